What follows belongs to an exercise in optimizing a design on an open flow for small area and a short achievable clock period; a production flow would make more cautious choices. RTL that was checked went through simulation tests only; none was proved equivalent to the original. Order is by start time. A run may have started before the one above it ended, and the first run may already hold edits. Not every run is shown, and edits may drop behaviour that the tests do not exercise. Only the layout flow was run in run 1; the RTL was not checked for function there. Power and IR drop assume default switching activity.

--- flow/config.mk ---
export PLATFORM = sky130hd
export DESIGN_NAME = ixu_sc_pipe
export DESIGN_NICKNAME = ixu_sc_pipe
export VERILOG_FILES = /design/flow/design.v
export SDC_FILE = /design/flow/constraint.sdc
export NUM_CORES = 4
export LEC_CHECK = 0
export CAP_MARGIN = 20
export CORE_MARGIN = 2
export CORE_UTILIZATION = 40
export SETUP_SLACK_MARGIN = 1.0
export SLEW_MARGIN = 20
--- flow/constraint.sdc ---
create_clock -name core_clock -period 8.5 [get_ports {core_clock_i}]
set_input_delay 1.7000 -clock core_clock [delete_from_list [all_inputs] [get_ports {core_clock_i}]]
set_output_delay 1.7000 -clock core_clock [all_outputs]
set_load 0.01 [all_outputs]
--- flow/design.v ---
module biriq_alu #(
    parameter C_HAS_ZBA_EXTENSION   = 1,
    parameter C_HAS_ZBB_EXTENSION   = 1,
    parameter C_HAS_ZBS_EXTENSION   = 1,
    parameter C_HAS_CZERO_EXTENSION = 1
) (
    input  wire logic [31:0] a_i,
    input  wire logic [31:0] b_i,
    input  wire logic [ 6:0] op_i,
    output wire logic [31:0] result_o,
    output wire logic [31:0] adder_result_o,
    output wire logic        mts_o,
    output wire logic        mtu_o,
    output wire logic        eq_o
);
  wire [31:0] adder_result;
  wire [31:0] shifter_result;
  wire [31:0] gates_result;
  wire [31:0] branch_result;
  biriq_adder #(
      .C_HAS_ZBA_EXTENSION(C_HAS_ZBA_EXTENSION),
      .C_HAS_ZBB_EXTENSION(C_HAS_ZBB_EXTENSION)
  ) adder_inst (
      .a_i (a_i),
      .b_i (b_i),
      .op_i(op_i[3:0]),
      .c_o (adder_result)
  );
  biriq_shifter #(
      .C_HAS_ZBB_EXTENSION(C_HAS_ZBB_EXTENSION),
      .C_HAS_ZBS_EXTENSION(C_HAS_ZBS_EXTENSION)
  ) shifter_inst (
      .a_i (a_i),
      .b_i (b_i),
      .op_i(op_i[4:0]),
      .c_o (shifter_result)
  );
  biriq_branch #(
      .C_HAS_ZBB_EXTENSION  (C_HAS_ZBB_EXTENSION),
      .C_HAS_CZERO_EXTENSION(C_HAS_CZERO_EXTENSION)
  ) branch_inst (
      .a_i  (a_i),
      .b_i  (b_i),
      .op_i (op_i[2:0]),
      .mts_o(mts_o),
      .mtu_o(mtu_o),
      .eq_o (eq_o),
      .c_o  (branch_result)
  );
  biriq_gates #(
      .C_HAS_ZBB_EXTENSION(C_HAS_ZBB_EXTENSION)
  ) gates_inst (
      .a_i (a_i),
      .b_i (b_i),
      .op_i(op_i[3:0]),
      .c_o (gates_result)
  );
  assign result_o = op_i[6:5] == 2'b00 ? adder_result :
                  op_i[6:5] == 2'b01 ? shifter_result :
                  op_i[6:5] == 2'b10 ? branch_result : 
                  gates_result;
  assign adder_result_o = adder_result;
endmodule
module biriq_adder #(
    parameter C_HAS_ZBA_EXTENSION = 0,
    parameter C_HAS_ZBB_EXTENSION = 0
) (
    input  wire logic [31:0] a_i,    
    input  wire logic [31:0] b_i,    
    /*verilator lint_off UNUSED*/
    input  wire logic [ 3:0] op_i,   
    /*verilator lint_on UNUSED*/
    output wire logic [31:0] c_o     
);
  wire [31:0] add_res;   
  /*verilator lint_off UNUSED*/
  wire [31:0] ext_res;   
  /*verilator lint_on UNUSED*/
  wire [31:0] sh_res;   
  generate
    if (C_HAS_ZBB_EXTENSION) begin : g_zbb
      assign ext_res = op_i[1:0] == 2'b00 ? {{24{a_i[7]}}, a_i[7:0]} : op_i[1:0] == 2'b01 ? {{16{a_i[15]}}, a_i[15:0]} : op_i[1:0] == 2'b10 ? {16'h0000, a_i[15:0]} : 32'h00000000;
    end else begin : g_nzbb
      assign ext_res = 32'd0;
    end
  endgenerate
  generate
    if (C_HAS_ZBA_EXTENSION) begin : g_zba
      assign sh_res = a_i << op_i[1:0];
    end else begin : g_nzba
      assign sh_res = a_i;
    end
  endgenerate
  assign add_res = op_i[2] ? sh_res - b_i : sh_res + b_i;
  generate
    if (C_HAS_ZBB_EXTENSION) begin : g_zbb_res
      assign c_o = op_i[3] == 1'b0 ? add_res : ext_res;
    end else begin : g_nzbb_res
      assign c_o = add_res;
    end
  endgenerate
endmodule
module biriq_branch #(
    parameter C_HAS_ZBB_EXTENSION   = 1,
    parameter C_HAS_CZERO_EXTENSION = 1
) (
    input  wire [31:0] a_i,     
    input  wire [31:0] b_i,     
    input  wire [ 2:0] op_i,    
    output wire        mts_o,
    output wire        mtu_o,
    output wire        eq_o,
    output wire [31:0] c_o      
);
  wire [31:0] operand_2;
  wire eq;
  wire gt_30;
  logic mts;
  logic mtu;
  wire mt;
  wire slt;
  generate
    if (C_HAS_CZERO_EXTENSION) begin : g_czero
      assign operand_2 = &op_i[2:1] ? 32'd0 : b_i;
    end else begin : g_nczero
      assign operand_2 = b_i;
    end
  endgenerate
  always_comb begin
    case ({
      a_i[31], b_i[31], gt_30
    })
      3'b000: begin
        mts = 0;
        mtu = 0;
      end
      3'b001: begin
        mts = 1;
        mtu = 1;
      end
      3'b010: begin
        mts = 1;
        mtu = 0;
      end
      3'b011: begin
        mts = 1;
        mtu = 0;
      end
      3'b100: begin
        mts = 0;
        mtu = 1;
      end
      3'b101: begin
        mts = 0;
        mtu = 1;
      end
      3'b110: begin
        mts = 0;
        mtu = 0;
      end
      3'b111: begin
        mts = 1;
        mtu = 1;
      end
    endcase
  end
  assign mt = op_i[2] ? mts : mtu;
  assign eq = a_i == operand_2;
  assign gt_30 = a_i[30:0] > b_i[30:0];
  assign slt = {op_i[1:0]} == 2'b10 ? {!(mts | eq)} : {!(mtu | eq)};
  generate
    if (C_HAS_ZBB_EXTENSION && C_HAS_CZERO_EXTENSION) begin : g_zbb_and_czero
      assign c_o = {op_i[2:1]}==2'b11 ? op_i[0]^eq ? a_i : 0 : {op_i[1:0]} == 2'b00 ? mt ? a_i : operand_2 : {op_i[1:0]} == 2'b01 ? !mt ? a_i : operand_2 : {31'd0, slt};
    end else if (C_HAS_ZBB_EXTENSION && !C_HAS_CZERO_EXTENSION) begin : g_zbb_and_nczero
      assign c_o = {op_i[1:0]} == 2'b00 ? mt ? a_i : operand_2 : {op_i[1:0]} == 2'b01 ? !mt ? a_i : operand_2 : {31'd0, slt};
    end else if (!C_HAS_ZBB_EXTENSION && C_HAS_CZERO_EXTENSION) begin : g_nzbb_and_czero
      assign c_o = {op_i[2:1]} == 2'b11 ? op_i[0] ^ eq ? a_i : 0 : {31'd0, slt};
    end else begin : g_nzbb_and_nczero
      assign c_o = {31'd0, slt};
    end
  endgenerate
  assign mts_o = mts;
  assign mtu_o = mtu;
  assign eq_o  = eq;
endmodule
module biriq_gates #(
    parameter C_HAS_ZBB_EXTENSION = 0
) (
    input  wire logic [31:0] a_i,    
    /*verilator lint_off UNUSEDSIGNAL*/
    input  wire logic [31:0] b_i,    
    input  wire logic [ 3:0] op_i,   
    output wire logic [31:0] c_o     
);
  logic [31:0] logic_gate_res;   
  wire  [31:0] operand_2;   
  wire  [31:0] ct_operand;   
  logic [ 5:0] res;   
  wire  [31:0] byte_rev_res;   
  logic [31:0] bitmanip_res;   
  wire [3:0] res_0, res_1, res_2, res_3;
  wire [4:0] res_0_1, res_1_1;
  logic [5:0] cpop_result;
  /*verilator lint_on UNUSEDSIGNAL*/
  assign operand_2 = op_i[2] ? ~b_i : b_i;
  generate
    if (C_HAS_ZBB_EXTENSION) begin : g_zbb
      always_comb begin
        case (op_i[1:0])
          2'b00: logic_gate_res = a_i & operand_2;
          2'b01: logic_gate_res = a_i | operand_2;
          2'b10: logic_gate_res = a_i ^ operand_2;
          2'b11:
          logic_gate_res = {
            {8{|a_i[31:24]}}, {8{|a_i[23:16]}}, {8{|a_i[15:8]}}, {8{|a_i[7:0]}}
          };   
        endcase
      end
    end else begin : g_nzbb
      always_comb begin
        case (op_i[1:0])
          2'b00: logic_gate_res = a_i & operand_2;
          2'b01: logic_gate_res = a_i | operand_2;
          2'b10: logic_gate_res = a_i ^ operand_2;
          2'b11: logic_gate_res = 'x;
        endcase
      end
    end
  endgenerate
  generate
    if (C_HAS_ZBB_EXTENSION) begin : g_zbb_logic
      for (genvar i = 0; i < 32; i++) begin : _clz
        assign ct_operand[i] = !op_i[2] ? a_i[i] : a_i[31-i];
      end
      always_comb begin
        casez (ct_operand)
          32'bzzzzzzzzzzzzzzzzzzzzzzzzzzzzzzz1: res = 0;
          32'bzzzzzzzzzzzzzzzzzzzzzzzzzzzzzz10: res = 1;
          32'bzzzzzzzzzzzzzzzzzzzzzzzzzzzzz100: res = 2;
          32'bzzzzzzzzzzzzzzzzzzzzzzzzzzzz1000: res = 3;
          32'bzzzzzzzzzzzzzzzzzzzzzzzzzzz10000: res = 4;
          32'bzzzzzzzzzzzzzzzzzzzzzzzzzz100000: res = 5;
          32'bzzzzzzzzzzzzzzzzzzzzzzzzz1000000: res = 6;
          32'bzzzzzzzzzzzzzzzzzzzzzzzz10000000: res = 7;
          32'bzzzzzzzzzzzzzzzzzzzzzzz100000000: res = 8;
          32'bzzzzzzzzzzzzzzzzzzzzzz1000000000: res = 9;
          32'bzzzzzzzzzzzzzzzzzzzzz10000000000: res = 10;
          32'bzzzzzzzzzzzzzzzzzzzz100000000000: res = 11;
          32'bzzzzzzzzzzzzzzzzzzz1000000000000: res = 12;
          32'bzzzzzzzzzzzzzzzzzz10000000000000: res = 13;
          32'bzzzzzzzzzzzzzzzzz100000000000000: res = 14;
          32'bzzzzzzzzzzzzzzzz1000000000000000: res = 15;
          32'bzzzzzzzzzzzzzzz10000000000000000: res = 16;
          32'bzzzzzzzzzzzzzz100000000000000000: res = 17;
          32'bzzzzzzzzzzzzz1000000000000000000: res = 18;
          32'bzzzzzzzzzzzz10000000000000000000: res = 19;
          32'bzzzzzzzzzzz100000000000000000000: res = 20;
          32'bzzzzzzzzzz1000000000000000000000: res = 21;
          32'bzzzzzzzzz10000000000000000000000: res = 22;
          32'bzzzzzzzz100000000000000000000000: res = 23;
          32'bzzzzzzz1000000000000000000000000: res = 24;
          32'bzzzzzz10000000000000000000000000: res = 25;
          32'bzzzzz100000000000000000000000000: res = 26;
          32'bzzzz1000000000000000000000000000: res = 27;
          32'bzzz10000000000000000000000000000: res = 28;
          32'bzz100000000000000000000000000000: res = 29;
          32'bz1000000000000000000000000000000: res = 30;
          32'b10000000000000000000000000000000: res = 31;
          default: res = 32;
        endcase
      end
      assign byte_rev_res = {a_i[7:0], a_i[15:8], a_i[23:16], a_i[31:24]};
      always_comb begin
        cpop_result = 0;
        for (integer i = 0; i < 32; i++) begin
          /*verilator lint_off WIDTHEXPAND*/
          cpop_result += a_i[i];
          /*verilator lint_on WIDTHEXPAND*/
        end
      end
      always_comb begin
        case (op_i[1:0])
          2'b00: bitmanip_res = {26'h0, res};
          2'b01: bitmanip_res = {26'h0, res};
          2'b10: bitmanip_res = byte_rev_res;
          2'b11: bitmanip_res = {26'h0, cpop_result};
        endcase
      end
      assign c_o = op_i[3] ? bitmanip_res : logic_gate_res;
    end else begin : g_nzbb_res
      assign c_o = logic_gate_res;
    end
  endgenerate
endmodule
/*verilator lint_on SELRANGE*/
module biriq_shifter #(
    parameter C_HAS_ZBB_EXTENSION = 0,
    parameter C_HAS_ZBS_EXTENSION = 0
) (
    input  wire [31:0] a_i,    
    /*verilator lint_off UNUSED*/
    input  wire [31:0] b_i,    
    input  wire [ 4:0] op_i,   
    /*verilator lint_on UNUSED*/
    output wire [31:0] c_o     
);
  wire [31:0] shift_res;
  wire [31:0] operand_1;
  wire [ 4:0] shamt;
  wire [31:0] shift_operand1, shift_stage1, shift_res_stage1, shift_stage2, shift_res_stage2, shift_stage3, shift_res_stage3, shift_stage4, shift_res_stage4, shift_stage5, shift_res_stage5;
  generate
    if (C_HAS_ZBS_EXTENSION) begin : g_one
      assign operand_1 = op_i[3] & !op_i[0] ? 32'b1 : a_i;
    end else begin : g_none
      assign operand_1 = a_i;
    end
  endgenerate
  assign shamt = b_i[4:0];
  for (genvar i = 0; i < 32; i++) begin : g_rev
    assign shift_operand1[i] = !op_i[0] ? operand_1[31-i] : operand_1[i];
  end
  generate
    if (C_HAS_ZBB_EXTENSION) begin : g_gen_shift_w_zbb
      assign shift_stage1[31] = op_i[1] & !op_i[3] ? shift_operand1[0] : (!op_i[3] & op_i[2]) ? a_i[31] : 1'b0;
      assign shift_stage1[30:0] = shift_operand1[31:1];
      assign shift_res_stage1 = shamt[0] ? shift_stage1 : shift_operand1;
      assign shift_stage2[31:30] = op_i[1] & !op_i[3] ? shift_res_stage1[1:0] :  (!op_i[3] & op_i[2]) ? {{2{a_i[31]}}} : 2'b00;
      assign shift_stage2[29:0] = shift_res_stage1[31:2];
      assign shift_res_stage2 = shamt[1] ? shift_stage2 : shift_res_stage1;
      assign shift_stage3[31:28] = op_i[1] & !op_i[3] ? shift_res_stage2[3:0] : (!op_i[3] & op_i[2]) ? {{4{a_i[31]}}} : 4'b00;
      assign shift_stage3[27:0] = shift_res_stage2[31:4];
      assign shift_res_stage3 = shamt[2] ? shift_stage3 : shift_res_stage2;
      assign shift_stage4[31:24] = op_i[1] & !op_i[3] ? shift_res_stage3[7:0] : (!op_i[3] & op_i[2]) ? {{8{a_i[31]}}} : 8'b00;
      assign shift_stage4[23:0] = shift_res_stage3[31:8];
      assign shift_res_stage4 = shamt[3] ? shift_stage4 : shift_res_stage3;
      assign shift_stage5[31:16] = op_i[1] & !op_i[3] ? shift_res_stage4[15:0] : (!op_i[3] & op_i[2]) ? {{16{a_i[31]}}} : 16'b00;
      assign shift_stage5[15:0] = shift_res_stage4[31:16];
      assign shift_res_stage5 = shamt[4] ? shift_stage5 : shift_res_stage4;
    end else begin : g_gen_shift_wo_zbb
      assign shift_stage1[31] = (!op_i[3] & op_i[2]) ? a_i[31] : 1'b0;
      assign shift_stage1[30:0] = shift_operand1[31:1];
      assign shift_res_stage1 = shamt[0] ? shift_stage1 : shift_operand1;
      assign shift_stage2[31:30] = (!op_i[3] & op_i[2]) ? {{2{a_i[31]}}} : 2'b00;
      assign shift_stage2[29:0] = shift_res_stage1[31:2];
      assign shift_res_stage2 = shamt[1] ? shift_stage2 : shift_res_stage1;
      assign shift_stage3[31:28] = (!op_i[3] & op_i[2]) ? {{4{a_i[31]}}} : 4'b00;
      assign shift_stage3[27:0] = shift_res_stage2[31:4];
      assign shift_res_stage3 = shamt[2] ? shift_stage3 : shift_res_stage2;
      assign shift_stage4[31:24] = (!op_i[3] & op_i[2]) ? {{8{a_i[31]}}} : 8'b00;
      assign shift_stage4[23:0] = shift_res_stage3[31:8];
      assign shift_res_stage4 = shamt[3] ? shift_stage4 : shift_res_stage3;
      assign shift_stage5[31:16] = (!op_i[3] & op_i[2]) ? {{16{a_i[31]}}} : 16'b00;
      assign shift_stage5[15:0] = shift_res_stage4[31:16];
      assign shift_res_stage5 = shamt[4] ? shift_stage5 : shift_res_stage4;
    end
  endgenerate
  for (genvar i = 0; i < 32; i++) begin : g_rev_b
    assign shift_res[i] = !op_i[0] ? shift_res_stage5[31-i] : shift_res_stage5[i];
  end
  generate
    if (C_HAS_ZBS_EXTENSION) begin : g_pg
      logic [31:0] postgate_res;
      always_comb begin
        case ({
          op_i[4], op_i[1]
        })
          2'b00: postgate_res = a_i & ~shift_res;
          2'b01: postgate_res = shift_res & 1;
          2'b10: postgate_res = a_i ^ shift_res;
          2'b11: postgate_res = a_i | shift_res;
        endcase
      end
      assign c_o = op_i[3] ? postgate_res : shift_res;
    end else begin : g_npg
      assign c_o = shift_res;
    end
  endgenerate
endmodule
module ixu_branchunit (
    input  wire        mts,
    input  wire        mtu,
    input  wire [31:0] operand_1,
    input  wire [31:0] operand_2,
    input  wire [31:0] offset,
    input  wire [29:0] pc,
    input  wire        auipc,
    input  wire        call,
    input  wire        ret,
    input  wire        jal,
    input  wire        jalr,
    input  wire [ 2:0] bnch_cond,
    output wire        brnch_res,
    output wire [ 1:0] branch_type,
    output wire [31:0] excp_addr,
    output wire [31:0] result_o
);
  wire mt;
  wire lt;
  wire eq;
  wire [31:0] first_operand;
  wire [31:0] second_operand;
  assign eq = operand_1 == operand_2;
  assign mt = !bnch_cond[1] ? mts : mtu;
  assign lt = !(mt | eq);
  assign brnch_res  = {bnch_cond[2], bnch_cond[0]} == 2'b00 ? eq :   {bnch_cond[2], bnch_cond[0]} == 2'b01 ? !eq :    {bnch_cond[2], bnch_cond[0]} == 2'b10 ? lt :   mt|eq;
  assign first_operand = jalr ? operand_1 : {pc, 2'b00};
  assign second_operand = (jal | jalr | brnch_res) && !(auipc) ? offset : 32'd4;
  assign excp_addr = first_operand + second_operand;
  assign branch_type = call ? 2'b01 : ret ? 2'b11 : jal | jalr ? 2'b10 : 2'b00;
  assign result_o = auipc ? offset + {pc, 2'b00} : {pc + 30'h1, 2'b00};
endmodule
module ixu_sc_pipe (
    input  wire         core_clock_i,
    input  wire         core_flush_i,
    input  wire  [17:0] data_i,
    input  wire         valid_i,
    output wire  [ 5:0] rs1_o,
    output wire  [ 5:0] rs2_o,
    input  wire  [31:0] rs1_data_i,
    input  wire  [31:0] rs2_data_i,
    output wire  [ 4:0] rob_o,
    input  wire  [ 6:0] opcode_i,
    input  wire  [ 6:0] ins_type,
    input  wire         imm_i,
    input  wire  [31:0] immediate_i,
    input  wire  [ 5:0] dest_i,
    input  wire  [ 1:0] hint_i,
    input  wire  [29:0] pc_i,
    input  wire  [ 1:0] bm_pred_i,
    input  wire  [ 1:0] btype_i,
    input  wire         btb_vld_i,
    input  wire  [29:0] btb_target_i,
    input  wire         btb_way_i,
    input  wire         btb_idx_i,
    output logic [ 5:0] wakeup_dest,
    output logic        wakeup_valid,
    output logic [ 5:0] ixu_sc_ex_dest,
    output logic [31:0] ixu_sc_ex_data,
    output logic        ixu_sc_ex_valid,
    output logic [ 5:0] ixu_sc_wb_dest,
    output logic [31:0] ixu_sc_wb_data,
    output logic        ixu_sc_wb_valid,
    output wire  [ 5:0] pmu_excp_rob_o,
    output wire  [ 4:0] pmu_excp_code_o,
    output wire         pmu_excp_valid_o,
    output wire  [29:0] pmu_btb_vpc_o,
    output wire  [29:0] pmu_btb_target_o,
    output wire  [ 1:0] pmu_cntr_pred_o,
    output wire         pmu_bnch_tkn_o,
    output wire  [ 1:0] pmu_bnch_type_o,
    output wire         pmu_call_affirm_o,
    output wire         pmu_ret_affirm_o,
    output wire         pmu_btb_way_o,
    output wire         pmu_btb_bm_mod_o,
    output wire  [ 4:0] pmu_ins_id_o,
    output wire         pmu_ins_valid_o
);
  assign rob_o = data_i[4:0];
  assign rs1_o = data_i[11:6];
  assign rs2_o = data_i[17:12];
  reg  [31:0] a;
  reg  [31:0] b;
  reg  [ 6:0] opc;
  reg  [ 5:0] ex_dest;
  reg  [ 5:0] ex_rob;
  reg         ex_valid;
  reg         ex_alu;
  reg         ex_fwd;
  wire [31:0] ex_alu_result;
  wire [31:0] ex_br_result;
  wire [31:0] ex_adder_result;
  wire        mts;
  wire        mtu;
  wire        eq;
  reg  [31:0] bnch_offset;
  reg  [29:0] bnch_pc;
  reg         bnch_auipc;
  reg         bnch_call;
  reg         bnch_ret;
  reg         bnch_jal;
  reg         bnch_jalr;
  reg  [ 1:0] bnch_bm_pred;
  reg  [ 1:0] bnch_btype;
  reg         bnch_btb_vld;
  reg  [29:0] bnch_btb_target;
  reg         bnch_btb_way;
  wire        brnch_res;
  wire [ 1:0] branch_type;
  wire [31:0] excp_addr;
  reg         wb_auipc;
  reg         wb_brnch_res;
  reg  [ 1:0] wb_branch_type;
  reg  [31:0] wb_excp_addr;
  reg  [29:0] wb_pc;
  reg         wb_call;
  reg         wb_ret;
  reg  [ 1:0] wb_bm_pred;
  reg  [ 1:0] wb_btype;
  reg         wb_btb_vld;
  reg  [29:0] wb_btb_target;
  reg         wb_btb_way;
  reg  [31:0] wb_data;
  reg  [ 5:0] wb_dest;
  reg  [ 5:0] wb_rob;
  reg         wb_fwd;
  reg         wb_valid;
  reg         wb_alu;
  wire        wrongful_nbranch;
  wire        wrongful_target;
  wire        wrongful_type;
  wire        wrongful_bm;
  always_ff @(posedge core_clock_i) begin
    a <= ins_type[3] ? 32'd0 : rs1_data_i;
    b <= imm_i | ins_type[3] ? immediate_i : rs2_data_i;
    opc <= ins_type[3] ? 7'd0 : opcode_i;
    bnch_offset <= immediate_i;
    {wb_pc, bnch_pc} <= {bnch_pc, {pc_i[29:1], pc_i[0] ? 1'b1 : data_i[0]}};
    {wb_auipc, bnch_auipc} <= {bnch_auipc, ins_type[4]};
    bnch_jal <= ins_type[1];
    bnch_jalr <= ins_type[2];
    {wb_bm_pred, bnch_bm_pred} <= {bnch_bm_pred, bm_pred_i};
    {wb_btype, bnch_btype} <= {bnch_btype, btype_i};
    {wb_btb_vld, bnch_btb_vld} <= {
      bnch_btb_vld, btb_vld_i & (btb_idx_i == (pc_i[0] ? 1'b1 : data_i[0]))
    };
    {wb_btb_target, bnch_btb_target} <= {bnch_btb_target, btb_target_i};
    {wb_btb_way, bnch_btb_way} <= {bnch_btb_way, btb_way_i};   
    {wb_call, bnch_call} <= {bnch_call, hint_i[1]};
    {wb_ret, bnch_ret} <= {bnch_ret, hint_i[0]};
    wb_brnch_res <= brnch_res;
    wb_excp_addr <= excp_addr;
    wb_branch_type <= branch_type;
  end
  always_ff @(posedge core_clock_i) {wb_dest, ex_dest} <= {ex_dest, dest_i};
  always_ff @(posedge core_clock_i) {wb_rob, ex_rob} <= {ex_rob, data_i[5:0]};
  always_ff @(posedge core_clock_i)
    if (core_flush_i) {wb_valid, ex_valid} <= '0;
    else {wb_valid, ex_valid} <= {ex_valid, valid_i};
  always_ff @(posedge core_clock_i) {wb_alu, ex_alu} <= {ex_alu, ins_type[0] | ins_type[3]};
  always_ff @(posedge core_clock_i)
    if (core_flush_i) {wb_fwd, ex_fwd} <= '0;
    else {wb_fwd, ex_fwd} <= {ex_fwd, (|ins_type) & valid_i & (dest_i != '0)};
  always_ff @(posedge core_clock_i) wb_data <= ixu_sc_ex_data;
  assign ixu_sc_ex_dest = ex_dest;
  assign ixu_sc_ex_data = ex_alu ? ex_alu_result : ex_br_result;
  assign ixu_sc_ex_valid = ex_fwd;
  assign ixu_sc_wb_dest = wb_dest;
  assign ixu_sc_wb_data = wb_data;
  assign ixu_sc_wb_valid = wb_fwd;
  assign wakeup_dest = dest_i;
  assign wakeup_valid = valid_i & (|ins_type);
  assign pmu_ins_id_o = wb_rob[4:0];
  assign pmu_ins_valid_o = wb_valid;
  assign pmu_excp_rob_o = wb_rob;
  assign pmu_excp_code_o = wb_excp_addr[1] ? 5'b00000 : 5'b10000;
  assign pmu_excp_valid_o = ((wrongful_nbranch&(wb_brnch_res|(wb_branch_type[1:0]!=2'b00)))|wrongful_target|wrongful_type|wrongful_bm)&&!wb_alu&&wb_valid;
  assign pmu_btb_vpc_o = wb_pc;
  assign pmu_btb_target_o = wb_excp_addr[31:2];
  assign pmu_cntr_pred_o = wb_bm_pred;
  assign pmu_bnch_tkn_o = wb_brnch_res || (wb_branch_type != 2'b00);
  assign pmu_bnch_type_o = wb_branch_type;
  assign pmu_btb_way_o = wb_btb_way;
  assign pmu_btb_bm_mod_o = !(wrongful_nbranch|wrongful_target|wrongful_type|wrongful_bm) && wb_btb_vld && !(wb_call || wb_ret) && !wb_alu && wb_valid;
  assign pmu_call_affirm_o = wb_call & !wb_alu;
  assign pmu_ret_affirm_o = wb_ret & !wb_alu;
  assign wrongful_nbranch = !wb_btb_vld && !wb_auipc;
  assign wrongful_target = {wb_btb_target, 2'b00} != wb_excp_addr && wb_btb_vld;
  assign wrongful_type = wb_branch_type != wb_btype && wb_btb_vld;
  assign wrongful_bm = (wb_brnch_res ^ wb_bm_pred[1]) && wb_btb_vld && wb_branch_type == 2'b00;
  biriq_alu #(
      .C_HAS_ZBA_EXTENSION  (1'b1),
      .C_HAS_ZBB_EXTENSION  (1'b1),
      .C_HAS_ZBS_EXTENSION  (1'b1),
      .C_HAS_CZERO_EXTENSION(1'b1)
  ) biriq_alu_inst (
      .a_i(a),
      .b_i(b),
      .op_i(opc),
      .result_o(ex_alu_result),
      .adder_result_o(ex_adder_result),
      .mts_o(mts),
      .mtu_o(mtu),
      .eq_o(eq)
  );
  ixu_branchunit branchUnit_inst (
      .mts(mts),
      .mtu(mtu),
      .operand_1(a),
      .operand_2(b),
      .offset(bnch_offset),
      .pc(bnch_pc),
      .auipc(bnch_auipc),
      .call(bnch_call),
      .ret(bnch_ret),
      .jal(bnch_jal),
      .jalr(bnch_jalr),
      .bnch_cond(opc[2:0]),
      .result_o(ex_br_result),
      .*
  );
  /*verilator lint_off UNUSED*/
  wire unused;
  assign unused = |ex_adder_result | eq;
  /*verilator lint_on UNUSED*/
endmodule
--- flow/run.sh ---
#!/bin/bash
# synth_recipe.tcl (not shown) runs the flow's synth.tcl, then flattens the netlist and writes it again
# the make line also repeats each setting of config.mk as NAME=value (left out here)
make -C /OpenROAD-flow-scripts/flow DESIGN_CONFIG=/design/flow/config.mk WORK_HOME=/design/flow/orfs CLKGATE_MAP_FILE= SYNTH_SCRIPT=/design/flow/synth_recipe.tcl finish
==> qor.yml, run 1 <==
first_pass_iters: 9
p_leak_uw: 0.0137
tritoncts.num_buffers: 40
drc: 0
slew_viol_final: 0
die-area_um2: 70900
routed.top_layer: "met4"
layout_common_cells: "359 x clkdlybuf4s50_1, 331 x dfxtp_1, 256 x ha_1, 216 x a21oi_1, 198 x nor2_1"
drt_wl_total_mm: 121
synthXorXnorAreaFrac: 0.0591
die_w_um: 266
die_y_um: 266
cts_tree: "yes"
synth_top_family_by_area: "compound AO/OA/AOI/OAI gates"
antenna_found_initial: 3
vias: 27200
min_path_type: "reg2reg"
insertion_delay_ns: 0.60
maxCapViolCount: 0
layout_commonest_cell: "clkdlybuf4s50_1"
dpl.hpwl_mm: 89.4
cts.clk_slew.worst_paths_ns: 0.06
h-tree-depth: 2
ys.warnings.count: 4
startpoint_type: "flop"
synth_compound_area_frac: 0.225
drive_gt1_frac: 0.128
grt_max_degree: 96
synth.cell_area_um2: 27500
synthAdderAreaFrac: 0.137
critPathMaxFanout: 2
grt_pass1_wl_mm: 173
cts_buffer_depth: 3
fin_nets: 3947
status: "finished clean"
ys_async_sr_fraction: 0
synth.distinct_cells: 103
grt_usage: 0.331
hold_violations: 0
drtAntennaViolNets: 0
gr-total-overflow: 0
rsz0062_at_grt: "yes"
fin_crit_ns: 7.87
worst_pin_slew_ns: 1.07
worstPathRequired_ns: 6.80
flow.area_growth_from_synthesis_pct: 21.7
detailedRoute.firstIterationViolations: 3266
synth-simple-area-share: 0.153
setup_viol: 0
wl_met2_mm: 50.9
clock_sinks: 340
fin_skew_ns: 0.0462
synth.avg_cell_area_um2: 8.52
io_buffer_count: 367
worstPathArrival_ns: 6.17
p_per_area_nw_per_um2: 187
ios: 396
peakVddDrop_v: 0.000159
wl_met1_mm: 49.8
synthCells: 3228
synthMuxAreaShare: 0.102
critPathKind: "reg2out"
tns_ns: 0
final_util: 0.490
gp_congestion: 1.01
viasPerCell: 6.23
grt_pass1_vias: 25400
synth_seq_area_share: 0.247
synth_flop_cell: "dfxtp_1"
period_share: 0.926
slew_headroom: 0.284
cp-end-kind: "primary output"
num_rows: 96
coreArea_um2: 68300
fmax_mhz: 127
start_util: 0.403
avgRoutedWirePerCell_um: 27.8
synth-edff-count: 0
dr_wl_met3_mm: 13.6
root_buffer: "clkbuf_16"
synth_seq_cells: 340
through the flow:
stage                     total power [uW]  instance area [um2]  setup WS, ns  std cells  hold WS (ns)
after CTS                             6200                33200         0.594       4360         0.308
after global routing                  6560                33500         0.443       4367         0.329
after global placement                4330                31600         0.637       4278         0.310
after floorplan                       3420                27500          1.08       3231         0.310
after detailed placement              4340                31600         0.621       4278         0.312
final                                 6260                33500         0.631       4367         0.320
per-layer routing:
metal,track usage,up-vias
met5,0,-
met4,0.166,0
li1,-,12200
met2,0.484,1711
met3,0.0802,400
met1,0.451,12900
worst paths after layout:
kind              slack, ns  cells after the start                 to           startpoint
hold / removal         0.32                      0  wb_btb_target[22]  bnch_btb_target[22]
setup reg to reg       1.34                     25   wb_excp_addr[31]                 b[4]
setup / recovery       0.63                     21  ixu_sc_ex_data[4]                a[17]
hold reg to reg        0.32                      0  wb_btb_target[22]  bnch_btb_target[22]
area by class of cell:
type	count	area (um2)
clock buffers	53	1100
flip-flops and latches	340	6830
well taps	882	1100
clock inverters	18	226
inverters	164	618
repair buffers	483	4620
multi-input cells	2425	19000
fillers	6568	34800
diodes	2	5.00
flip-flops by register name (all words and copies together) (netlist names), 2 cells and up:
| register | cells |
|---|---|
| wb_dest | 6 |
| wb_data | 32 |
| bnch_offset | 32 |
| ex_dest | 6 |
| wb_bm_pred | 2 |
| bnch_pc | 30 |
| wb_btype | 2 |
| wb_branch_type | 2 |
| bnch_btb_target | 30 |
| a | 32 |
| wb_excp_addr | 32 |
| wb_pc | 30 |
| b | 32 |
| opc | 7 |
| wb_rob | 6 |
| bnch_bm_pred | 2 |
| wb_btb_target | 30 |
| bnch_btype | 2 |
| ex_rob | 6 |
Yosys cell counts (all sizes together), types with 21 or more instances:
library cell / number / area (um2)
xnor2: 100 / 895
fa: 27 / 541
dfxtp: 340 / 6810
o31ai: 22 / 165
o211ai: 23 / 173
a221oi: 23 / 208
o21a: 25 / 188
clkbuf: 159 / 597
nor3: 64 / 325
a31oi: 48 / 300
a32oi: 33 / 312
nand3: 50 / 250
nand2: 185 / 694
a21o: 40 / 300
nand4: 23 / 144
and2: 80 / 500
a21oi: 222 / 1110
nor2: 200 / 751
nor2b: 67 / 419
nor4: 21 / 153
o22ai: 49 / 307
mux4: 44 / 991
or3b: 28 / 245
mux2i: 76 / 764
inv: 162 / 608
ha: 259 / 3240
mux2: 93 / 1050
buf: 144 / 898
nand2b: 21 / 131
o21ai: 188 / 945
xor2: 81 / 709
a211oi: 51 / 383
worst max-delay path, stage by stage (launching register included):
cell	delay (ns)
dfxtp_2	0.32
fa_1	0.54
inv_2	0.04
fa_1	0.49
inv_1	0.05
fa_1	0.47
inv_1	0.05
fa_1	0.50
fa_1	0.43
fa_1	0.50
inv_2	0.05
ha_4	0.16
fa_2	0.35
a21o_1	0.17
a21oi_2	0.15
xnor2_1	0.09
mux2i_2	0.27
o21ai_1	0.10
a21oi_1	0.15
o221ai_1	0.13
o32a_1	0.40
buf_2	0.17
cell families (layout without fill, tap and decap cells):
| kind of cell | count (synthesis) | in the layout |
|---|---|---|
| AO/OA/AOI/OAI | 924 | 925 |
| AND/OR/NAND/NOR | 815 | 815 |
| buffers and inverters | 467 | 718 |
| flip-flops | 340 | 340 |
| adder cells (fa/ha/maj) | 286 | 286 |
| multiplexers | 213 | 213 |
| XOR/XNOR | 182 | 182 |
| other | 1 | 6 |
report_power, final:
part / switching, uW / internal, uW / total [uW]
combinational: 1490 / 1140 / 2630
sequential: 129 / 1740 / 1870
clock: 747 / 1020 / 1760
total: 2370 / 3900 / 6260
repair_timing:
action                     4_1_cts  5_1_grt
cloned                           1        0
buffers inserted                10        4
resized for setup               61       39
pin swaps                       19       15
setup endpoints to repair       18       26
hold buffers                     0        0
==> run 2, diff against run 1 <==
==> flow/design.v (replaced) <==
module biriq_alu (
    input  wire [31:0] a_i,
    input  wire [31:0] b_i,
    input  wire [ 6:0] op_i,
    input  wire        en_i,      
    input  wire        mts_i,
    input  wire        mtu_i,
    input  wire        eq_i,
    output wire [31:0] result_o,
    output wire [ 9:0] cpop_o
);
  wire [1:0] cls = op_i[6:5];
  wire [3:0] op = op_i[3:0];
  wire       op4 = op_i[4];
  wire c_add = en_i & (cls == 2'b00), c_sh = en_i & (cls == 2'b01);
  wire c_br = en_i & (cls == 2'b10), c_gt = en_i & (cls == 2'b11);
  wire [31:0] sh_a = a_i << op_i[1:0];
  wire [31:0] add_res;
  biriq_addsub add_inst (
      .a_i  (sh_a),
      .b_i  (b_i),
      .sub_i(op_i[2]),
      .sum_o(add_res)
  );
  wire [31:0] ext_res = op_i[1:0] == 2'b00 ? {{24{a_i[7]}}, a_i[7:0]} :
                        op_i[1:0] == 2'b01 ? {{16{a_i[15]}}, a_i[15:0]} :
                        op_i[1:0] == 2'b10 ? {16'h0000, a_i[15:0]} : 32'h00000000;
  wire [31:0] shift_res;
  biriq_shifter shifter_inst (
      .a_i (a_i),
      .b_i (b_i),
      .op_i(op_i[4:0]),
      .c_o (shift_res)
  );
  wire mt = op[2] ? mts_i : mtu_i;
  logic k00, k01, k10, k11, hi_off;
  always_comb begin
    {k00, k01, k10, k11} = 4'b0000;
    hi_off = 1'b0;
    if (c_sh) begin
      if (!op[3]) {k01, k11} = 2'b11;
      else
        case ({op4, op[1]})
          2'b00: k10 = 1'b1;
          2'b01: begin
            {k01, k11} = 2'b11;
            hi_off = 1'b1;
          end
          2'b10: {k01, k10} = 2'b11;
          default: {k01, k10, k11} = 3'b111;
        endcase
    end else if (c_br) begin
      if (op[2:1] == 2'b11) {k10, k11} = {2{op[0]}};
      else if (op[1:0] == 2'b00) {k01, k10, k11} = {!mt, mt, 1'b1};
      else if (op[1:0] == 2'b01) {k01, k10, k11} = {mt, !mt, 1'b1};
    end else if (c_gt && !op[3])
      case (op[1:0])
        2'b00: {k10, k11} = {op[2], !op[2]};
        2'b01: {k00, k01, k10, k11} = {op[2], !op[2], 2'b11};
        2'b10: {k00, k01, k10, k11} = {op[2], !op[2], !op[2], op[2]};
        default: ;
      endcase
  end
  wire [31:0] x = op_i[6:5] == 2'b01 ? shift_res : b_i;
  wire [31:0] lut_res;
  for (genvar i = 0; i < 32; i++) begin : g_lut
    if (i == 0) begin : g0
      assign lut_res[i] = x[i] ? (a_i[i] ? k11 : k01) : (a_i[i] ? k10 : k00);
    end else begin : gn
      assign lut_res[i] = x[i] ? (a_i[i] ? k11 & !hi_off : k01 & !hi_off) : (a_i[i] ? k10 : k00);
    end
  end
  wire slt = op[0] ? !(mtu_i | eq_i) : !(mts_i | eq_i);
  wire [31:0] orc_res = {{8{|a_i[31:24]}}, {8{|a_i[23:16]}}, {8{|a_i[15:8]}}, {8{|a_i[7:0]}}};
  wire [31:0] ct_operand;
  for (genvar i = 0; i < 32; i++) begin : g_ct
    assign ct_operand[i] = op[2] ? a_i[31-i] : a_i[i];
  end
  logic [5:0] tz;
  always_comb begin
    tz = 6'd32;
    for (integer i = 31; i >= 0; i--) if (ct_operand[i]) tz = i[5:0];
  end
  wire [31:0] rev8_res = {a_i[7:0], a_i[15:8], a_i[23:16], a_i[31:24]};
  wire [4:0] cpop_lo, cpop_hi;
  biriq_cpop16 cpop_lo_inst (
      .a_i(a_i[15:0]),
      .c_o(cpop_lo)
  );
  biriq_cpop16 cpop_hi_inst (
      .a_i(a_i[31:16]),
      .c_o(cpop_hi)
  );
  assign cpop_o = {cpop_hi, cpop_lo};
  wire s_add = c_add & !op[3];
  wire s_ext = c_add & op[3];
  wire s_slt = c_br & op[1] & !op[2];
  wire s_orc = c_gt & !op[3] & (op[1:0] == 2'b11);
  wire s_tz = c_gt & op[3] & !op[1];
  wire s_rev = c_gt & op[3] & (op[1:0] == 2'b10);
  assign result_o = lut_res | ({32{s_add}} & add_res) | ({32{s_ext}} & ext_res) |
                    {31'd0, s_slt & slt} | ({32{s_orc}} & orc_res) |
                    {26'd0, {6{s_tz}} & tz} | ({32{s_rev}} & rev8_res);
endmodule
module biriq_shifter (
    input  wire [31:0] a_i,
    input  wire [31:0] b_i,
    input  wire [ 4:0] op_i,
    output wire [31:0] c_o
);
  wire [ 4:0] shamt = b_i[4:0];
  wire [31:0] operand_1 = op_i[3] & !op_i[0] ? 32'b1 : a_i;
  wire        rot = op_i[1] & !op_i[3];
  wire        fill = !op_i[3] & op_i[2] & a_i[31];
  wire [31:0] s0;
  for (genvar i = 0; i < 32; i++) begin : g_rev
    assign s0[i] = !op_i[0] ? operand_1[31-i] : operand_1[i];
  end
  wire [31:0] s1 = shamt[0] ? {rot ? s0[0] : fill, s0[31:1]} : s0;
  wire [31:0] s2 = shamt[1] ? {rot ? s1[1:0] : {2{fill}}, s1[31:2]} : s1;
  wire [31:0] s3 = shamt[2] ? {rot ? s2[3:0] : {4{fill}}, s2[31:4]} : s2;
  wire [31:0] s4 = shamt[3] ? {rot ? s3[7:0] : {8{fill}}, s3[31:8]} : s3;
  wire [31:0] s5 = shamt[4] ? {rot ? s4[15:0] : {16{fill}}, s4[31:16]} : s4;
  for (genvar i = 0; i < 32; i++) begin : g_rev_b
    assign c_o[i] = !op_i[0] ? s5[31-i] : s5[i];
  end
endmodule
module biriq_prefix_add #(
    parameter W = 32
) (
    input  wire [W-1:0] a_i,
    input  wire [W-1:0] b_i,
    input  wire         cin_i,
    output wire [W-1:0] sum_o
);
  wire [W-1:0] p0 = a_i ^ b_i;
  logic [W-1:0] g, p;
  always_comb begin
    g = a_i & b_i;
    p = p0;
    g[0] = g[0] | (p[0] & cin_i);
    for (int l = 0; (1 << l) < W; l++)
      for (int i = 0; i < W; i++)
        if ((i >> l) & 1) begin
          g[i] = g[i] | (p[i] & g[((i>>l)<<l)-1]);
          p[i] = p[i] & p[((i>>l)<<l)-1];
        end
  end
  assign sum_o = p0 ^ {g[W-2:0], cin_i};
endmodule
module biriq_addsub (
    input  wire [31:0] a_i,
    input  wire [31:0] b_i,
    input  wire        sub_i,
    output wire [31:0] sum_o
);
  wire [31:0] bx = b_i ^ {32{sub_i}};
  wire [31:0] p0 = a_i ^ bx;
  logic [31:0] g, p;
  always_comb begin
    g = a_i & bx;
    p = p0;
    g[0] = sub_i ? a_i[0] | !b_i[0] : a_i[0] & b_i[0];
    for (int l = 0; l < 5; l++)
      for (int i = 0; i < 32; i++)
        if ((i >> l) & 1) begin
          g[i] = g[i] | (p[i] & g[((i>>l)<<l)-1]);
          p[i] = p[i] & p[((i>>l)<<l)-1];
        end
  end
  assign sum_o = p0 ^ {g[30:0], sub_i};
endmodule
module biriq_compare (
    input  wire [31:0] a_i,
    input  wire [31:0] b_i,
    output wire        gt_o,
    output wire        eq_o
);
  logic [31:0] g, e;
  always_comb begin
    g = a_i & ~b_i;
    e = ~(a_i ^ b_i);
    for (int l = 0; l < 5; l++)
      for (int i = 0; i < 32; i += (2 << l)) begin
        g[i] = g[i+(1<<l)] | (e[i+(1<<l)] & g[i]);
        e[i] = e[i+(1<<l)] & e[i];
      end
  end
  assign gt_o = g[0];
  assign eq_o = e[0];
endmodule
module biriq_cpop16 (
    input  wire [15:0] a_i,
    output wire [ 4:0] c_o
);
  function automatic [2:0] cnt4(input [3:0] v);
    case (v)
      4'h0: cnt4 = 3'd0;
      4'h1, 4'h2, 4'h4, 4'h8: cnt4 = 3'd1;
      4'h3, 4'h5, 4'h6, 4'h9, 4'hA, 4'hC: cnt4 = 3'd2;
      4'hF: cnt4 = 3'd4;
      default: cnt4 = 3'd3;
    endcase
  endfunction
  function automatic [3:0] add3(input [2:0] x, input [2:0] y);
    logic [2:0] g, p;
    g = x & y;
    p = x ^ y;
    add3 = {g[2] | p[2] & g[1] | p[2] & p[1] & g[0],
            p[2] ^ (g[1] | p[1] & g[0]), p[1] ^ g[0], p[0]};
  endfunction
  function automatic [4:0] add4(input [3:0] x, input [3:0] y);
    logic [3:0] g, p;
    g = x & y;
    p = x ^ y;
    add4 = {g[3] | p[3] & g[2] | p[3] & p[2] & g[1] | p[3] & p[2] & p[1] & g[0],
            p[3] ^ (g[2] | p[2] & g[1] | p[2] & p[1] & g[0]),
            p[2] ^ (g[1] | p[1] & g[0]), p[1] ^ g[0], p[0]};
  endfunction
  wire [3:0] lo = add3(cnt4(a_i[3:0]), cnt4(a_i[7:4]));
  wire [3:0] hi = add3(cnt4(a_i[11:8]), cnt4(a_i[15:12]));
  assign c_o = add4(lo, hi);
endmodule
module ixu_branchunit (
    input  wire        mts,
    input  wire        mtu,
    input  wire        eq,           
    input  wire        lui,          
    input  wire        offset_zero,
    input  wire [31:0] operand_1,
    input  wire [31:0] offset,
    input  wire [29:0] pc,
    input  wire        auipc,
    input  wire        call,
    input  wire        ret,
    input  wire        jal,
    input  wire        jalr,
    input  wire [ 2:0] bnch_cond,
    output wire        brnch_res,
    output wire [ 1:0] branch_type,
    input  wire [29:0] btb_target,
    output wire        use_offset,
    output wire        target_ne_offset,   
    output wire        target_ne_four,     
    output wire [31:0] excp_addr,
    output wire [31:0] result_o
);
  wire mt = !bnch_cond[1] ? mts : mtu;
  wire lt = !(mt | eq);
  wire cond_res = {bnch_cond[2], bnch_cond[0]} == 2'b00 ? eq :
                  {bnch_cond[2], bnch_cond[0]} == 2'b01 ? !eq :
                  {bnch_cond[2], bnch_cond[0]} == 2'b10 ? lt : mt | eq;
  assign brnch_res = lui ? offset_zero : cond_res;
  wire [31:0] rs1 = lui ? 32'd0 : operand_1;
  wire [31:0] add_a = jalr & !auipc ? rs1 : {pc, 2'b00};
  wire [31:0] inc_a = jalr & auipc ? rs1 : {pc, 2'b00};
  wire [31:0] sum_offset;
  biriq_prefix_add #(32) add_inst (
      .a_i  (add_a),
      .b_i  (offset),
      .cin_i(1'b0),
      .sum_o(sum_offset)
  );
  wire [29:0] sum_four;
  biriq_prefix_add #(30) inc_inst (
      .a_i  (inc_a[31:2]),
      .b_i  (30'd0),
      .cin_i(1'b1),
      .sum_o(sum_four)
  );
  assign use_offset = (jal | jalr | brnch_res) && !auipc;
  assign target_ne_offset = sum_offset != {btb_target, 2'b00};
  assign target_ne_four = {sum_four, inc_a[1:0]} != {btb_target, 2'b00};
  assign excp_addr = use_offset ? sum_offset : {sum_four, inc_a[1:0]};
  assign branch_type = call ? 2'b01 : ret ? 2'b11 : jal | jalr ? 2'b10 : 2'b00;
  assign result_o = auipc ? sum_offset : {sum_four, 2'b00};
endmodule
module ixu_sc_pipe (
    input  wire         core_clock_i,
    input  wire         core_flush_i,
    input  wire  [17:0] data_i,
    input  wire         valid_i,
    output wire  [ 5:0] rs1_o,
    output wire  [ 5:0] rs2_o,
    input  wire  [31:0] rs1_data_i,
    input  wire  [31:0] rs2_data_i,
    output wire  [ 4:0] rob_o,
    input  wire  [ 6:0] opcode_i,
    input  wire  [ 6:0] ins_type,
    input  wire         imm_i,
    input  wire  [31:0] immediate_i,
    input  wire  [ 5:0] dest_i,
    input  wire  [ 1:0] hint_i,
    input  wire  [29:0] pc_i,
    input  wire  [ 1:0] bm_pred_i,
    input  wire  [ 1:0] btype_i,
    input  wire         btb_vld_i,
    input  wire  [29:0] btb_target_i,
    input  wire         btb_way_i,
    input  wire         btb_idx_i,
    output logic [ 5:0] wakeup_dest,
    output logic        wakeup_valid,
    output logic [ 5:0] ixu_sc_ex_dest,
    output logic [31:0] ixu_sc_ex_data,
    output logic        ixu_sc_ex_valid,
    output logic [ 5:0] ixu_sc_wb_dest,
    output logic [31:0] ixu_sc_wb_data,
    output logic        ixu_sc_wb_valid,
    output wire  [ 5:0] pmu_excp_rob_o,
    output wire  [ 4:0] pmu_excp_code_o,
    output wire         pmu_excp_valid_o,
    output wire  [29:0] pmu_btb_vpc_o,
    output wire  [29:0] pmu_btb_target_o,
    output wire  [ 1:0] pmu_cntr_pred_o,
    output wire         pmu_bnch_tkn_o,
    output wire  [ 1:0] pmu_bnch_type_o,
    output wire         pmu_call_affirm_o,
    output wire         pmu_ret_affirm_o,
    output wire         pmu_btb_way_o,
    output wire         pmu_btb_bm_mod_o,
    output wire  [ 4:0] pmu_ins_id_o,
    output wire         pmu_ins_valid_o
);
  assign rob_o = data_i[4:0];
  assign rs1_o = data_i[11:6];
  assign rs2_o = data_i[17:12];
  assign wakeup_dest = dest_i;
  assign wakeup_valid = valid_i & (|ins_type);
  wire        lui = ins_type[3];
  wire        alu = ins_type[0] | lui;
  wire        jal = ins_type[1];
  wire        jalr = ins_type[2];
  wire        auipc = ins_type[4];
  wire        call = hint_i[1];
  wire        ret = hint_i[0];
  wire [31:0] b = imm_i ? immediate_i : rs2_data_i;   
  wire [29:0] pc = {pc_i[29:1], pc_i[0] | data_i[0]};
  wire        btb_vld = btb_vld_i & (btb_idx_i == pc[0]);
  wire        mtu, eq;
  biriq_compare compare_inst (
      .a_i (rs1_data_i),
      .b_i (b),
      .gt_o(mtu),
      .eq_o(eq)
  );
  wire        mts = (rs1_data_i[31] ^ b[31]) ? b[31] : mtu;
  wire [31:0] alu_result;
  wire [ 9:0] cpop_halves;
  biriq_alu alu_inst (
      .a_i(rs1_data_i),
      .b_i(b),
      .op_i(opcode_i),
      .en_i(alu & !lui),
      .mts_i(mts),
      .mtu_i(mtu),
      .eq_i(eq),
      .result_o(alu_result),
      .cpop_o(cpop_halves)
  );
  wire [31:0] br_result;
  wire [31:0] excp_addr;
  wire        brnch_res;
  wire [ 1:0] branch_type;
  wire        use_offset, target_ne_offset, target_ne_four;
  ixu_branchunit branchUnit_inst (
      .mts(mts),
      .mtu(mtu),
      .eq(eq),
      .lui(lui),
      .offset_zero(immediate_i == 32'd0),
      .operand_1(rs1_data_i),
      .offset(immediate_i),
      .pc(pc),
      .auipc(auipc),
      .call(call),
      .ret(ret),
      .jal(jal),
      .jalr(jalr),
      .bnch_cond(opcode_i[2:0]),
      .brnch_res(brnch_res),
      .branch_type(branch_type),
      .btb_target(btb_target_i),
      .use_offset(use_offset),
      .target_ne_offset(target_ne_offset),
      .target_ne_four(target_ne_four),
      .excp_addr(excp_addr),
      .result_o(br_result)
  );
  wire        cpop_d = alu & !lui & (opcode_i[6:5] == 2'b11) & opcode_i[3] & (opcode_i[1:0] == 2'b11);
  wire [31:0] ex_data_d = alu_result | ({32{lui}} & immediate_i) | ({32{!alu}} & br_result) |
                          {22'd0, {10{cpop_d}} & cpop_halves};
  wire wrongful_nbranch = !btb_vld && !auipc;
  wire wrongful_target = (use_offset ? target_ne_offset : target_ne_four) && btb_vld;
  wire wrongful_type = branch_type != btype_i && btb_vld;
  wire wrongful_bm = (brnch_res ^ bm_pred_i[1]) && btb_vld && branch_type == 2'b00;
  wire tkn = brnch_res || (branch_type != 2'b00);
  wire excp_d = ((wrongful_nbranch & tkn) | wrongful_target | wrongful_type | wrongful_bm) & !alu;
  wire bm_mod_d = !(wrongful_nbranch | wrongful_target | wrongful_type | wrongful_bm) & btb_vld &
      !(call | ret) & !alu;
  reg  [31:0] ex_data, wb_data;
  reg         ex_cpop;
  reg  [ 5:0] ex_dest, wb_dest;
  reg  [ 5:0] ex_rob, wb_rob;
  reg         ex_valid, wb_valid;
  reg         ex_fwd, wb_fwd;
  reg  [29:0] ex_pc, wb_pc;
  reg  [31:1] ex_excp_addr, wb_excp_addr;
  reg  [ 1:0] ex_bm_pred, wb_bm_pred;
  reg         ex_btb_way, wb_btb_way;
  reg         ex_tkn, wb_tkn;
  reg  [ 1:0] ex_branch_type, wb_branch_type;
  reg         ex_call, wb_call;
  reg         ex_ret, wb_ret;
  reg         ex_excp, wb_excp;
  reg         ex_bm_mod, wb_bm_mod;
  always_ff @(posedge core_clock_i) begin
    ex_data <= ex_data_d;
    ex_cpop <= cpop_d;
    wb_data <= ixu_sc_ex_data;
    {wb_dest, ex_dest} <= {ex_dest, dest_i};
    {wb_rob, ex_rob} <= {ex_rob, data_i[5:0]};
    {wb_pc, ex_pc} <= {ex_pc, pc};
    {wb_excp_addr, ex_excp_addr} <= {ex_excp_addr, excp_addr[31:1]};
    {wb_bm_pred, ex_bm_pred} <= {ex_bm_pred, bm_pred_i};
    {wb_btb_way, ex_btb_way} <= {ex_btb_way, btb_way_i};
    {wb_tkn, ex_tkn} <= {ex_tkn, tkn};
    {wb_branch_type, ex_branch_type} <= {ex_branch_type, branch_type};
    {wb_call, ex_call} <= {ex_call, call & !alu};
    {wb_ret, ex_ret} <= {ex_ret, ret & !alu};
    {wb_excp, ex_excp} <= {ex_excp, excp_d};
    {wb_bm_mod, ex_bm_mod} <= {ex_bm_mod, bm_mod_d};
  end
  always_ff @(posedge core_clock_i)
    if (core_flush_i) {wb_valid, ex_valid} <= '0;
    else {wb_valid, ex_valid} <= {ex_valid, valid_i};
  always_ff @(posedge core_clock_i)
    if (core_flush_i) {wb_fwd, ex_fwd} <= '0;
    else {wb_fwd, ex_fwd} <= {ex_fwd, (|ins_type) & valid_i & (dest_i != '0)};
  assign ixu_sc_ex_dest = ex_dest;
  assign ixu_sc_ex_data = ex_cpop ? {26'd0, {1'b0, ex_data[4:0]} + {1'b0, ex_data[9:5]}} : ex_data;
  assign ixu_sc_ex_valid = ex_fwd;
  assign ixu_sc_wb_dest = wb_dest;
  assign ixu_sc_wb_data = wb_data;
  assign ixu_sc_wb_valid = wb_fwd;
  assign pmu_ins_id_o = wb_rob[4:0];
  assign pmu_ins_valid_o = wb_valid;
  assign pmu_excp_rob_o = wb_rob;
  assign pmu_excp_code_o = {!wb_excp_addr[1], 4'b0000};
  assign pmu_excp_valid_o = wb_excp & wb_valid;
  assign pmu_btb_vpc_o = wb_pc;
  assign pmu_btb_target_o = wb_excp_addr[31:2];
  assign pmu_cntr_pred_o = wb_bm_pred;
  assign pmu_bnch_tkn_o = wb_tkn;
  assign pmu_bnch_type_o = wb_branch_type;
  assign pmu_btb_way_o = wb_btb_way;
  assign pmu_btb_bm_mod_o = wb_bm_mod & wb_valid;
  assign pmu_call_affirm_o = wb_call;
  assign pmu_ret_affirm_o = wb_ret;
endmodule
--- a/flow/config.mk
+++ b/flow/config.mk
@@ -6,7 +6,8 @@
 export NUM_CORES = 4
 export LEC_CHECK = 0
+export ABC_AREA = 1
 export CAP_MARGIN = 20
 export CORE_MARGIN = 2
 export CORE_UTILIZATION = 40
-export SETUP_SLACK_MARGIN = 1.0
+export SETUP_SLACK_MARGIN = 4.0
 export SLEW_MARGIN = 20
==> run 2 against run 1 <==
Net effect: power fell by 25%; combinational power shrank 11%; global-route usage grew 8.7 points; area after synthesis decreased by 24%; sequential cell count shrank 105; design area decreased by 8.2%; register-to-register slack gained 5.3 ns; cell count increased by 3.7%.
==> qor.yml, run 2 <==
status: "finished clean"
crit_path_frequent_cell: "buf_6"
synth_area_leader_cell: "dfxtp_1"
fmax_mhz: 204
path_buf_inv: 15
root_buffer: "clkbuf_16"
coreArea_um2: 51500
num_rows: 83
hold_violations: 0
antenna_found_initial: 8
grt.busiest_layer: "met2"
grt_max_degree: 64
drive_gt1_frac: 0.221
first_pass_iters: 9
flow.area_growth_from_synthesis_pct: 46.7
fin_crit_ns: 4.91
io_buffer_count: 367
synth_seq_cells: 235
peakVddDrop_v: 0.000177
maxCapViolCount: 0
ios: 396
period_share: 0.578
cts_tree: "yes"
die_w_um: 233
cts_buffer_depth: 3
slew_viol_final: 0
h-tree-depth: 1
avgRoutedWirePerCell_um: 26.2
start_util: 0.407
worst_pin_slew_ns: 0.978
drc: 0
cpMaxStageDelayCell: "o21ai_4"
netlist_top_cells_area: "dfxtp_1 22%, nand2_1 15%, o21ai_0 9.2%"
worstPathArrival_ns: 5.34
grt_util_met2: 0.635
tns_ns: 0
ys_async_sr_fraction: 0
grt_use_met3: 0.0966
synth_seq_area_share: 0.224
synth.distinct_cells: 65
synth_common_cells: "849 x nand2_1, 411 x inv_1, 384 x o21ai_0"
clock_sinks: 235
critPathMaxFanout: 6
tritoncts.num_buffers: 25
fin_skew_ns: 0.0172
min_path_type: "reg2reg"
die_y_um: 233
fin_nets: 4202
grt_usage: 0.417
die-area_um2: 54200
synth_top_area_share: 0.224
drtAntennaViolNets: 0
cts.clk_slew.worst_paths_ns: 0.06
largestRegisters: "ex_data x32, wb_data x32"
slowest_delay_ns: 0.32
fillCellCount: 4876
critPathKind: "in2reg"
p_per_area_nw_per_um2: 152
worstPathRequired_ns: 8.93
detailedRoute.firstIterationViolations: 3030
synth.avg_cell_area_um2: 6.27
drt_wl_total_mm: 119
synthCells: 3344
grt_use_met1: 0.516
synth-edff-count: 0
grt_pass1_wl_mm: 165
synth_flop_cell: "dfxtp_1"
regToRegSetupSlack_ns: 6.66
ys.warnings.count: 7
gr-total-overflow: 0
grt_pass1_vias: 24600
setup_viol: 0
synth.most_common_cell: "nand2_1"
layout_commonest_cell: "nand2_1"
crit_family: "buffers and inverters"
startpoint_type: "input pin"
synth.cell_area_um2: 21000
gp_congestion: 1.07
viasPerCell: 5.89
p_leak_uw: 0.0143
insertion_delay_ns: 0.56
whs_ns: 0.321
dpl.hpwl_mm: 83.9
vias: 26700
cp-end-kind: "flop"
slew_headroom: 0.344
layout_common_cells: "792 x nand2_1, 350 x inv_1, 290 x o21ai_0, 258 x clkdlybuf4s50_1, 235 x dfxtp_1"
rsz0062_at_grt: "yes"
run 2: cell types whose count changed in the layout (fill, tap and decap cells not counted), moves of 66 or more:
cell,delta
nor2b_1,-66
o21ai_0,+114
a21oi_1,-69
nand2_1,+609
mux2_2,-92
nand3_1,+96
ha_1,-130
xnor2_1,-89
dfxtp_1,-96
buf_4,+102
inv_1,+195
and2_1,-78
clkdlybuf4s50_1,-101
run 2: cell type report:
type | instances | area [um2] | share of cell area
repair buffers | 672 | 6970 | 0.227
well taps | 680 | 851 | 0.0277
flip-flops and latches | 235 | 4700 | 0.153
clock inverters | 11 | 106 | 0.00346
inverters | 435 | 1820 | 0.0594
clock buffers | 32 | 682 | 0.0222
multi-input cells | 2452 | 15500 | 0.505
repair inverters | 8 | 65.1 | 0.00212
diodes | 3 | 7.51 | 0.000244
run 2: metal layers:
metal	share of wire	vias to the layer above
met4	0.091	6
li1	-	11900
met2	0.42	1945
met5	0.00028	-
met3	0.12	569
met1	0.37	12200
run 2: power by group:
group / total, uW / switching, uW / leakage, uW / internal, uW
sequential: 1270 / 38.5 / 0.00198 / 1230
combinational: 2350 / 1390 / 0.0120 / 962
clock: 1070 / 467 / 0.000377 / 600
total: 4690 / 1900 / 0.0143 / 2790
run 2: cells by family (layout without fill, tap and decap cells):
logic type	count (synthesis)	in the layout	share of synthesized area
simple gates	1376	1376	0.274
compound gates	790	791	0.213
buf+inv	661	1158	0.134
flops	235	235	0.224
fa+ha+maj	166	166	0.105
xor+xnor	87	87	0.0364
mux	28	28	0.0134
other cells	1	7	0.000179
run 2: worst reg2reg max path, cell delays in order, from the launching register on:
cell     delay (ns)
dfxtp_1        0.43
ha_1           0.21
inv_1          0.05
fa_1           0.40
inv_1          0.09
a21oi_1        0.07
nor2_1         0.10
nor2_1         0.06
xor2_1         0.13
o21ai_1        0.21
run 2: worst paths after layout:
kind                            startpoint    endpoint  cells after the start
worst max register to register  ex_data[5]  wb_data[4]                      9
worst min register to register    ex_pc[8]    wb_pc[8]                      0
worst min-delay path              ex_pc[8]    wb_pc[8]                      0
worst max-delay path                 imm_i  ex_data[7]                     27
run 2: through the flow:
| stage | util | total power, uW | cells | setup slack [ns] | area [um2] |
|---|---|---|---|---|---|
| after CTS | 0.574 | 4490 | 4471 | 3.78 | 29600 |
| after detailed placement | 0.483 | 3050 | 4227 | 1.79 | 24900 |
| after global placement | 0.483 | 3030 | 4227 | 1.77 | 24900 |
| final | 0.597 | 4690 | 4528 | 3.59 | 30700 |
| after global routing | 0.597 | 4890 | 4527 | 3.48 | 30700 |
| after floorplan | - | 2340 | 3347 | 2.97 | 21300 |
run 2: what timing repair did:
action                     in CTS  in global routing
setup buffers                 173                 49
setup endpoints to repair      67                 36
cloned                         28                  5
gates resized for setup       842                201
hold endpoints to repair        0                  0
hold buffers                    0                  0
pin swaps                     147                117
==> run 3, diff against run 2 <==
--- a/flow/config.mk
+++ b/flow/config.mk
@@ -10,4 +10,4 @@
 export CORE_MARGIN = 2
 export CORE_UTILIZATION = 40
-export SETUP_SLACK_MARGIN = 4.0
+export SETUP_SLACK_MARGIN = 3.5
 export SLEW_MARGIN = 20
==> run 3 against run 2 <==
Net effect: first-iteration DRC count grew 5.4%; global-route usage shrank 2.1 points; utilization shrank 4.3 points; clock power grew 13%; clock skew shrank 0.0033 ns; routed wire length shrank 4.8%; power shrank 2.9%; critical path type unchanged; largest cell class unchanged.
==> qor.yml, run 3 <==
status: "finished clean"
worstPathArrival_ns: 5.50
largestRegisters: "ex_data x32, wb_data x32"
detailedRoute.firstIterationViolations: 3195
num_rows: 83
antenna_found_initial: 4
maxCapViolCount: 0
worstPathRequired_ns: 8.96
slew_headroom: 0.219
cp-end-kind: "flop"
fin_skew_ns: 0.0138
grt_max_degree: 73
rsz0062_at_grt: "yes"
critPathMaxFanout: 22
synth_flop_cell: "dfxtp_1"
synth.most_common_cell: "nand2_1"
tns_ns: 0
synth_area_leader_cell: "dfxtp_1"
postCtsHoldBufs: 0
startpoint_type: "input pin"
critPathKind: "in2reg"
viasPerCell: 5.84
place_ws_ns: 1.67
drc: 0
slew_viol_final: 0
first_pass_iters: 8
path_buf_inv: 8
layout_commonest_cell: "nand2_1"
peakVddDrop_v: 0.0000885
reg2regPathDepth: 9
timing.final.ws_setup_ns: 3.46
reg2reg_from: "ex_data[5]"
synthXorXnorAreaFrac: 0.0364
slowest_delay_ns: 0.56
crit_family: "buffers and inverters"
synth.cell_area_um2: 21000
start_util: 0.407
root_buffer: "clkbuf_16"
synth_seq_cells: 235
crit_end: "ex_data[26]"
gr-total-overflow: 0
synth_top_family_by_area: "simple AND/OR/NAND/NOR gates"
crit_chain: "clkdlybuf4s50_1 > buf_12 > clkinv_1 > buf_6 > nor2_1 > inv_1 > a21oi_1 > inv_1 > nor2_1 > inv_1 > nand2_1 > inv_1 > o221ai_1 > nor2_1 > nand4_1"
setup_viol: 0
synthMuxAreaShare: 0.0134
crit_path_frequent_cell: "inv_1"
path_depth: 15
synth_common_cells: "849 x nand2_1, 411 x inv_1, 384 x o21ai_0"
gp_congestion: 1.11
fin_nets: 4075
layout_common_cells: "820 x nand2_1, 370 x inv_1, 313 x o21ai_0, 279 x clkdlybuf4s50_1, 235 x dfxtp_1"
cts_buffer_depth: 3
fmax_mhz: 198
hold_violations: 0
cp-startpoint: "opcode_i[3]"
synth.distinct_cells: 65
die_y_um: 233
ios: 396
whs_ns: 0.324
tritoncts.num_buffers: 25
insertion_delay_ns: 0.55
drive_gt1_frac: 0.152
ys_async_sr_fraction: 0
synthAdderAreaFrac: 0.105
netlist_top_cells_area: "dfxtp_1 22%, nand2_1 15%, o21ai_0 9.2%"
worst_pin_slew_ns: 1.16
synth_top_area_share: 0.224
synth-edff-count: 0
finalPower_uw: 4550
die-area_um2: 54200
grt_usage: 0.396
avgRoutedWirePerCell_um: 25.7
h-tree-depth: 1
cts_tree: "yes"
period_share: 0.593
min_path_type: "reg2reg"
synth.avg_cell_area_um2: 6.27
cpMaxStageDelayCell: "nor2_1"
regToRegEndpoint: "wb_data[4]"
die_w_um: 233
synth_seq_area_share: 0.224
coreArea_um2: 51500
dpl.hpwl_mm: 84.9
fin_crit_ns: 5.04
regToRegSetupSlack_ns: 6.57
clock_sinks: 235
p_leak_uw: 0.0136
vias: 25700
final_util: 0.554
synth-simple-area-share: 0.274
grt_pass1_wl_mm: 157
ys.warnings.count: 7
io_buffer_count: 367
synth_compound_area_frac: 0.213
grt_pass1_vias: 23500
drtAntennaViolNets: 0
flow.area_growth_from_synthesis_pct: 36.1
drt_wl_total_mm: 113
p_per_area_nw_per_um2: 159
synthCells: 3344
cts.clk_slew.worst_paths_ns: 0.06
[run 3: layer usage]
layer  up-vias  wire length [um]  track usage
met2      1784             46700        0.593
met4         4              9040        0.251
met1     11800             43200        0.506
met5         -                27            0
met3       423             14100       0.0993
li1      11700                 -            -
[run 3: kinds of logic (layout without fill, tap and decap cells)]
logic type,count (synthesis),in the layout
simple gates,1376,1378
mux,28,28
xor+xnor,87,87
fa+ha+maj,166,166
flops,235,235
buf+inv,661,1033
other cells,1,6
compound gates,790,790
[run 3: worst min path at each step]
stage / start / depth (start not counted) / to
finish: ex_pc[13] / 0 / wb_pc[13]
floorplan: ex_bm_mod / 0 / wb_bm_mod
CTS: ex_pc[10] / 0 / wb_pc[10]
global placement: ex_pc[1] / 0 / wb_pc[1]
detailed placement: ex_call / 0 / wb_call
global route: ex_excp_addr[18] / 0 / wb_excp_addr[18]
[run 3: cell type report]
class	instances	area (um2)
multi-input combinational	2453	14700
antenna	2	5.00
tap	680	851
sequential	235	4700
clock inverter	11	173
timing repair buffer	550	5610
timing repair inverter	2	13.8
fill	5154	23000
inverter	435	1750
clock buffer	35	753
[run 3: worst reg2reg max path: cells and delay by family, from the launching register on]
| family | cells | cell delay (ns) |
|---|---|---|
| simple gates | 2 | 0.16 |
| fa+ha+maj | 2 | 0.58 |
| buf+inv | 2 | 0.14 |
| compound gates | 2 | 0.40 |
| flops | 1 | 0.38 |
| xor+xnor | 1 | 0.13 |
[run 3: repair_timing]
item,4_1_cts,5_1_grt
resized for setup,347,308
endpoints found under the hold margin,0,0
buffers inserted,65,51
pin swaps,35,90
endpoints found under the setup margin,66,35
cloned,15,4
[run 3: metrics by stage]
stage               cell area, um2  cells
CTS                          27300   4346
finish                       28500   4403
global route                 28500   4401
global placement             24800   4220
floorplan                    21300   3347
detailed placement           24800   4220
[run 3: power by group]
group	leakage (uW)	switching (uW)	internal, uW	total [uW]
registers	0.00198	38.6	1230	1270
clock network	0.000458	465	740	1210
logic	0.0111	1260	815	2080
total	0.0136	1770	2780	4550
==> run 4, diff against run 3 <==
--- a/flow/design.v
+++ b/flow/design.v
@@ -26,7 +26,13 @@
                         op_i[1:0] == 2'b01 ? {{16{a_i[15]}}, a_i[15:0]} :
                         op_i[1:0] == 2'b10 ? {16'h0000, a_i[15:0]} : 32'h00000000;
+  wire        rev = op_i[6:5] == 2'b01 ? !op_i[0] : op_i[2];
+  wire [31:0] a_rev;
+  for (genvar i = 0; i < 32; i++) begin : g_rev
+    assign a_rev[i] = rev ? a_i[31-i] : a_i[i];
+  end
   wire [31:0] shift_res;
   biriq_shifter shifter_inst (
       .a_i (a_i),
+      .a_rev_i(a_rev),
       .b_i (b_i),
       .op_i(op_i[4:0]),
@@ -73,8 +79,5 @@
   wire slt = op[0] ? !(mtu_i | eq_i) : !(mts_i | eq_i);
   wire [31:0] orc_res = {{8{|a_i[31:24]}}, {8{|a_i[23:16]}}, {8{|a_i[15:8]}}, {8{|a_i[7:0]}}};
-  wire [31:0] ct_operand;
-  for (genvar i = 0; i < 32; i++) begin : g_ct
-    assign ct_operand[i] = op[2] ? a_i[31-i] : a_i[i];
-  end
+  wire [31:0] ct_operand = a_rev;
   logic [5:0] tz;
   always_comb begin
@@ -105,4 +108,5 @@
 module biriq_shifter (
     input  wire [31:0] a_i,
+    input  wire [31:0] a_rev_i,   
     input  wire [31:0] b_i,
     input  wire [ 4:0] op_i,
@@ -110,11 +114,7 @@
 );
   wire [ 4:0] shamt = b_i[4:0];
-  wire [31:0] operand_1 = op_i[3] & !op_i[0] ? 32'b1 : a_i;
   wire        rot = op_i[1] & !op_i[3];
   wire        fill = !op_i[3] & op_i[2] & a_i[31];
-  wire [31:0] s0;
-  for (genvar i = 0; i < 32; i++) begin : g_rev
-    assign s0[i] = !op_i[0] ? operand_1[31-i] : operand_1[i];
-  end
+  wire [31:0] s0 = op_i[3] & !op_i[0] ? 32'h80000000 : a_rev_i;
   wire [31:0] s1 = shamt[0] ? {rot ? s0[0] : fill, s0[31:1]} : s0;
   wire [31:0] s2 = shamt[1] ? {rot ? s1[1:0] : {2{fill}}, s1[31:2]} : s1;
==> run 4 against run 3 <==
Net effect: design area increased by 1.7%; largest cell class unchanged; first-iteration DRC count decreased by 7.6%; sequential power about the same; global-route usage decreased by 1.5 points; largest power group unchanged.
==> qor.yml, run 4 <==
synth_seq_area_share: 0.232
grt_pass1_wl_mm: 150
path_buf_inv: 3
crit_family: "compound AO/OA/AOI/OAI gates"
avgRoutedWirePerCell_um: 24.5
h-tree-depth: 1
insertion_delay_ns: 0.53
num_rows: 82
grt_max_degree: 42
setup_viol: 0
gr-total-overflow: 0
layout_common_cells: "780 x nand2_1, 351 x inv_1, 279 x o21ai_0, 271 x clkdlybuf4s50_1, 235 x dfxtp_1"
slowest_delay_ns: 0.50
cts_tree: "yes"
placed_area_um2: 24300
regToRegEndpoint: "wb_data[4]"
period_share: 0.603
cts.clk_slew.worst_paths_ns: 0.06
layout_commonest_cell: "nand2_1"
register_area_um2: 4700
fillCellCount: 4807
synth_common_cells: "829 x nand2_1, 399 x o21ai_0, 398 x inv_1"
die_y_um: 229
io_buffer_count: 367
coreArea_um2: 50200
critPathMaxFanout: 22
drc: 0
crit_path_frequent_cell: "nand2_1"
regToRegSetupSlack_ns: 6.70
path_depth: 25
holdPathStages: 0
clock_sinks: 235
vias: 25000
fmax_mhz: 195
critPathKind: "in2reg"
root_buffer: "clkbuf_16"
fin_crit_ns: 5.13
postCtsHoldBufs: 0
synth.most_common_cell: "nand2_1"
worst_pin_slew_ns: 1.01
worstPathArrival_ns: 5.52
synth_top_area_share: 0.232
fin_skew_ns: 0.00504
whs_ns: 0.325
netlist_top_cells_area: "dfxtp_1 23%, nand2_1 15%, o21ai_0 9.8%"
synth_area_leader_cell: "dfxtp_1"
maxCapViolCount: 0
flow.area_growth_from_synthesis_pct: 42.9
viasPerCell: 5.75
synth_seq_cells: 235
multiInputGateArea_um2: 14500
synth.avg_cell_area_um2: 6.36
p_per_area_nw_per_um2: 156
p_leak_uw: 0.0138
min_path_type: "reg2reg"
drt_wl_total_mm: 107
tritoncts.num_buffers: 24
drive_gt1_frac: 0.188
synth_flop_cell: "dfxtp_1"
die_w_um: 229
rsz0062_at_grt: "yes"
cp-end-kind: "flop"
die-area_um2: 52600
fin_nets: 4033
hold_violations: 0
ys_async_sr_fraction: 0
dpl.hpwl_mm: 78.7
grt_usage: 0.381
reg2reg_from: "ex_data[5]"
cpMaxStageDelayCell: "fa_1"
worstPathRequired_ns: 8.89
tns_ns: 0
drtAntennaViolNets: 0
cp-startpoint: "opcode_i[0]"
status: "finished clean"
slew_viol_final: 0
ios: 396
cts_buffer_depth: 3
gp_congestion: 1.02
ys.warnings.count: 7
finalPower_uw: 4520
final_util: 0.578
start_util: 0.405
slew_headroom: 0.327
synthCells: 3195
peakVddDrop_v: 0.000153
grt_pass1_vias: 23400
reg2regPathDepth: 9
detailedRoute.firstIterationViolations: 2952
largestRegisters: "ex_data x32, wb_data x32"
hp-start: "ex_pc[13]"
antenna_found_initial: 4
startpoint_type: "input pin"
first_pass_iters: 6
synth-edff-count: 0
min_to: "wb_pc[13]"
synth.distinct_cells: 61
synth.cell_area_um2: 20300
design_area_um2: 29000
run 4: what timing repair did:
| item | 4_1_cts | 5_1_grt |
|---|---|---|
| endpoints found under the setup margin | 66 | 35 |
| pin swaps | 77 | 153 |
| gates resized for setup | 486 | 324 |
| cloned | 16 | 6 |
| buffers inserted | 90 | 98 |
run 4: logic make-up after synthesis:
logic type,share of synthesized area
compound gates,0.214
fa+ha+maj,0.109
other cells,0.000185
buf+inv,0.129
xor+xnor,0.0393
simple gates,0.261
mux,0.0158
flops,0.232
run 4: report_power, final:
group          total, uW  internal [uW]  switching [uW]
sequential          1260           1230            35.1
clock               1060            631             432
combinational       2200            895            1300
run 4: layout make-up:
type / instances / share of cell area
Antenna cell: 3 / 0.000259
Clock buffer: 35 / 0.0242
Clock inverter: 6 / 0.00293
Inverter: 408 / 0.0574
Multi-Input combinational cell: 2344 / 0.501
Sequential cell: 235 / 0.162
Tap cell: 672 / 0.0290
Timing Repair Buffer: 645 / 0.222
Timing Repair inverter: 2 / 0.000604
run 4: how the worst max path moves through the flow:
stage,end,slack (ns)
global placement,ex_excp,1.60
floorplan,ex_data[16],3.01
CTS,ex_excp,3.41
global route,ex_excp,3.25
detailed placement,ex_excp,1.38
finish,ex_data[16],3.37
run 4: stage by stage:
stage	worst slack [ns]	instances
final	3.37	4350
after global routing	3.25	4349
after CTS	3.41	4243
after detailed placement	1.38	4096
after global placement	1.60	4096
after floorplan	3.01	3198
run 4: per-layer routing:
metal / up-vias / global-route usage / routed length [um]
met5: - / 0 / 0
met4: 0 / 0.277 / 9630
met3: 457 / 0.0698 / 10800
met2: 1639 / 0.615 / 46900
met1: 11500 / 0.456 / 39300
li1: 11400 / - / -
run 4: worst register-to-register path, cell delays in order, from the launching register on:
cell,delay (ns)
dfxtp_1,0.38
ha_1,0.19
inv_1,0.06
fa_1,0.41
inv_1,0.10
a21oi_1,0.06
nor2_1,0.09
nor2_1,0.06
xor2_1,0.13
o21ai_0,0.23
==> run 5, diff against run 4 <==
--- a/flow/design.v
+++ b/flow/design.v
@@ -26,13 +26,7 @@
                         op_i[1:0] == 2'b01 ? {{16{a_i[15]}}, a_i[15:0]} :
                         op_i[1:0] == 2'b10 ? {16'h0000, a_i[15:0]} : 32'h00000000;
-  wire        rev = op_i[6:5] == 2'b01 ? !op_i[0] : op_i[2];
-  wire [31:0] a_rev;
-  for (genvar i = 0; i < 32; i++) begin : g_rev
-    assign a_rev[i] = rev ? a_i[31-i] : a_i[i];
-  end
   wire [31:0] shift_res;
   biriq_shifter shifter_inst (
       .a_i (a_i),
-      .a_rev_i(a_rev),
       .b_i (b_i),
       .op_i(op_i[4:0]),
@@ -79,5 +73,8 @@
   wire slt = op[0] ? !(mtu_i | eq_i) : !(mts_i | eq_i);
   wire [31:0] orc_res = {{8{|a_i[31:24]}}, {8{|a_i[23:16]}}, {8{|a_i[15:8]}}, {8{|a_i[7:0]}}};
-  wire [31:0] ct_operand = a_rev;
+  wire [31:0] ct_operand;
+  for (genvar i = 0; i < 32; i++) begin : g_ct
+    assign ct_operand[i] = op[2] ? a_i[31-i] : a_i[i];
+  end
   logic [5:0] tz;
   always_comb begin
@@ -108,5 +105,4 @@
 module biriq_shifter (
     input  wire [31:0] a_i,
-    input  wire [31:0] a_rev_i,   
     input  wire [31:0] b_i,
     input  wire [ 4:0] op_i,
@@ -114,7 +110,11 @@
 );
   wire [ 4:0] shamt = b_i[4:0];
+  wire [31:0] operand_1 = op_i[3] & !op_i[0] ? 32'b1 : a_i;
   wire        rot = op_i[1] & !op_i[3];
   wire        fill = !op_i[3] & op_i[2] & a_i[31];
-  wire [31:0] s0 = op_i[3] & !op_i[0] ? 32'h80000000 : a_rev_i;
+  wire [31:0] s0;
+  for (genvar i = 0; i < 32; i++) begin : g_rev
+    assign s0[i] = !op_i[0] ? operand_1[31-i] : operand_1[i];
+  end
   wire [31:0] s1 = shamt[0] ? {rot ? s0[0] : fill, s0[31:1]} : s0;
   wire [31:0] s2 = shamt[1] ? {rot ? s1[1:0] : {2{fill}}, s1[31:2]} : s1;
--- a/flow/config.mk
+++ b/flow/config.mk
@@ -10,4 +10,4 @@
 export CORE_MARGIN = 2
 export CORE_UTILIZATION = 40
-export SETUP_SLACK_MARGIN = 3.5
+export SETUP_SLACK_MARGIN = 3.0
 export SLEW_MARGIN = 20
==> run 5 against run 4 <==
Net effect: still clean; clock skew up 0.0052 ns; worst setup slack got worse by 0.36 ns; first-iteration DRC count decreased by 3.7%; power shrank 3.9%; critical endpoint is now ex_data[8]; highest routed layer is now met5.
==> qor.yml, run 5 <==
h-tree-depth: 1
gr-total-overflow: 0
viasPerCell: 5.73
setup_viol: 0
reg2reg_from: "ex_data[5]"
slew_headroom: 0.303
synth.avg_cell_area_um2: 6.27
grt_usage: 0.381
cts.clk_slew.worst_paths_ns: 0.06
finalPower_uw: 4350
slowest_delay_ns: 0.47
coreArea_um2: 51500
maxCapViolCount: 0
antenna_found_initial: 6
grt_max_degree: 75
clock_sinks: 235
whs_ns: 0.323
synth_area_leader_cell: "dfxtp_1"
rsz0062_at_grt: "yes"
avgRoutedWirePerCell_um: 24.9
tns_ns: 0
cts_buffer_depth: 3
period_share: 0.645
die-area_um2: 54200
critPathMaxFanout: 8
fmax_mhz: 182
grt.busiest_layer: "met2"
slew_viol_final: 0
status: "finished clean"
grt_pass1_wl_mm: 152
die_y_um: 233
synth_common_cells: "849 x nand2_1, 411 x inv_1, 384 x o21ai_0"
grt_util_met2: 0.586
stdcell_count: 4323
synth.cell_area_um2: 21000
switching_share: 0.394
first_pass_iters: 8
crit_family: "adder cells"
hold_violations: 0
p_leak_uw: 0.0127
peakVddDrop_v: 0.000140
detailedRoute.firstIterationViolations: 2843
dpl.hpwl_mm: 86.1
ios: 396
vias: 24800
cp-end-kind: "flop"
largestRegisters: "ex_data x32, wb_data x32"
p_per_area_nw_per_um2: 163
die_w_um: 233
fin_nets: 3993
worstPathRequired_ns: 8.92
synthCells: 3344
min_path_type: "reg2reg"
drc: 0
path_buf_inv: 4
drt_wl_total_mm: 108
fin_crit_ns: 5.48
ys.warnings.count: 7
critPathKind: "in2reg"
ys_async_sr_fraction: 0
fin_skew_ns: 0.0102
netlist_top_cells_area: "dfxtp_1 22%, nand2_1 15%, o21ai_0 9.2%"
worstPathArrival_ns: 5.91
cts_tree: "yes"
synth.most_common_cell: "nand2_1"
crit_chain: "clkdlybuf4s50_1 > buf_6 > clkinv_4 > ha_1 > xnor2_1 > xor2_1 > inv_1 > ha_1 > fa_2 > xor2_4 > ha_1 > a21o_1 > a31oi_1 > xor2_1 > nor2_1 > a2111oi_1 > o2111ai_1"
p_clk_frac: 0.273
startpoint_type: "input pin"
dp.cells: 4232
power_frac_comb: 0.435
synth_seq_area_share: 0.224
design_area_um2: 26600
root_buffer: "clkbuf_16"
synth-edff-count: 0
intPower_uw: 2630
gp_congestion: 1.09
tritoncts.num_buffers: 25
drtAntennaViolNets: 0
grt_pass1_vias: 22900
worst_pin_slew_ns: 1.03
crit_path_frequent_cell: "ha_1"
switchingPower_uw: 1710
drive_gt1_frac: 0.0792
cpMaxStageDelayCell: "clkdlybuf4s50_1"
synth.distinct_cells: 65
insertion_delay_ns: 0.57
pwr-share-seq: 0.292
grt_use_met1: 0.496
layout_common_cells: "845 x nand2_1, 393 x inv_1, 358 x o21ai_0, 327 x clkdlybuf4s50_1, 235 x dfxtp_1"
synth_flop_cell: "dfxtp_1"
placed_area_um2: 24900
layout_commonest_cell: "nand2_1"
hp-start: "ex_excp_addr[19]"
synth_top_area_share: 0.224
cp-startpoint: "rs1_data_i[24]"
num_rows: 83
start_util: 0.407
grt_use_met3: 0.0766
flow.area_growth_from_synthesis_pct: 27.0
synth_seq_cells: 235
io_buffer_count: 367
run 5: cell count changes in the layout (fill, tap and decap cells not counted), moves of 39 or more:
cell / previous run / this run
buf_4: 212 / 80
clkdlybuf4s50_1: 271 / 327
inv_1: 351 / 393
o21ai_2: 61 / 20
o21ai_0: 279 / 358
o21ai_1: 72 / 33
nand3_1: 118 / 162
nand2_1: 780 / 845
run 5: cells by family (layout without fill, tap and decap cells):
family | after synthesis | count (layout) | synth area share
AO/OA/AOI/OAI | 790 | 790 | 0.213
XOR/XNOR | 87 | 87 | 0.0364
adder cells (fa/ha/maj) | 166 | 166 | 0.105
buffers and inverters | 661 | 951 | 0.134
flip-flops | 235 | 235 | 0.224
multiplexers | 28 | 28 | 0.0134
other | 1 | 9 | 0.000179
AND/OR/NAND/NOR | 1376 | 1377 | 0.274
run 5: cell type report:
| cell class | instances | area, um2 |
|---|---|---|
| clock inverters | 15 | 214 |
| multi-input cells | 2452 | 13800 |
| repair inverters | 3 | 18.8 |
| flip-flops and latches | 235 | 4700 |
| clock buffers | 30 | 674 |
| diodes | 5 | 12.5 |
| fillers | 5247 | 24900 |
| well taps | 680 | 851 |
| repair buffers | 468 | 4580 |
| inverters | 435 | 1710 |
run 5: path summary, 6_finish.rpt:
path	depth (start not counted)	slack, ns	end
worst min-delay path	0	0.32	wb_excp_addr[19]
worst min register to register	0	0.32	wb_excp_addr[19]
worst max register to register	9	6.65	wb_data[4]
worst max-delay path	17	3.02	ex_data[8]
run 5: metrics by stage:
stage,setup slack (ns),utilization
floorplan,2.97,-
global placement,1.70,0.483
detailed placement,1.63,0.483
CTS,2.96,0.506
global route,2.91,0.516
finish,3.02,0.517
run 5: per-layer routing:
layer	part of all wire	routed length, um
met5	0.00024	26
met4	0.067	7230
met3	0.11	11400
met2	0.42	45400
met1	0.40	43400
run 5: what timing repair did:
action / in CTS / in global routing
hold buffers: 0 / 0
gates cloned: 2 / 4
buffers inserted: 12 / 23
resized for setup: 91 / 123
pin swaps: 5 / 18
hold endpoints to repair: 0 / 0
endpoints found under the setup margin: 35 / 33
run 5: power by group through the flow:
stage          Combinational (uW)  Clock (uW)  Sequential [uW]
6_report                     1890        1180             1270
5_1_grt                      2030        1250             1280
4_1_cts                      1800        1200             1270
3_5_place_dp                 1760           0             1290
3_3_place_gp                 1750           0             1290
2_1_floorplan                1030           0             1300
==> run 6, diff against run 5 <==
--- a/flow/config.mk
+++ b/flow/config.mk
@@ -10,4 +10,5 @@
 export CORE_MARGIN = 2
 export CORE_UTILIZATION = 40
-export SETUP_SLACK_MARGIN = 3.0
+export PLACE_DENSITY = 0.75
+export SETUP_SLACK_MARGIN = 3.5
 export SLEW_MARGIN = 20
==> run 6 against run 5 <==
Net effect: cell count increased by 1.7%; sequential cell count unchanged; via count up 1.5%; synthesized cell count unchanged; global-route usage fell by 3.5 points; critical path type unchanged.
==> qor.yml, run 6 <==
status: "finished clean"
synth_seq_cells: 235
viasPerCell: 5.72
worstPathArrival_ns: 5.38
switching_share: 0.390
min_path_type: "reg2reg"
fin_nets: 4067
tns_ns: 0
worstPathRequired_ns: 8.95
slew_viol_final: 0
fmax_mhz: 203
stdcell_count: 4396
intPower_uw: 2710
p_leak_uw: 0.0136
start_util: 0.407
layout_common_cells: "810 x nand2_1, 375 x inv_1, 334 x o21ai_0, 276 x clkdlybuf4s50_1, 235 x dfxtp_1"
die_y_um: 233
postCtsHoldBufs: 0
synth-edff-count: 0
synth_seq_area_share: 0.224
fillCellCount: 4957
grt_usage: 0.347
startpoint_type: "input pin"
antenna_found_initial: 7
io_buffer_count: 367
switchingPower_uw: 1730
critPathKind: "in2reg"
ys_async_sr_fraction: 0
setup_viol: 0
cts_tree: "yes"
slowest_delay_ns: 0.45
avgRoutedWirePerCell_um: 23.1
die-area_um2: 54200
power_frac_comb: 0.452
drc: 0
crit_path_frequent_cell: "nand2_1"
synth_flop_cell: "dfxtp_1"
drtAntennaViolNets: 0
h-tree-depth: 1
largestRegisters: "ex_data x32, wb_data x32"
flow.area_growth_from_synthesis_pct: 34.9
dp.cells: 4215
drive_gt1_frac: 0.138
slew_headroom: 0.284
p_clk_frac: 0.263
insertion_delay_ns: 0.55
coreArea_um2: 51500
cpMaxStageDelayCell: "clkdlybuf4s50_1"
grt_max_degree: 87
maxCapViolCount: 0
die_w_um: 233
grt_pass1_vias: 22300
synth_common_cells: "849 x nand2_1, 411 x inv_1, 384 x o21ai_0"
root_buffer: "clkbuf_16"
timing.final.ws_setup_ns: 3.57
hold_violations: 0
detailedRoute.firstIterationViolations: 3218
worst_pin_slew_ns: 1.06
layout_commonest_cell: "nand2_1"
rsz0062_at_grt: "yes"
netlist_top_cells_area: "dfxtp_1 22%, nand2_1 15%, o21ai_0 9.2%"
critPathMaxFanout: 8
place_ws_ns: 1.60
gp_congestion: 1.06
cts_buffer_depth: 3
ys.warnings.count: 7
period_share: 0.579
ios: 396
fin_skew_ns: 0.0109
p_per_area_nw_per_um2: 157
tritoncts.num_buffers: 23
synth_top_area_share: 0.224
peakVddDrop_v: 0.000116
synth_area_leader_cell: "dfxtp_1"
drt_wl_total_mm: 101
synthCells: 3344
synth.most_common_cell: "nand2_1"
synth.distinct_cells: 65
grt_pass1_wl_mm: 141
clock_sinks: 235
vias: 25200
num_rows: 83
fin_crit_ns: 4.93
synth.avg_cell_area_um2: 6.27
synth.cell_area_um2: 21000
pwr-share-seq: 0.286
first_pass_iters: 6
cp-end-kind: "flop"
dpl.hpwl_mm: 74.9
cts.clk_slew.worst_paths_ns: 0.07
gr-total-overflow: 0
run 6: cell counts after synthesis:
No cell type changed its count.
run 6: metrics by stage:
stage          power [uW]  hold WS, ns  utilization  cell area [um2]
6_report             4440        0.324        0.549            28300
3_5_place_dp         3000        0.312        0.481            24800
2_1_floorplan        2330        0.310            -            21300
3_3_place_gp         2990        0.310        0.481            24800
4_1_cts              4260        0.326        0.519            26700
5_1_grt              4640        0.327        0.549            28300
run 6: cell type report:
| class | count | area, um2 | share of cell area |
|---|---|---|---|
| timing repair buffer | 544 | 5640 | 0.199 |
| clock buffer | 26 | 617 | 0.0218 |
| clock inverter | 16 | 251 | 0.00889 |
| tap | 680 | 851 | 0.0301 |
| multi-input combinational | 2452 | 14400 | 0.510 |
| timing repair inverter | 3 | 21.3 | 0.000752 |
| sequential | 235 | 4700 | 0.166 |
| antenna | 5 | 12.5 | 0.000442 |
| inverter | 435 | 1760 | 0.0622 |
run 6: logic make-up after synthesis:
logic type               synth area share
XOR/XNOR                           0.0364
flip-flops                          0.224
AO/OA/AOI/OAI                       0.213
adder cells (fa/ha/maj)             0.105
buffers and inverters               0.134
other                            0.000179
multiplexers                       0.0134
AND/OR/NAND/NOR                     0.274
run 6: final timing paths:
kind	startpoint	cells past startpoint	end	slack, ns
min reg2reg	ex_excp_addr[19]	0	wb_excp_addr[19]	0.32
max reg2reg	ex_data[0]	9	wb_data[4]	6.78
min	ex_excp_addr[19]	0	wb_excp_addr[19]	0.32
max	rs2_data_i[6]	32	ex_excp	3.57
run 6: power by group through the flow:
| stage | clock network [uW] | registers, uW | logic [uW] |
|---|---|---|---|
| 2_1_floorplan | 0 | 1300 | 1030 |
| 3_3_place_gp | 0 | 1290 | 1700 |
| 3_5_place_dp | 0 | 1290 | 1700 |
| 4_1_cts | 1180 | 1270 | 1810 |
| 5_1_grt | 1220 | 1280 | 2140 |
| 6_report | 1170 | 1270 | 2000 |
run 6: worst max-delay path, delay by kind of cell:
kind,cells,cell delay [ns]
simple gates,24,2.43
buf+inv,5,0.89
compound gates,2,0.08
fa+ha+maj,1,0.27
run 6: timing repair:
action	in CTS	in global routing
pin swaps	28	73
cloned	10	14
setup endpoints to repair	66	34
resized for setup	234	358
setup buffers	40	70
run 6: routing by layer:
layer | global-route usage | routed length, um
met4 | 0.226 | 8390
met1 | 0.439 | 38400
met2 | 0.530 | 42300
met5 | 0 | 40
met3 | 0.0752 | 12300
==> run 7, diff against run 6 <==
==> flow/flow/run.sh (new file) <==
#!/bin/bash
# The standard layout (standard.sh, all steps), with every input and output
# port buffered by a plain buf_2 instead of the delay-cell buffer that
# buffer_ports picks by default. Each tool's output goes to ORFS's own logs
# under orfs/logs/; the make output goes to standard.log here.
set -euo pipefail
echo "export BUFFER_PORTS_ARGS = -buffer_cell sky130_fd_sc_hd__buf_2" >> config.mk
bash standard.sh > standard.log 2>&1
==> flow/standard.sh (new file) <==
#!/bin/bash
# synth_recipe.tcl (not shown) runs the flow's synth.tcl, then flattens the netlist and writes it again
# the make line also repeats each setting of config.mk as NAME=value (left out here)
make -C /OpenROAD-flow-scripts/flow DESIGN_CONFIG=/design/flow/config.mk WORK_HOME=/design/flow/orfs CLKGATE_MAP_FILE= SYNTH_SCRIPT=/design/flow/synth_recipe.tcl "${@:-finish}"
--- a/flow/config.mk
+++ b/flow/config.mk
@@ -13,2 +13,3 @@
 export SETUP_SLACK_MARGIN = 3.5
 export SLEW_MARGIN = 20
+export BUFFER_PORTS_ARGS = -buffer_cell sky130_fd_sc_hd__buf_2
removed: flow/run.sh
==> run 7 against run 6 <==
Net effect: synthesized cell count did not move; sequential cell count did not move; clock power fell by 13%; worst hold slack got worse by 0.0076 ns; via count fell by 2.2%; clock skew rose by 0.0036 ns; count of clock-buffer cells in the layout rose by 3; cell count fell by 2.0%; register-to-register slack barely moved; sequential share of layout area rose by 1.9 points; critical endpoint is now ex_data[16].
==> qor.yml, run 7 <==
worstPathArrival_ns: 5.49
synthAdderAreaFrac: 0.105
cts_buffer_depth: 3
slowest_delay_ns: 0.52
grt_max_degree: 69
num_rows: 83
tritoncts.num_buffers: 22
hold_violations: 0
die-area_um2: 54200
fillCellCount: 5298
synth_compound_area_frac: 0.213
coreArea_um2: 51500
synth_flop_cell: "dfxtp_1"
place_ws_ns: 1.80
wl_met2_mm: 40.3
viasPerCell: 5.71
design_area_um2: 25400
largestRegisters: "ex_data x32, wb_data x32"
peakVddDrop_v: 0.000115
startpoint_type: "input pin"
synth_top_area_share: 0.224
postCtsHoldBufs: 0
tns_ns: 0
ios: 396
fmax_mhz: 197
synth.most_common_cell: "nand2_1"
synthXorXnorAreaFrac: 0.0364
first_pass_iters: 6
maxCapViolCount: 0
layout_common_cells: "828 x nand2_1, 385 x inv_1, 344 x buf_2, 340 x o21ai_0, 235 x dfxtp_1"
synth-simple-area-share: 0.274
insertion_delay_ns: 0.53
root_buffer: "clkbuf_16"
synth_common_cells: "849 x nand2_1, 411 x inv_1, 384 x o21ai_0"
die_w_um: 233
worst_pin_slew_ns: 0.964
min_path_type: "reg2reg"
regToRegEndpoint: "wb_data[4]"
synth_seq_area_share: 0.224
synthMuxAreaShare: 0.0134
worstPathRequired_ns: 8.92
grt_pass1_vias: 21700
critPathKind: "in2reg"
vias: 24600
drc: 0
cp-startpoint: "immediate_i[1]"
slew_viol_final: 0
synthCells: 3344
final_util: 0.492
synth_area_leader_cell: "dfxtp_1"
synth-edff-count: 0
crit_path_frequent_cell: "nand2_2"
netlist_top_cells_area: "dfxtp_1 22%, nand2_1 15%, o21ai_0 9.2%"
placed_area_um2: 22900
synth.avg_cell_area_um2: 6.27
hp-start: "ex_pc[22]"
p_leak_uw: 0.0127
detailedRoute.firstIterationViolations: 3391
gr-total-overflow: 0
die_y_um: 233
drt_wl_total_mm: 97.3
regToRegSetupSlack_ns: 6.78
synth_seq_cells: 235
period_share: 0.596
cp-end-kind: "flop"
flow.area_growth_from_synthesis_pct: 21.0
reg2regPathDepth: 9
timing.final.ws_setup_ns: 3.43
cts_tree: "yes"
h-tree-depth: 1
status: "finished clean"
layout_commonest_cell: "nand2_1"
io_buffer_count: 367
start_util: 0.407
avgRoutedWirePerCell_um: 22.6
grt_pass1_wl_mm: 137
p_per_area_nw_per_um2: 161
cts.clk_slew.worst_paths_ns: 0.07
crit_end: "ex_data[16]"
synth.cell_area_um2: 21000
fin_crit_ns: 5.07
antenna_found_initial: 7
dr_wl_met3_mm: 12.7
fin_nets: 3983
drive_gt1_frac: 0.191
drtAntennaViolNets: 0
dpl.hpwl_mm: 75.0
gp_congestion: 1.06
synth_top_family_by_area: "simple AND/OR/NAND/NOR gates"
rsz0062_at_grt: "yes"
clock_sinks: 235
routed.top_layer: "met5"
holdPathStages: 0
whs_ns: 0.316
cpMaxStageDelayCell: "fa_2"
setup_viol: 0
ys.warnings.count: 7
ys_async_sr_fraction: 0
grt_usage: 0.336
fin_skew_ns: 0.0145
synth.distinct_cells: 65
critPathMaxFanout: 20
reg2reg_from: "ex_data[0]"
slew_headroom: 0.351
wl_met1_mm: 36.6
## run 7: cell count changes in the layout (fill, tap and decap cells not counted), sizes merged
cell	previous run	this run
clkdlybuf4s50	276	0
dlymetal6s2s	38	0
clkinvlp	25	22
dlygate4sd2	4	0
diode	5	4
clkinv	15	11
clkbuf	74	47
clkdlybuf4s15	1	0
buf	171	443
bufbuf	6	1
bufinv	5	3
## run 7: through the flow
step                instances  total power, uW
floorplan                3347             2330
global placement         4200             2850
detailed placement       4200             2850
CTS                      4259             3940
global route             4305             4300
finish                   4307             4090
## run 7: how the worst min path moves through the flow
stage                        end  slack, ns
2_1_floorplan          wb_bm_mod       0.31
3_3_place_gp           wb_rob[1]       0.31
3_5_place_dp           wb_bm_mod       0.31
4_1_cts                wb_pc[22]       0.31
5_1_grt        wb_branch_type[0]       0.33
6_report               wb_pc[22]       0.32
## run 7: final cells by class
class | count | area (um2) | area share
diodes | 4 | 10.0 | 0.000395
clock buffers | 29 | 617 | 0.0243
clock inverters | 8 | 133 | 0.00523
inverters | 435 | 1750 | 0.0690
multi-input cells | 2452 | 14200 | 0.560
flip-flops and latches | 235 | 4700 | 0.186
well taps | 680 | 851 | 0.0336
repair buffers | 462 | 3090 | 0.122
repair inverters | 2 | 13.8 | 0.000543
## run 7: logic make-up (layout without fill, tap and decap cells)
group,after synthesis,after routing
AOI/OAI and AO/OA,790,790
xor gates and xnor gates,87,87
adders and majority gates,166,166
buffers and inverters,661,936
DFF,235,235
muxes,28,28
other,1,8
and+or+nand+nor,1376,1377
## run 7: timing repair
item / in CTS / in global routing
gates cloned: 4 / 11
endpoints found under the setup margin: 57 / 28
pin swaps: 11 / 39
hold endpoints to repair: 0 / 0
setup buffers: 18 / 33
resized for setup: 122 / 170
## run 7: power by group
part,leakage (uW),internal (uW),switching [uW]
combinational,0.0103,621,1180
clock,0.000365,603,418
sequential,0.00198,1230,35.6
## run 7: metal layers
metal  vias up  global-route usage
met5         -                   0
met4         6               0.211
met3       366              0.0752
met2      1681               0.508
met1     11100               0.432
li1      11500                   -
## run 7: critical path, delay by kind of cell
| family | cells | cell delay (ns) |
|---|---|---|
| and+or+nand+nor | 14 | 1.21 |
| AOI/OAI and AO/OA | 8 | 0.89 |
| adders and majority gates | 2 | 0.93 |
| buffers and inverters | 6 | 0.62 |
| xor gates and xnor gates | 1 | 0.16 |
==> run 8, diff against run 7 <==
--- a/flow/design.v
+++ b/flow/design.v
@@ -26,7 +26,13 @@
                         op_i[1:0] == 2'b01 ? {{16{a_i[15]}}, a_i[15:0]} :
                         op_i[1:0] == 2'b10 ? {16'h0000, a_i[15:0]} : 32'h00000000;
+  wire        rev = op_i[6:5] == 2'b01 ? !op_i[0] : op_i[2];
+  wire [31:0] a_rev;
+  for (genvar i = 0; i < 32; i++) begin : g_rev
+    assign a_rev[i] = rev ? a_i[31-i] : a_i[i];
+  end
   wire [31:0] shift_res;
   biriq_shifter shifter_inst (
       .a_i (a_i),
+      .a_rev_i(a_rev),
       .b_i (b_i),
       .op_i(op_i[4:0]),
@@ -73,8 +79,5 @@
   wire slt = op[0] ? !(mtu_i | eq_i) : !(mts_i | eq_i);
   wire [31:0] orc_res = {{8{|a_i[31:24]}}, {8{|a_i[23:16]}}, {8{|a_i[15:8]}}, {8{|a_i[7:0]}}};
-  wire [31:0] ct_operand;
-  for (genvar i = 0; i < 32; i++) begin : g_ct
-    assign ct_operand[i] = op[2] ? a_i[31-i] : a_i[i];
-  end
+  wire [31:0] ct_operand = a_rev;
   logic [5:0] tz;
   always_comb begin
@@ -105,4 +108,5 @@
 module biriq_shifter (
     input  wire [31:0] a_i,
+    input  wire [31:0] a_rev_i,   
     input  wire [31:0] b_i,
     input  wire [ 4:0] op_i,
@@ -110,11 +114,7 @@
 );
   wire [ 4:0] shamt = b_i[4:0];
-  wire [31:0] operand_1 = op_i[3] & !op_i[0] ? 32'b1 : a_i;
   wire        rot = op_i[1] & !op_i[3];
   wire        fill = !op_i[3] & op_i[2] & a_i[31];
-  wire [31:0] s0;
-  for (genvar i = 0; i < 32; i++) begin : g_rev
-    assign s0[i] = !op_i[0] ? operand_1[31-i] : operand_1[i];
-  end
+  wire [31:0] s0 = op_i[3] & !op_i[0] ? 32'h80000000 : a_rev_i;
   wire [31:0] s1 = shamt[0] ? {rot ? s0[0] : fill, s0[31:1]} : s0;
   wire [31:0] s2 = shamt[1] ? {rot ? s1[1:0] : {2{fill}}, s1[31:2]} : s1;
==> run 8 against run 7 <==
Net effect: utilization grew 2.0 points; worst setup slack improved by 0.0053 ns; non-clock buffer count up 68; maximum frequency grew 0.10%; critical path type unchanged; combinational power is 2% higher; cell count fell by 1.6%; first-iteration DRC count down 5.8%.
==> qor.yml, run 8 <==
period_share: 0.595
grt_util_met2: 0.517
ys_async_sr_fraction: 0
startpoint_type: "input pin"
synth_common_cells: "829 x nand2_1, 399 x o21ai_0, 398 x inv_1"
num_rows: 82
synth_seq_cells: 235
cts_buffer_depth: 3
crit_family: "adder cells"
synth_flop_cell: "dfxtp_1"
cts.clk_slew.worst_paths_ns: 0.06
vias: 24100
timing.final.ws_setup_ns: 3.44
setup_viol: 0
grt_use_met3: 0.0854
p_leak_uw: 0.0128
grt_pass1_vias: 21100
stdcell_count: 4240
avgRoutedWirePerCell_um: 22.8
flow.area_growth_from_synthesis_pct: 26.6
dp.cells: 4068
drtAntennaViolNets: 0
synth_seq_area_share: 0.232
synthCells: 3195
worstPathArrival_ns: 5.44
crit_chain: "buf_2 > clkinvlp_4 > ha_1 > xnor2_1 > xor2_1 > inv_1 > ha_1 > fa_1 > inv_1 > fa_1 > o22ai_1 > a311oi_1 > o21ai_0 > nor2_1 > nand3_1"
worstPathRequired_ns: 8.88
cpMaxStageDelayCell: "fa_1"
maxCapViolCount: 0
start_util: 0.405
synth-edff-count: 0
cts_tree: "yes"
worst_pin_slew_ns: 1.22
layout_common_cells: "804 x nand2_1, 366 x inv_1, 339 x buf_2, 304 x o21ai_0, 235 x dfxtp_1"
grt.busiest_layer: "met2"
synth.distinct_cells: 61
insertion_delay_ns: 0.55
slowest_delay_ns: 0.56
antenna_found_initial: 13
gp_congestion: 1.08
place_ws_ns: 1.70
cp-end-kind: "flop"
slew_viol_final: 0
die-area_um2: 52600
root_buffer: "clkbuf_16"
min_path_type: "reg2reg"
first_pass_iters: 7
tritoncts.num_buffers: 25
grt_max_degree: 61
io_buffer_count: 367
fin_crit_ns: 5.06
die_w_um: 229
largestRegisters: "ex_data x32, wb_data x32"
postCtsHoldBufs: 0
synth_area_leader_cell: "dfxtp_1"
path_buf_inv: 4
dpl.hpwl_mm: 71.8
drt_wl_total_mm: 96.8
viasPerCell: 5.69
grt_use_met1: 0.418
synth_top_area_share: 0.232
tns_ns: 0
p_per_area_nw_per_um2: 167
clock_sinks: 235
critPathKind: "in2reg"
synth.avg_cell_area_um2: 6.36
ios: 396
rsz0062_at_grt: "yes"
synth.cell_area_um2: 20300
die_y_um: 229
fin_nets: 3923
coreArea_um2: 50200
h-tree-depth: 1
fin_skew_ns: 0.0150
detailedRoute.firstIterationViolations: 3196
peakVddDrop_v: 0.000130
slew_headroom: 0.183
critPathMaxFanout: 7
synth.most_common_cell: "nand2_1"
netlist_top_cells_area: "dfxtp_1 23%, nand2_1 15%, o21ai_0 9.8%"
gr-total-overflow: 0
status: "finished clean"
grt_usage: 0.336
fmax_mhz: 198
fillCellCount: 5000
drive_gt1_frac: 0.220
grt_pass1_wl_mm: 133
layout_commonest_cell: "nand2_1"
hold_violations: 0
drc: 0
ys.warnings.count: 7
[run 8: cell count changes after synthesis, moves of 13 or more]
cell	change
o21ai_0	+15
nand2_1	-20
a31oi_1	-16
o221ai_1	+22
inv_1	-13
nand3_1	-33
nor2_1	-24
a21oi_1	-15
[run 8: per-stage QoR]
step	cell area, um2	utilization	hold WS [ns]	total power, uW
CTS	23900	0.476	0.323	4080
detailed placement	22300	0.444	0.312	2840
global route	25700	0.512	0.328	4510
global placement	22300	0.444	0.310	2830
floorplan	20400	-	0.310	2320
finish	25700	0.512	0.325	4290
[run 8: path summary, 6_finish.rpt]
| check | from | endpoint | slack [ns] | cells after the start |
|---|---|---|---|---|
| worst max register to register | ex_cpop | wb_data[1] | 6.61 | 3 |
| worst min register to register | ex_excp_addr[18] | wb_excp_addr[18] | 0.32 | 0 |
| worst min-delay path | ex_excp_addr[18] | wb_excp_addr[18] | 0.32 | 0 |
| worst max-delay path | rs1_data_i[25] | ex_data[6] | 3.44 | 15 |
[run 8: cell type report]
cell class	count	area, um2	share of cell area
antenna	2	5.00	0.000195
clock buffer	30	664	0.0258
clock inverter	13	234	0.00910
inverter	408	1670	0.0649
multi-input combinational	2347	13800	0.538
sequential	235	4700	0.183
tap	672	841	0.0327
timing repair buffer	530	3740	0.145
timing repair inverter	3	22.5	0.000876
[run 8: repair_timing]
| item | 4_1_cts | 5_1_grt |
|---|---|---|
| gates resized for setup | 131 | 268 |
| setup endpoints to repair | 65 | 34 |
| pin swaps | 15 | 67 |
| setup buffers | 34 | 68 |
| gates cloned | 6 | 19 |
[run 8: kinds of logic after synthesis]
group                    share of synthesized area
AND/OR/NAND/NOR                              0.261
AO/OA/AOI/OAI                                0.214
multiplexers                                0.0158
XOR/XNOR                                    0.0393
adder cells (fa/ha/maj)                      0.109
buffers and inverters                        0.129
other                                     0.000185
flip-flops                                   0.232
[run 8: per-layer routing]
layer / up-vias / routed length (um) / share of wire
met2: 1679 / 40800 / 0.42
met1: 10800 / 35900 / 0.37
met5: - / 108 / 0.0011
met4: 16 / 7810 / 0.081
li1: 11200 / - / -
met3: 434 / 12200 / 0.13
[run 8: worst reg2reg max path, cell delays in order (launching register included)]
cell      delay [ns]
dfxtp_1         0.72
buf_4           0.36
clkinv_1        0.26
o21ai_0         0.41
[run 8: where the power goes]
part           total (uW)  internal [uW]  leakage, uW  switching [uW]
logic                1840            656       0.0104            1180
registers            1270           1230      0.00198            36.7
clock network        1190            740     0.000439             447
total                4290           2630       0.0128            1670

[port drivers added, routing unchanged]
How much do the figures lean on ideal ports? The routed layouts below were timed once more, with nothing changed but the port constraints. Step 1 (the two cells are an assumption about what drives the block):
set clk [get_ports {core_clock_i}]
set_driving_cell -lib_cell sky130_fd_sc_hd__clkbuf_16 $clk
set_driving_cell -lib_cell sky130_fd_sc_hd__buf_2 [delete_from_list [all_inputs] $clk]
Step 2 adds t to the input delays and takes it off the output delays; t is the mean of the earliest and latest rising clock arrival at the registers after step 1. Input paths then give back, and output paths get back, about the clock's delay inside the block. Three values: no drivers, after step 1, after step 2; two values: the first two.
run | shift t [ns] | slack for setup (ns) | latest minus earliest clock arrival (ns)
run 1 | 0.644 | 0.631 / 0.563 / 1.207 | 0.047 / 0.046
run 2 | 0.601 | 3.590 / 3.387 / 2.786 | 0.028 / 0.028
run 3 | 0.603 | 3.461 / 3.339 / 2.736 | 0.016 / 0.016
run 4 | 0.586 | 3.373 / 3.224 / 2.638 | 0.008 / 0.008
run 5 | 0.615 | 3.017 / 3.030 / 2.415 | 0.022 / 0.021
run 6 | 0.605 | 3.574 / 3.507 / 2.902 | 0.021 / 0.020
run 7 | 0.581 | 3.433 / 3.302 / 2.721 | 0.015 / 0.015
run 8 | 0.603 | 3.439 / 3.387 / 2.784 | 0.015 / 0.015
After both steps every run listed still meets setup and hold. The setup slack of run 2, which loses most, moves by -0.203 ns with the drivers and by -0.804 ns with both steps.
